From an optimization exercise on the open Yosys and OpenROAD flow, aimed at small area; shortcuts taken in it are not production practice. At most, simulation tests tie the RTL to the original design; equivalence was not proved. Order is by start time. A run may have started before the one above it ended, and the first run may already hold edits. Some runs may be left out. An edit can pass the tests and still lose a function that they never use. For runs 2 to 4, only the layout was checked, not whether the RTL still works. Power is estimated from default activity; no workload was simulated.

==> flow/design.v <==
module Mux #(parameter N = 4)(
	input [N-1:0] A, B,
	input S,
	output [N-1:0] C
);
assign C = S? A: B;
endmodule 
module Adder #(parameter N = 4)(
    input [N-1:0] A,B,
    output [N-1:0] C
);
assign C = A+B;
endmodule
module Register #(parameter N = 10) (
	input clk, rst,
	input [N-1:0] D,
	input en,
	output logic [N-1:0] Q
);
always_ff @(posedge clk or posedge rst)
	if(rst) Q <= 10'h00;
	else if(en)
		Q <= D;
endmodule 
module Register_File(
    input  logic [3:0] A1, A2, A3,
    input  logic       clk,
    input  logic       rst,
    input  logic       WE3,
    input  logic [31:0] WD3,
    input  logic [31:0] R15,
    output logic [31:0] RD1, RD2
);
    logic [31:0] rf [14:0];   
    always_ff @(posedge clk) begin
        if (rst) begin
            for (int i = 0; i < 15; i++)
                rf[i] <= 32'h00000000;
        end else if (WE3) begin
            rf[A3] <= WD3;
        end
    end
    assign RD1 = (A1 == 4'b1111) ? R15 : rf[A1];
    assign RD2 = (A2 == 4'b1111) ? R15 : rf[A2];
endmodule
module Extender(
    input  logic [23:0] A,
    input  logic [1:0] ImmSrc,
    output logic [31:0] Out
);
 always_comb
    case(ImmSrc)
    2'b00: Out={24'b0,A[7:0]};
    2'b01: Out={20'b0,A[11:0]};
    2'b10: Out={{6{A[23]}},A[23:0],2'b00};
    default: Out=32'bx; 
    endcase
 endmodule
module ALU #(parameter N = 32)(
    input  logic [N-1:0] A,
    input  logic [N-1:0] B,
    input  logic [1:0]   ALUCtrl,
    output logic [N-1:0] Result,
    output logic [3:0]   Flags  
);
    logic [N:0] pre_Result;   
    logic [N:0] pre_Sub;      
    always_comb begin
        Result     = '0;
        pre_Result = '0;
        pre_Sub    = '0;
        Flags      = 4'b0000;
        case (ALUCtrl)
            2'b10: begin   
                Result = A & B;
            end
            2'b11: begin   
                Result = A | B;
            end
            2'b00: begin   
                pre_Result = {1'b0, A} + {1'b0, B};
                Result     = pre_Result[N-1:0];
                Flags[2]   = pre_Result[N];   
                Flags[3]   = (A[N-1] == B[N-1]) && (Result[N-1] != A[N-1]);  
            end
            2'b01: begin   
                pre_Sub    = {1'b0, A} - {1'b0, B};
                Result     = pre_Sub[N-1:0];
                Flags[2]   = pre_Sub[N];   
                Flags[3]   = (A[N-1] != B[N-1]) && (Result[N-1] != A[N-1]);  
            end
        endcase
        Flags[0] = (Result == 0);      
        Flags[1] = Result[N-1];        
    end
endmodule
module Condition_Check(
    input  logic [3:0] Flag,   
    input  logic [3:0] Cond,
    output logic       CondEx
);
logic V, C, N, Z;
assign {V, C, N, Z} = Flag;
always_comb begin
    case (Cond)
        4'b0000: CondEx = Z;                      
        4'b0001: CondEx = ~Z;                     
        4'b0010: CondEx = C;                      
        4'b0011: CondEx = ~C;                     
        4'b0100: CondEx = N;                      
        4'b0101: CondEx = ~N;                     
        4'b0110: CondEx = V;                      
        4'b0111: CondEx = ~V;                     
        4'b1000: CondEx = ~Z & C;                 
        4'b1001: CondEx = Z | ~C;                 
        4'b1010: CondEx = ~(N ^ V);               
        4'b1011: CondEx = N ^ V;                  
        4'b1100: CondEx = ~Z & ~(N ^ V);          
        4'b1101: CondEx = Z | (N ^ V);            
        4'b1110: CondEx = 1'b1;                   
        default: CondEx = 1'b0;                   
    endcase
end
endmodule
module Decoder (
	input logic [1:0] Op,
	input logic[5:0] Funct,
	input logic[3:0] Rd,
	output logic [1:0] FlagW,
	output logic PCS, RegW, MemW, MemtoReg, ALUSrc, 
	output logic [1:0] ImmSrc, RegSrc, ALUControl,
	output logic NoWrite
);
	logic Branch, ALUOP;
	PC_Logic pc_logic_inst(
		.Rd(Rd),
		.Branch(Branch), 
		.RegW(RegW),
		.PCS(PCS)
	);
	Main_Decoder main_decoder_inst(
		.Op(Op),
		.Funct(Funct),
		.Branch(Branch), 
		.RegW(RegW), 
		.MemW(MemW), 
		.MemtoReg(MemtoReg), 
		.ALUSrc(ALUSrc), 
		.ImmSrc(ImmSrc), 
		.RegSrc(RegSrc),
		.ALUOP(ALUOP)
	);
	ALU_Decoder alu_decoder_inst (
		.ALUOP(ALUOP),
		.Funct(Funct[4:0]),
		.ALUControl(ALUControl), 
		.FlagW(FlagW),
		.NoWrite(NoWrite)
	);
endmodule 
module PC_Logic (
	input logic [3:0] Rd,
	input logic Branch, RegW,
	output logic PCS
);
	assign PCS = ((Rd == 4'd15) & RegW) | Branch;
endmodule 
module Main_Decoder (
	input logic [1:0] Op,
	input logic [5:0] Funct,
	output logic Branch, RegW, MemW, MemtoReg, ALUSrc, 
	output logic [1:0] ImmSrc, RegSrc,
	output logic ALUOP
);
    always_comb begin
	     Branch = 0;
        RegW = 0;
        MemW = 0;
        MemtoReg = 0;
        ALUSrc = 0;
        ImmSrc = 2'b00;
        RegSrc = 2'b00;
        ALUOP = 0;
        case (Op)
            2'b00: begin
					 Branch = 0;
					 MemtoReg = 0;
					 MemW = 0;
					 RegW = 1;
					 ALUOP = 1;
                if (Funct[5] == 1'b0) begin
                    ALUSrc = 0;
                    RegSrc = 2'b00;
                end else begin
                    ALUSrc = 1;
                    ImmSrc = 2'b00;
                    RegSrc = 2'b00;  
                end
            end
            2'b01: begin
					 Branch = 0;
					 ALUSrc = 1;
					 ImmSrc = 2'b01;
					 ALUOP = 0;
                if (Funct[0] == 1'b0) begin
                    MemW  = 1;
                    RegW  = 0;
                    RegSrc = 2'b10;
                end else begin
						  MemtoReg = 1;
						  MemW = 0;
						  RegW = 1;
						  RegSrc = 2'b00;
                end
            end
            2'b10: begin
					 Branch = 1;
					 MemtoReg = 0;
					 MemW = 0;
					 ALUSrc = 1;
					 ImmSrc = 2'b10;
					 RegW = 0;
					 RegSrc = 2'b01;
					 ALUOP = 0;
            end
        endcase
    end
endmodule
module ALU_Decoder (
	input logic ALUOP,
	input logic [4:0] Funct,
	output logic [1:0] ALUControl, FlagW,
	output logic NoWrite
);
	always_comb begin
		 case (ALUOP)
			  1'b0: begin
					ALUControl = 2'b00;
					FlagW      = 2'b00;
					NoWrite    = 1'b0;
			  end
			  1'b1: begin
					case (Funct[4:1])
						 4'b0100: begin
							  ALUControl = 2'b00;
							  FlagW      = Funct[0] ? 2'b11 : 2'b00;
							  NoWrite    = 1'b0;
						 end
						 4'b0010: begin
							  ALUControl = 2'b01;
							  FlagW      = Funct[0] ? 2'b11 : 2'b00;
							  NoWrite    = 1'b0;
						 end
						 4'b0000: begin
							  ALUControl = 2'b10;
							  FlagW      = Funct[0] ? 2'b10 : 2'b00;
							  NoWrite    = 1'b0;
						 end
						 4'b1100: begin
							  ALUControl = 2'b11;
							  FlagW      = Funct[0] ? 2'b10 : 2'b00;
							  NoWrite    = 1'b0;
						 end
						 4'b1010: begin 
							  ALUControl = 2'b01;
							  FlagW = 2'b11;
							  NoWrite = 1'b1;
						 end
						 default: begin
							  ALUControl = 2'b00;
							  FlagW      = 2'b00;
							  NoWrite    = 1'b0;
						 end
					endcase
			  end
		 endcase
	end
endmodule 
module Control_Unit(
    input  logic [3:0] Cond,
    input  logic [1:0] Op,
    input  logic [5:0] Funct,
    input  logic [3:0] Rd,
    input  logic [3:0] Flags,
    input  logic       clk,
    input  logic       rst,
    output logic       PCSrc,
    output logic       MemtoReg,
    output logic       MemWrite,
    output logic [1:0] ALUControl,
    output logic       ALUSrc,
    output logic [1:0] ImmSrc,
    output logic       RegWrite,
    output logic [1:0] RegSrc
);
    logic       RegW;
    logic       MemW;
    logic       ALUOP;
    logic       Branch;
    logic       PCS;
    logic       CondEx;
    logic [1:0] FlagW;
    logic [3:0] ALUfLags;
	 logic NoWrite;
	Decoder decoder_inst (
		.Op(Op),
		.Funct(Funct),
		.Rd(Rd),
		.FlagW(FlagW),
		.PCS(PCS), 
		.RegW(RegW), 
		.MemW(MemW), 
		.MemtoReg(MemtoReg), 
		.ALUSrc(ALUSrc), 
		.ImmSrc(ImmSrc), 
		.RegSrc(RegSrc), 
		.ALUControl(ALUControl),
		.NoWrite(NoWrite)
	);
    Register #(2) Register_Flag1(
        .clk(clk), 
        .rst(rst),
        .D(Flags[3:2]),
        .en(FlagW[1] & CondEx),
        .Q(ALUfLags[3:2])
    );
    Register #(2) Register_Flag2(
        .clk(clk), 
        .rst(rst),
        .D(Flags[1:0]),
        .en(FlagW[0] & CondEx),
        .Q(ALUfLags[1:0])
    );
    Condition_Check inst_Condition_Check(
        .Flag(ALUfLags), 
        .Cond(Cond), 
        .CondEx(CondEx)
    );
    assign PCSrc     = PCS & CondEx & ~NoWrite;
    assign RegWrite  = RegW & CondEx;
    assign MemWrite  = MemW & CondEx;
endmodule
module CPU (
	input logic clk, rst,
	input logic [31:0] Instr,
	input logic [31:0] ReadData,
	output logic [31:0] WriteData,
	output logic MemWrite,
	output logic [31:0] PC,
	output logic [31:0] ALUResult,
	output logic [31:0] Result
);
	logic [3:0] RA1, RA2;
	logic [31:0] SrcA, SrcB;
	logic [31:0] next_PC, PCPlus4, PCPlus8;
	logic [31:0] ExtImm;
	logic PCSrc;
	logic MemtoReg;
	logic [1:0] ALUControl;
	logic ALUSrc;
	logic [1:0] ImmSrc;
	logic RegWrite;
	logic [1:0] RegSrc;
	logic [3:0] AluFlags;
	logic started;
	logic load_PC;
	always_ff @(posedge clk or posedge rst) begin
		if (rst)
			started <= 0;
		else
			started <= 1;
	end
	assign load_PC = started;
	Mux #(.N(32)) next_PC_inst (
		.A(Result),
		.B(PCPlus4),
		.S(PCSrc),
		.C(next_PC)
	);
	Register #(.N(32)) PC_Register (
		.clk(clk), 
		.rst(rst),
		.D(next_PC),
		.en(load_PC),
		.Q(PC)
	);
	Mux #(.N(4)) RA1_inst (
		.A(4'd15),
		.B(Instr[19:16]),
		.S(RegSrc[0]),
		.C(RA1)
	);
	Mux #(.N(4)) RA2_inst (
		.A(Instr[15:12]),
		.B(Instr[3:0]),
		.S(RegSrc[1]),
		.C(RA2)
	);
	Adder #(.N(32)) PCPlus4_inst (
		.A(PC),
		.B(32'd4),
		.C(PCPlus4)
	);
	Adder #(.N(32)) PCPlus8_inst (
		.A(32'd8),
		.B(PC),
		.C(PCPlus8)
	);
	Register_File Reg_file_inst (
		.A1(RA1),
		.A2(RA2),
		.A3(Instr[15:12]),
		.clk(clk),
		.rst(rst),
		.WE3(RegWrite),
		.R15(PCPlus8),
		.RD1(SrcA),
		.RD2(WriteData),
		.WD3(Result)
	);
	Extender Extender_ins (
		.A(Instr[23:0]),
		.ImmSrc(ImmSrc),
		.Out(ExtImm)
	);
	Mux #(.N(32)) ALUSrc_inst (
		.A(ExtImm),
		.B(WriteData),
		.S(ALUSrc),
		.C(SrcB)
	);
	ALU #(.N(32)) ALU_inst (
		.A(SrcA),
		.B(SrcB),
		.ALUCtrl(ALUControl),
		.Result(ALUResult),
		.Flags(AluFlags)
	);
	Mux #(.N(32)) MemToReg_inst (
		.A(ReadData),
		.B(ALUResult),
		.S(MemtoReg),
		.C(Result)
	);
	Control_Unit CU_Inst (
		.clk(clk),
		.rst(rst),
		.Cond(Instr[31:28]),
		.Op(Instr[27:26]),
		.Funct(Instr[25:20]),
		.Rd(Instr[15:12]),
		.Flags(AluFlags),
		.PCSrc(PCSrc),
		.MemtoReg(MemtoReg),
		.MemWrite(MemWrite),
		.ALUControl(ALUControl),
		.ALUSrc(ALUSrc),
		.ImmSrc(ImmSrc),
		.RegWrite(RegWrite),
		.RegSrc(RegSrc)
	);
endmodule
==> flow/run.sh <==
#!/bin/bash
# synth_recipe.tcl (not shown) runs the flow's synth.tcl, then flattens the netlist and writes it again
# the make line also repeats each setting of config.mk as NAME=value (left out here)
make -C /OpenROAD-flow-scripts/flow DESIGN_CONFIG=/design/flow/config.mk WORK_HOME=/design/flow/orfs CLKGATE_MAP_FILE= SYNTH_SCRIPT=/design/flow/synth_recipe.tcl finish
==> flow/config.mk <==
export PLATFORM = sky130hd
export DESIGN_NAME = CPU
export DESIGN_NICKNAME = CPU
export VERILOG_FILES = /design/flow/design.v
export SDC_FILE = /design/flow/constraint.sdc
export NUM_CORES = 4
export LEC_CHECK = 0
export CAP_MARGIN = 20
export CORE_MARGIN = 2
export CORE_UTILIZATION = 40
export SLEW_MARGIN = 20
==> flow/constraint.sdc <==
create_clock -name core_clock -period 20.0 [get_ports {clk}]
set_input_delay 4.0000 -clock core_clock [delete_from_list [all_inputs] [get_ports {clk}]]
set_output_delay 4.0000 -clock core_clock [all_outputs]
set_load 0.01 [all_outputs]
==> results of run 1 <==
## worst max-delay path, cell delays in order
cell and delay (ps):
clkdlybuf4s50_1 530, inv_1 100, ha_1 230, nand2b_1 570, mux2_8 850, buf_4 690
mux4_2 590, mux4_2 520, nor2_1 220, nor2_1 60, a31o_2 260, ha_1 670
nand4b_1 280, nor4_1 750, o211ai_1 430, a21oi_2 350, a21oi_1 170, nor2_1 230
mux2i_1 310, a31oi_4 180, mux2i_4 160, buf_4 310, inv_2 60, clkdlybuf4s50_1 510
## flip-flops by register name (all words and copies together) (netlist names)
signal                    cells
Reg_file_inst.rf            482
PC_Register.Q                32
CU_Inst.Register_Flag1.Q      2
CU_Inst.Register_Flag2.Q      2
started                       1
## kinds of logic (layout without fill, tap and decap cells)
kind of cell / count (synthesis) / count (layout) / synth area share
and+or+nand+nor: 1312 / 1312 / 0.161
AOI/OAI and AO/OA: 767 / 767 / 0.147
DFF: 519 / 519 / 0.444
buffers and inverters: 470 / 560 / 0.0544
muxes: 301 / 301 / 0.133
adders and majority gates: 109 / 109 / 0.0398
xor gates and xnor gates: 79 / 79 / 0.0200
other: 1 / 2 / 0.000108
## per-layer routing
layer  vias up  part of all wire  wire (um)
li1      12900                 -          -
met1     14800              0.40      56200
met2      1863              0.45      63200
met3       383              0.10      14900
met4         2             0.052       7320
met5         -          0.000092         13
## cell type report
cell class | count | area (um2) | area share
Multi-Input combinational cell | 2569 | 17600 | 0.447
Sequential cell | 519 | 15400 | 0.391
Timing Repair Buffer | 296 | 2750 | 0.0697
Tap cell | 1144 | 1430 | 0.0363
Clock buffer | 70 | 1410 | 0.0358
Inverter | 172 | 646 | 0.0164
Clock inverter | 22 | 173 | 0.00438
Antenna cell | 1 | 2.50 | 0.0000635
## cells in the final DEF (no fill, tap or decap), drive strengths merged, types with 70 or more instances in the layout
| cell type | instances |
|---|---|
| nor2 | 682 |
| edfxtp | 482 |
| nand2 | 351 |
| o21ai | 202 |
| clkdlybuf4s50 | 191 |
| inv | 173 |
| a21oi | 143 |
| mux2i | 121 |
| mux4 | 117 |
| ha | 107 |
| buf | 105 |
| a31oi | 102 |
| clkbuf | 70 |
## power by group
part | total (W) | switching, W | internal, W
clock | 0.000951 | 0.000432 | 0.000519
combinational | 0.00177 | 0.00113 | 0.000648
sequential | 0.00137 | 0.000115 | 0.00126
## metrics by stage
stage / power [W] / utilization / setup slack [ps]
6_report: 0.00410 / 0.461 / 2900
5_1_grt: 0.00426 / 0.461 / 2450
4_1_cts: 0.00407 / 0.460 / 2940
3_5_place_dp: 0.00312 / 0.442 / 2970
3_3_place_gp: 0.00313 / 0.441 / 2950
2_1_floorplan: 0.00233 / - / 6630
## worst max path at each step
stage / to / slack [ps] / from
finish: Result[31] / 2900 / Instr[27]
global route: Result[31] / 2450 / Instr[27]
CTS: Result[31] / 2940 / Instr[27]
detailed placement: Result[31] / 2970 / Instr[27]
global placement: Result[31] / 2950 / Instr[27]
floorplan: Result[26] / 6630 / Instr[27]
==> reports/qor.yml, run 1 <==
hold_viol: 0
hold_ws_ps: 533
maxSlewViolCount: 0
postSynthCellCount: 3558
grt_most_used_layer: "met2"
met1_usage: 0.417
die_h_um: 298
antenna_found_initial: 1
stdcell_count: 4793
place_area_mm2: 0.0378
clk_pin_slew_ps: 60
finalSetupTns_ps: 0
cp-start-kind: "input port"
mappedNetlistNets: 3733
critical_path_class: "in -> out"
status: "no timing/DRC/antenna violations"
min_period_ps: 17100
cp_max_fo: 75
holdPathEnd: "CU_Inst.Register_Flag2.Q[0]"
fp-row-count: 107
cts_setup_buffers: 0
max-clock-path-buffers: 3
timing.final.crit_share: 0.855
fillerInstances: 7999
maxCapViolations: 0
ys_top_cells_by_area: "edfxtp_1, mux4_2, nor2_1, ha_1, nand2_1"
synth_top_area_frac: 0.417
yosys.area.top_type: "edfxtp_1"
wire_per_inst_um: 29.6
yosys_warnings: 9
vdd_drop_max_mv: 0.0625
finClkSkew_ps: 27.4
numPortBuffers: 194
cp.arrival_ps: 13100
drt_iter0_drc: 3649
ios: 195
grtUsageTotal: 0.310
grt_pass1_vias: 28800
regToRegSetupSlack_ps: 12880
gp_congestion: 0.951
drt_wl_total_um: 142000
cts_tree: "yes"
p_per_area_mw_per_mm2: 104
slew_headroom: 0.348
worstSkewPairLatency_ps: 630
die_width_um: 298
grt_pass1_wl_um: 203000
rsz0062_at_grt: "no"
drc: 0
dpl.hpwl_um: 94400
worstHoldStart: "CU_Inst.Register_Flag2.Q[0]"
synth_cell_types: 101
grtUsageMet3: 0.0623
async_flop_share: 0.0713
ys_seq_elements: 519
nNetsFinal: 3786
cts.sinks: 519
avgSynthCellArea_um2: 9.75
timing.fmax_ghz: 0.0585
syn_area_mm2: 0.0347
initial_utilization: 0.405
synthToLayoutAreaGrowth_pct: 13.6
worst_setup_path_end_kind: "output port"
rr_startpoint: "PC_Register.Q[3]"
hp-class: "reg -> reg"
holdBufCountCts: 0
num_vias: 29900
drive_gt1_frac: 0.128
required_ps: 16000
yosysMostFrequentCell: "nor2_1"
setup_viol: 0
tightestPinTransition_ps: 958
grt_util_met2: 0.482
synth_flop_cell: "edfxtp_1"
dp_cells: 4698
grt_max_degree: 84
numCtsBuffers: 53
cts_root_buffer: "clkbuf_16"
drt-vias-per-instance: 6.24
htree_levels: 2
grt_overflow: 0
cts_resized: 0
design_area_mm2: 0.0394
p_leak_nw: 15.0
dieArea_mm2: 0.0891
dr.pass1.iters: 7
core-area_mm2: 0.0855
synth_edf_count: 482
reg2reg_to: "Reg_file_inst.rf[1][31]"
r2r_cells: 22
synth_common_cells: "nor2_1, edfxtp_1, nand2_1"
hold_path_depth: 1
ant_nets: 0
yosysSeqAreaShare: 0.444
==> run 2, diff against run 1 <==
==> flow/design.v (replaced) <==
module CPU (
	input  logic        clk, rst,
	input  logic [31:0] Instr,
	input  logic [31:0] ReadData,
	output logic [31:0] WriteData,
	output logic        MemWrite,
	output logic [31:0] PC,
	output logic [31:0] ALUResult,
	output logic [31:0] Result
);
	logic        started;
	logic [3:0]  flags;             
	logic [31:0] rf [0:14];         
	logic [3:0] cond, rn, rd, rm;
	logic [1:0] op;
	logic [5:0] funct;
	assign cond  = Instr[31:28];
	assign op    = Instr[27:26];
	assign funct = Instr[25:20];
	assign rn    = Instr[19:16];
	assign rd    = Instr[15:12];
	assign rm    = Instr[3:0];
	logic fV, fC, fN, fZ, condex;
	assign {fV, fC, fN, fZ} = flags;
	always_comb begin
		case (cond)
			4'b0000: condex = fZ;
			4'b0001: condex = ~fZ;
			4'b0010: condex = fC;
			4'b0011: condex = ~fC;
			4'b0100: condex = fN;
			4'b0101: condex = ~fN;
			4'b0110: condex = fV;
			4'b0111: condex = ~fV;
			4'b1000: condex = ~fZ & fC;
			4'b1001: condex = fZ | ~fC;
			4'b1010: condex = ~(fN ^ fV);
			4'b1011: condex = fN ^ fV;
			4'b1100: condex = ~fZ & ~(fN ^ fV);
			4'b1101: condex = fZ | (fN ^ fV);
			4'b1110: condex = 1'b1;
			default: condex = 1'b0;
		endcase
	end
	logic is_dp, is_ls, is_br;
	logic c_add, c_sub, c_and, c_orr, c_cmp;
	logic do_sub, do_log;
	logic regw, memw, memtoreg, alusrc, str;
	logic fw_vc, fw_nz;
	assign is_dp = (op == 2'b00);
	assign is_ls = (op == 2'b01);
	assign is_br = (op == 2'b10);
	assign c_add = (funct[4:1] == 4'b0100);
	assign c_sub = (funct[4:1] == 4'b0010);
	assign c_and = (funct[4:1] == 4'b0000);
	assign c_orr = (funct[4:1] == 4'b1100);
	assign c_cmp = (funct[4:1] == 4'b1010);
	assign do_sub   = is_dp & (c_sub | c_cmp);
	assign do_log   = is_dp & (c_and | c_orr);
	assign str      = is_ls & ~funct[0];
	assign regw     = is_dp | (is_ls & funct[0]);
	assign memw     = str;
	assign memtoreg = is_ls & funct[0];
	assign alusrc   = (is_dp & funct[5]) | is_ls | is_br;
	assign fw_vc    = is_dp & ((funct[0] & (c_add | c_sub | c_and | c_orr)) | c_cmp);
	assign fw_nz    = is_dp & ((funct[0] & (c_add | c_sub)) | c_cmp);
	logic [31:0] pc4, pc8;
	logic [31:3] inc;
	logic [32:3] ic;
	always_comb begin
		ic[3] = 1'b1;
		for (int i = 3; i < 32; i++) begin
			inc[i]  = PC[i] ^ ic[i];
			ic[i+1] = PC[i] & ic[i];
		end
	end
	assign pc8 = {inc, PC[2:0]};
	assign pc4 = {PC[2] ? inc : PC[31:3], ~PC[2], PC[1:0]};
	logic [3:0]  ra1, ra2;
	logic [31:0] rd1, rd2;
	assign ra1 = is_br ? 4'd15 : rn;
	assign ra2 = str ? rd : rm;
	always_comb begin
		rd1 = (ra1 == 4'd15) ? pc8 : 32'd0;
		rd2 = (ra2 == 4'd15) ? pc8 : 32'd0;
		for (int i = 0; i < 15; i++) begin
			rd1 = rd1 | ({32{ra1 == i[3:0]}} & rf[i]);
			rd2 = rd2 | ({32{ra2 == i[3:0]}} & rf[i]);
		end
	end
	assign WriteData = rd2;
	logic [31:0] imm, srcb, bx, sum, alu;
	logic        cout, v_add;
	always_comb begin
		if (is_br)      imm = {{6{Instr[23]}}, Instr[23:0], 2'b00};
		else if (is_ls) imm = {20'd0, Instr[11:0]};
		else            imm = {24'd0, Instr[7:0]};
	end
	assign srcb = alusrc ? imm : rd2;
	assign bx   = srcb ^ {32{do_sub}};
	localparam int K = 12;
	logic [32:0] c;
	logic [31:0] p, g;
	assign p = rd1 ^ bx;
	assign g = rd1 & bx;
	always_comb begin
		c[0] = do_sub;
		for (int i = 0; i < K; i++) begin
			sum[i]  = rd1[i] ^ bx[i] ^ c[i];
			c[i+1]  = (rd1[i] & bx[i]) | (rd1[i] & c[i]) | (bx[i] & c[i]);
		end
		for (int i = K; i < 32; i += 2) begin
			sum[i]   = p[i] ^ c[i];
			sum[i+1] = p[i+1] ^ (g[i] | (p[i] & c[i]));
			c[i+1]   = g[i] | (p[i] & c[i]);
			c[i+2]   = g[i+1] | (p[i+1] & g[i]) | (p[i+1] & p[i] & c[i]);
		end
	end
	assign cout = c[32];
	assign v_add = (rd1[31] == bx[31]) & (sum[31] != rd1[31]);
	always_comb begin
		if (do_log) alu = funct[4] ? (rd1 | srcb) : (rd1 & srcb);
		else        alu = sum;
	end
	assign ALUResult = alu;
	logic nV, nC, nN, nZ;
	assign nZ = (alu == 32'd0);
	assign nN = alu[31];
	assign nC = ~do_log & (cout ^ do_sub);
	assign nV = ~do_log & v_add;
	logic pcsrc, regwrite;
	assign Result   = memtoreg ? ReadData : alu;
	assign MemWrite = memw & condex;
	assign regwrite = regw & condex;
	assign pcsrc    = (((rd == 4'd15) & regw & ~(is_dp & c_cmp)) | is_br) & condex;
	always_ff @(posedge clk) begin
		started <= ~rst;
		PC <= (pcsrc ? Result : pc4) & {32{started & ~rst}};
	end
	always_ff @(posedge clk) begin
		if (rst) flags <= 4'd0;
		else begin
			if (fw_vc & condex) flags[3:2] <= {nV, nC};
			if (fw_nz & condex) flags[1:0] <= {nN, nZ};
		end
	end
	logic [31:0] wd;
	assign wd = Result & {32{~rst}};
	always_ff @(posedge clk) begin
		for (int i = 0; i < 15; i++)
			if (rst | (regwrite & (rd == i[3:0])))
				rf[i] <= wd;
	end
endmodule
==> flow/flow/run.sh (new file) <==
#!/bin/bash
# Own layout flow: the standard ORFS flow, with an area-oriented ABC mapping
# script (no buffering or gate upsizing in ABC) and minimum-size port buffers.
set -euo pipefail
W=$PWD
rm -rf "$W/scripts_own"
cp -r "$FLOW_HOME/scripts" "$W/scripts_own"
cp "$W/flow/abc.script" "$W/scripts_own/abc_speed.script"
bash "$W/standard.sh" \
  SCRIPTS_DIR="$W/scripts_own" \
  BUFFER_PORTS_ARGS="-buffer_cell sky130_fd_sc_hd__buf_1" \
  finish > "$W/orfs_make.log" 2>&1
==> flow/flow/abc.script (new file) <==
&get -n
&st
&dch -f
&nf -p -R 1000 -F 8 -A 8
&put
&get -n
&st
&dch -f
&nf -p -R 1000
&put
topo
==> flow/standard.sh (new file) <==
#!/bin/bash
# synth_recipe.tcl (not shown) runs the flow's synth.tcl, then flattens the netlist and writes it again
# the make line also repeats each setting of config.mk as NAME=value (left out here)
make -C /OpenROAD-flow-scripts/flow DESIGN_CONFIG=/design/flow/config.mk WORK_HOME=/design/flow/orfs CLKGATE_MAP_FILE= SYNTH_SCRIPT=/design/flow/synth_recipe.tcl "${@:-finish}"
removed: flow/run.sh
==> run 2 against run 1 <==
Combinational power is 51% lower. Hold slack improved by 5.1 ps. Sequential power rose by 18%. Routed wire length decreased by 25%. Clock-buffer cell count increased by 12. Maximum frequency is 12% lower. Clock power up 9%. Flip-flop and latch count shrank 2. Critical endpoint is now Result[30].
==> reports/qor.yml, run 2 <==
status: "no timing/DRC/antenna violations"
timing.fmax_ghz: 0.0515
antenna_found_initial: 2
switching_share: 0.329
finalSetupTns_ps: 0
htree_levels: 2
numCtsBuffers: 55
drt_wl_total_um: 107000
cp_max_fo: 5
yosys_warnings: 2
timing.final.crit_share: 0.971
drt-vias-per-instance: 7.06
initial_utilization: 0.403
ios: 195
dpl.hpwl_um: 66100
cts_root_buffer: "clkbuf_16"
worstHoldStart: "PC[31]"
tightestPinTransition_ps: 1010
slew_headroom: 0.325
gp_congestion: 0.981
ant_nets: 0
synth_flop_cell: "edfxtp_1"
fp-row-count: 90
crit_slowest_cell: "fa_2"
dp_cells: 2938
critical_path_class: "in -> out"
power.sequential.fraction: 0.459
worstSkewPairLatency_ps: 620
mappedNetlistNets: 1952
yosysMostFrequentCell: "edfxtp_1"
worst_setup_path_end_kind: "output port"
clkPwrFrac: 0.295
syn_area_mm2: 0.0243
p_int_w: 0.00237
dr.pass1.iters: 10
place_area_mm2: 0.0274
design_area_mm2: 0.0294
grt_overflow: 0
place_ws_ps: -337
setup_viol: 0
drt_iter0_drc: 5119
holdBufCountCts: 0
combPwrFrac: 0.247
clk_pin_slew_ps: 60
final_cell_mix: "edfxtp_1, a222oi_1, buf_1"
finClkSkew_ps: 15.4
stdcell_count: 3045
final_common_cell: "edfxtp_1"
yosysSeqAreaShare: 0.625
holdPathEnd: "PC[31]"
hold_viol: 0
ys_seq_elements: 517
p_per_area_mw_per_mm2: 120
vdd_drop_max_mv: 0.0691
wire_per_inst_um: 35.1
core-area_mm2: 0.0601
synth_top_area_frac: 0.594
required_ps: 16000
max_stage_delay_ps: 570
synth_cell_types: 43
postSynthCellCount: 1818
largest_reg_flops: 480
p_leak_nw: 10.3
cts_tree: "yes"
yosys.area.top_type: "edfxtp_1"
grt_pass1_vias: 20800
maxCapViolations: 0
numPortBuffers: 194
worst_slack_ps: 575
rsz0062_at_grt: "no"
num_vias: 21500
grtUsageTotal: 0.330
hold_ws_ps: 538
avgSynthCellArea_um2: 13.3
synth_common_cells: "edfxtp_1, a222oi_1, nand2_1"
cp.arrival_ps: 15430
nNetsFinal: 2350
synthToLayoutAreaGrowth_pct: 21.0
dieArea_mm2: 0.0626
rr_startpoint: "rf[0][0]"
die_width_um: 250
maxSlewViolCount: 0
synth_edf_count: 480
reg2reg_to: "flags[0]"
regToRegSetupSlack_ps: 8270
fillerInstances: 5310
p_switching_w: 0.00116
min_period_ps: 19430
grt_pass1_wl_um: 148000
async_flop_share: 0
ys_top_cells_by_area: "edfxtp_1, a222oi_1, a22oi_1, dfxtp_1, nand2_1"
registers.top_by_ff_count: "rf"
cp-start-kind: "input port"
drc: 0
die_h_um: 250
cts.sinks: 517
cp_common_cell: "fa_2"
grt_max_degree: 35
reg_top3: "rf: 480 flops, PC: 32 flops, flags: 4 flops"
hold_path_depth: 2
drive_gt1_frac: 0.139
r2r_cells: 48
max-clock-path-buffers: 3
hp-class: "reg -> reg"
-- run 2: cell count changes after synthesis, sizes merged, moves of 59 or more --
cell    delta
a22oi    +110
a222oi   +220
nor2     -555
buf       -76
o21ai    -167
ha        -60
a31oi     -97
mux4     -117
nand2    -166
mux2i    -105
clkinv    +59
a21oi     -61
clkbuf   -221
inv      -172
-- run 2: routing by layer --
| layer | vias to the layer above | GRT usage | part of all wire |
|---|---|---|---|
| met3 | 376 | 0.0955 | 0.15 |
| met2 | 1976 | 0.498 | 0.44 |
| met5 | - | 0 | 0.00012 |
| li1 | 8606 | - | - |
| met4 | 2 | 0.169 | 0.055 |
| met1 | 10500 | 0.435 | 0.36 |
-- run 2: critical path, delay by kind of cell --
kind / cells / cell delay (ps)
compound gates: 14 / 2840
fa+ha+maj: 12 / 5390
buf+inv: 7 / 1110
mux: 2 / 330
simple gates: 15 / 1710
-- run 2: stage by stage --
| stage | util | total power (W) |
|---|---|---|
| floorplan | - | 0.00205 |
| global placement | 0.456 | 0.00246 |
| detailed placement | 0.456 | 0.00248 |
| CTS | 0.487 | 0.00351 |
| global route | 0.488 | 0.00365 |
| finish | 0.488 | 0.00354 |
-- run 2: worst max-delay path by stage --
stage	startpoint	to	slack, ps	cells after the start
floorplan	Instr[26]	Result[31]	3	47
global placement	Instr[26]	Result[31]	-230	51
detailed placement	Instr[26]	Result[31]	-340	51
CTS	Instr[26]	Result[31]	70	52
global route	Instr[26]	Result[31]	0.5	52
finish	Instr[26]	Result[30]	570	50
-- run 2: timing repair --
| item | in CTS | in global routing |
|---|---|---|
| pin swaps | 2 | 6 |
| resized for setup | 9 | 16 |
| endpoints found under the setup margin | 8 | 10 |
| endpoints found under the hold margin | 0 | 0 |
| buffers inserted | 1 | 2 |
-- run 2: power groups by stage --
stage | combinational [W] | sequential (W) | clock [W]
finish | 0.000872 | 0.00162 | 0.00104
global route | 0.000932 | 0.00164 | 0.00108
CTS | 0.000856 | 0.00161 | 0.00105
detailed placement | 0.000850 | 0.00163 | 0
global placement | 0.000838 | 0.00162 | 0
floorplan | 0.000463 | 0.00159 | 0
-- run 2: area by class of cell --
cell class	instances	area, um2	share of cell area
repair buffers	342	1870	0.0635
flip-flops and latches	517	15200	0.516
clock buffers	82	1580	0.0538
well taps	782	978	0.0333
inverters	59	221	0.00754
multi-input cells	1241	9310	0.317
clock inverters	21	245	0.00835
diodes	1	2.50	0.0000852
-- run 2: kinds of logic after synthesis --
family	Yosys count	synth area share
and+or+nand+nor	495	0.0923
muxes	29	0.0126
DFF	517	0.625
AOI/OAI and AO/OA	586	0.196
adders and majority gates	84	0.0482
buffers and inverters	60	0.00944
xor gates and xnor gates	47	0.0170
==> run 3, diff against run 2 <==
--- a/flow/design.v
+++ b/flow/design.v
@@ -99,5 +99,5 @@
 	assign srcb = alusrc ? imm : rd2;
 	assign bx   = srcb ^ {32{do_sub}};
-	localparam int K = 12;
+	localparam int K = 4;
 	logic [32:0] c;
 	logic [31:0] p, g;
@@ -119,8 +119,9 @@
 	assign cout = c[32];
 	assign v_add = (rd1[31] == bx[31]) & (sum[31] != rd1[31]);
-	always_comb begin
-		if (do_log) alu = funct[4] ? (rd1 | srcb) : (rd1 & srcb);
-		else        alu = sum;
-	end
+	logic s_sum, s_and, s_orr;
+	assign s_sum = ~rst & ~do_log;
+	assign s_and = ~rst & do_log & ~funct[4];
+	assign s_orr = ~rst & do_log & funct[4];
+	assign alu = ({32{s_sum}} & sum) | ({32{s_and}} & (rd1 & srcb)) | ({32{s_orr}} & (rd1 | srcb));
 	assign ALUResult = alu;
 	logic nV, nC, nN, nZ;
@@ -130,11 +131,15 @@
 	assign nV = ~do_log & v_add;
 	logic pcsrc, regwrite;
-	assign Result   = memtoreg ? ReadData : alu;
+	assign Result   = (memtoreg & ~rst) ? ReadData : alu;
 	assign MemWrite = memw & condex;
 	assign regwrite = regw & condex;
 	assign pcsrc    = (((rd == 4'd15) & regw & ~(is_dp & c_cmp)) | is_br) & condex;
+	logic go, s_res, s_seq;
+	assign go    = started & ~rst;
+	assign s_res = go & pcsrc;
+	assign s_seq = go & ~pcsrc;
 	always_ff @(posedge clk) begin
 		started <= ~rst;
-		PC <= (pcsrc ? Result : pc4) & {32{started & ~rst}};
+		PC <= ({32{s_res}} & Result) | ({32{s_seq}} & pc4);
 	end
 	always_ff @(posedge clk) begin
@@ -146,5 +151,5 @@
 	end
 	logic [31:0] wd;
-	assign wd = Result & {32{~rst}};
+	assign wd = Result;    
 	always_ff @(posedge clk) begin
 		for (int i = 0; i < 15; i++)
--- a/flow/config.mk
+++ b/flow/config.mk
@@ -6,6 +6,8 @@
 export NUM_CORES = 4
 export LEC_CHECK = 0
-export CAP_MARGIN = 20
+export CAP_MARGIN = 0
 export CORE_MARGIN = 2
-export CORE_UTILIZATION = 40
-export SLEW_MARGIN = 20
+export CORE_UTILIZATION = 35
+export CTS_BUF_LIST = sky130_fd_sc_hd__clkbuf_4 sky130_fd_sc_hd__clkbuf_8
+export PLACE_DENSITY = 0.5
+export SLEW_MARGIN = 0
==> run 3 against run 2 <==
Total power grew 1.3%. Sequential power grew 4%. Die area grew 14%. Final area grew 0.33%. Combinational power shrank about 10%. Routed wire length grew 8.9%. Area after synthesis is essentially flat. Synthesized cell count grew 0.17%. Sequential share of layout area shrank 0.17 points. Critical endpoint is now Result[31]. Largest cell class unchanged.
==> reports/qor.yml, run 3 <==
grt_pass1_wl_um: 160000
drt_iter0_drc: 5000
dieArea_mm2: 0.0715
fp-row-count: 96
p_switching_w: 0.00119
cp_common_cell: "nor2_1"
p_per_area_mw_per_mm2: 122
ios: 195
cts_setup_buffers: 0
synth_top_area_frac: 0.594
drive_gt1_frac: 0.147
place_area_mm2: 0.0273
min_period_ps: 19010
synth_edf_count: 480
numPortBuffers: 194
cts.sinks: 517
p_int_w: 0.00239
cp-start-kind: "input port"
numCtsBuffers: 92
clkPwrFrac: 0.309
timing.fmax_ghz: 0.0526
syn_area_mm2: 0.0243
ys_seq_elements: 517
synth_cell_types: 45
worst_setup_path_end_kind: "output port"
yosysMostFrequentCell: "edfxtp_1"
max-clock-path-buffers: 3
max_stage_delay_ps: 590
finClkSkew_ps: 49.8
cts_root_buffer: "clkbuf_8"
vdd_drop_max_mv: 0.0594
timing.final.crit_share: 0.950
core-area_mm2: 0.0686
wire_per_inst_um: 36.1
htree_levels: 3
synth_flop_cell: "edfxtp_1"
grtUsageTotal: 0.320
setup_viol: 0
crit_slowest_cell: "nor2_4"
avgSynthCellArea_um2: 13.3
dpl.hpwl_um: 77100
mappedNetlistNets: 1959
final_common_cell: "edfxtp_1"
synth_adder_area_share: 0.0424
synthToLayoutAreaGrowth_pct: 21.3
worstSkewPairLatency_ps: 720
grt_pass1_vias: 21000
p_leak_nw: 10.1
holdBufCountCts: 0
tightestPinTransition_ps: 1280
cp_max_fo: 17
antenna_found_initial: 2
postSynthCellCount: 1821
critical_path_class: "in -> out"
die_width_um: 267
drt_wl_total_um: 116000
yosysSeqAreaShare: 0.624
largest_reg_flops: 480
initial_utilization: 0.354
synth_compound_gate_area_share: 0.200
clk_pin_slew_ps: 50
switching_share: 0.332
cts_tree: "yes"
hp-class: "reg -> reg"
registers.top_by_ff_count: "rf"
drc: 0
yosys_warnings: 2
die_h_um: 267
yosys.area.top_type: "edfxtp_1"
grt_max_degree: 44
cp.arrival_ps: 15010
worst_slack_ps: 991
hold_ws_ps: 568
nNetsFinal: 2355
maxSlewViolCount: 0
synth_xor_area_frac: 0.0184
synth_top_family_by_area: "compound AO/OA/AOI/OAI gates"
required_ps: 16000
async_flop_share: 0
dp_cells: 3054
synth.area.mux_share: 0.0177
ys_top_cells_by_area: "edfxtp_1, a222oi_1, a22oi_1, dfxtp_1, ha_1"
combPwrFrac: 0.219
ant_nets: 0
synth-simple-area-share: 0.0839
design_area_mm2: 0.0295
num_vias: 21600
finalSetupTns_ps: 0
gp_congestion: 0.976
grt_overflow: 0
rsz0062_at_grt: "no"
maxCapViolations: 0
drt-vias-per-instance: 6.71
hold_viol: 0
reg_top3: "rf: 480 flops, PC: 32 flops, flags: 4 flops"
status: "no timing/DRC/antenna violations"
slew_headroom: 0.141
final_cell_mix: "edfxtp_1, a222oi_1, buf_1"
synth_common_cells: "edfxtp_1, a222oi_1, nand2_1"
power.sequential.fraction: 0.471
place_ws_ps: 39.4
stdcell_count: 3226
dr.pass1.iters: 14
[run 3: routing by layer]
metal,routed length [um],vias to the layer above,global-route usage,part of all wire
met4,7020,0,0.170,0.060
met2,51000,1903,0.488,0.44
met3,14900,407,0.0810,0.13
met1,43500,10700,0.420,0.37
li1,-,8653,-,-
met5,0,-,0,0
[run 3: critical path: cells and delay by family]
family                   cells  cell delay [ps]
multiplexers                 1              330
XOR/XNOR                     2              430
AND/OR/NAND/NOR             16             3000
buffers and inverters        2              380
AO/OA/AOI/OAI               18             5940
adder cells (fa/ha/maj)      4              900
[run 3: final timing paths]
kind,start,endpoint,slack [ps],depth (start not counted)
worst min register to register,flags[3],flags[3],570,2
worst min-delay path,flags[3],flags[3],570,2
worst max-delay path,Instr[26],Result[31],990,43
worst max register to register,PC[3],flags[0],8810,44
[run 3: power by group through the flow]
stage	logic [W]	clock network [W]	registers [W]
detailed placement	0.000767	0	0.00169
global route	0.000837	0.00116	0.00170
CTS	0.000770	0.00111	0.00168
floorplan	0.000407	0	0.00163
global placement	0.000761	0	0.00170
finish	0.000785	0.00111	0.00169
[run 3: through the flow]
stage	utilization	total power, W
after CTS	0.429	0.00356
after global placement	0.399	0.00246
final	0.430	0.00358
after global routing	0.430	0.00370
after floorplan	-	0.00204
after detailed placement	0.399	0.00246
[run 3: area by class of cell]
type / count / area (um2)
fillers: 6361 / 39100
flip-flops and latches: 517 / 15200
multi-input cells: 1221 / 9210
clock buffers: 139 / 1720
repair buffers: 303 / 1550
well taps: 931 / 1160
clock inverters: 32 / 354
inverters: 82 / 308
diodes: 1 / 2.50
[run 3: timing repair]
| item | in CTS | in global routing |
|---|---|---|
| pin swaps | 0 | 1 |
| setup endpoints to repair | 1 | 9 |
| resized for setup | 1 | 9 |
[run 3: kinds of logic (layout without fill, tap and decap cells)]
group	Yosys count	count (layout)
mux	42	42
xor+xnor	51	51
simple gates	443	443
compound gates	613	613
flops	517	517
buf+inv	83	556
other cells	0	1
fa+ha+maj	72	72
==> run 4, diff against run 3 <==
--- a/flow/flow/run.sh
+++ b/flow/flow/run.sh
@@ -10,3 +10,4 @@
   SCRIPTS_DIR="$W/scripts_own" \
   BUFFER_PORTS_ARGS="-buffer_cell sky130_fd_sc_hd__buf_1" \
+  RECOVER_POWER=100 \
   finish > "$W/orfs_make.log" 2>&1
--- a/flow/config.mk
+++ b/flow/config.mk
@@ -10,4 +10,5 @@
 export CORE_UTILIZATION = 35
 export CTS_BUF_LIST = sky130_fd_sc_hd__clkbuf_4 sky130_fd_sc_hd__clkbuf_8
+export GPL_TIMING_DRIVEN = 0
 export PLACE_DENSITY = 0.5
 export SLEW_MARGIN = 0
==> run 4 against run 3 <==
Now fails the layout checks on capacitance limit, slew limit. Final cell count hardly changed. Final area is 1.7% higher. Via count up 0.18%. Non-clock buffer count rose by 10. Clock power decreased by 8%. Critical endpoint is now Result[28]. Largest cell class unchanged.
==> reports/qor.yml, run 4 <==
status: "failed layout checks"
violations: "capacitance limit, slew limit"
maxCapViolations: 22
ant_nets: 0
avgSynthCellArea_um2: 13.3
critical_path_class: "in -> out"
reg_top3: "rf: 480 flops, PC: 32 flops, flags: 4 flops"
nNetsFinal: 2360
htree_levels: 3
registers.top_by_ff_count: "rf"
hold_viol: 0
dp_cells: 3033
hp-class: "reg -> reg"
rsz0062_at_grt: "no"
worstSkewPairLatency_ps: 730
cts.sinks: 517
cp-start-kind: "input port"
grt_max_degree: 35
synth_top_area_frac: 0.594
dpl.hpwl_um: 74100
worst_setup_path_end_kind: "output port"
timing.fmax_ghz: 0.0514
rr_startpoint: "PC[2]"
tightestPinTransition_ps: 2910
synthToLayoutAreaGrowth_pct: 23.4
ys_seq_elements: 517
crit_slowest_cell: "fa_1"
grt_overflow: 0
slew_headroom: -0.940
drive_gt1_frac: 0.124
async_flop_share: 0
finClkSkew_ps: 59.9
vdd_drop_max_mv: 0.0593
setup_viol: 0
numCtsBuffers: 87
cp_common_cell: "nor2_1"
grt_pass1_wl_um: 157000
holdPathEnd: "PC[0]"
cp_max_fo: 16
antenna_found_initial: 5
cp.arrival_ps: 15460
numPortBuffers: 194
syn_area_mm2: 0.0243
holdBufCountCts: 0
cts_root_buffer: "clkbuf_8"
required_ps: 16000
die_width_um: 267
stdcell_count: 3228
final_common_cell: "edfxtp_1"
num_vias: 21700
reg2reg_to: "PC[31]"
power_w: 0.00345
maxSlewViolCount: 420
r2r_cells: 40
timing.final.crit_share: 0.973
yosys.area.top_type: "edfxtp_1"
yosysMostFrequentCell: "edfxtp_1"
grt_pass1_vias: 21000
final_util: 0.437
drc: 0
synth_flop_cell: "edfxtp_1"
hold_path_depth: 2
clk_pin_slew_ps: 60
gp_congestion: 0.853
core-area_mm2: 0.0686
drt_wl_total_um: 115000
ys_top_cells_by_area: "edfxtp_1, a222oi_1, a22oi_1, dfxtp_1, ha_1"
fillerInstances: 6296
grtUsageTotal: 0.316
dr.pass1.iters: 12
cts_tree: "yes"
postSynthCellCount: 1821
regToRegSetupSlack_ps: 8300
yosysSeqAreaShare: 0.624
wire_per_inst_um: 35.5
drt-vias-per-instance: 6.71
synth_common_cells: "edfxtp_1, a222oi_1, nand2_1"
synth_cell_types: 45
dieArea_mm2: 0.0715
initial_utilization: 0.354
max_stage_delay_ps: 480
ios: 195
die_h_um: 267
drt_iter0_drc: 4539
yosys_warnings: 2
p_per_area_mw_per_mm2: 115
final_cell_mix: "edfxtp_1, a222oi_1, buf_1"
max-clock-path-buffers: 3
fp-row-count: 96
worstHoldStart: "PC[0]"
min_period_ps: 19460
synth_edf_count: 480
largest_reg_flops: 480
mappedNetlistNets: 1959
p_leak_nw: 10.2
finalSetupTns_ps: 0
==> run 4: cell counts after synthesis <==
Identical to the previous run, type by type.
==> run 4: area by class of cell <==
| class | instances | area [um2] | area share |
|---|---|---|---|
| Sequential cell | 517 | 15200 | 0.506 |
| Buffer | 1 | 7.51 | 0.000251 |
| Inverter | 82 | 308 | 0.0103 |
| Clock inverter | 42 | 362 | 0.0121 |
| Antenna cell | 3 | 7.51 | 0.000251 |
| Tap cell | 931 | 1160 | 0.0389 |
| Multi-Input combinational cell | 1221 | 9210 | 0.307 |
| Clock buffer | 119 | 1480 | 0.0492 |
| Timing Repair Buffer | 312 | 2270 | 0.0756 |
==> run 4: through the flow <==
step,hold WS [ps],instance area (um2),worst slack [ps]
2_1_floorplan,488,24300,1700
3_3_place_gp,504,26200,-6650
5_1_grt,556,30000,36.9
3_5_place_dp,515,28200,-2940
6_report,532,30000,539
4_1_cts,527,30300,3.51
==> run 4: repair_timing <==
item                       CTS  global route
setup endpoints to repair   18             7
cloned                       0             0
gates resized for setup     19             5
setup buffers               20            11
pin swaps                   11             5
==> run 4: cells by family (layout without fill, tap and decap cells) <==
group                      Yosys count  count (layout)  synth area share
other                                0               3                 0
xor gates and xnor gates            51              51            0.0184
DFF                                517             517             0.624
buffers and inverters               83             556            0.0130
AOI/OAI and AO/OA                  613             613             0.200
adders and majority gates           72              72            0.0424
muxes                               42              42            0.0177
and+or+nand+nor                    443             443            0.0839
==> run 4: layer usage <==
metal,part of all wire,vias to the layer above,track usage
li1,-,8677,-
met1,0.36,10700,0.401
met2,0.45,1840,0.487
met3,0.13,434,0.0806
met4,0.061,4,0.187
met5,0.00026,-,0
==> run 4: worst max path at each step <==
stage                   start    endpoint  cells after the start
floorplan           Instr[26]  Result[30]                     40
global placement    Instr[27]  Result[31]                     41
detailed placement  Instr[26]  Result[30]                     43
CTS                 Instr[26]  Result[30]                     43
global route        Instr[26]  Result[28]                     45
finish              Instr[26]  Result[28]                     45
==> run 4: power by group <==
part | total (W) | switching (W) | leakage (nW) | internal (W)
logic | 0.000772 | 0.000554 | 3.98 | 0.000218
clock network | 0.00102 | 0.000458 | 0.981 | 0.000559
registers | 0.00166 | 0.000128 | 5.20 | 0.00153
total | 0.00345 | 0.00114 | 10.2 | 0.00231
==> run 4: critical path: cells and delay by family <==
kind | cells | cell delay [ps]
AND/OR/NAND/NOR | 19 | 3280
buffers and inverters | 4 | 1090
adder cells (fa/ha/maj) | 4 | 1160
multiplexers | 1 | 390
AO/OA/AOI/OAI | 17 | 5510
==> run 5, diff against run 4 <==
--- a/flow/design.v
+++ b/flow/design.v
@@ -65,5 +65,5 @@
 	assign fw_vc    = is_dp & ((funct[0] & (c_add | c_sub | c_and | c_orr)) | c_cmp);
 	assign fw_nz    = is_dp & ((funct[0] & (c_add | c_sub)) | c_cmp);
-	logic [31:0] pc4, pc8;
+	logic [31:0] pc8;
 	logic [31:3] inc;
 	logic [32:3] ic;
@@ -76,17 +76,27 @@
 	end
 	assign pc8 = {inc, PC[2:0]};
-	assign pc4 = {PC[2] ? inc : PC[31:3], ~PC[2], PC[1:0]};
 	logic [3:0]  ra1, ra2;
 	logic [31:0] rd1, rd2;
 	assign ra1 = is_br ? 4'd15 : rn;
 	assign ra2 = str ? rd : rm;
+	logic [15:0] sel1, sel2;
 	always_comb begin
-		rd1 = (ra1 == 4'd15) ? pc8 : 32'd0;
-		rd2 = (ra2 == 4'd15) ? pc8 : 32'd0;
-		for (int i = 0; i < 15; i++) begin
-			rd1 = rd1 | ({32{ra1 == i[3:0]}} & rf[i]);
-			rd2 = rd2 | ({32{ra2 == i[3:0]}} & rf[i]);
+		for (int i = 0; i < 16; i++) begin
+			sel1[i] = (ra1 == i[3:0]);
+			sel2[i] = (ra2 == i[3:0]);
 		end
 	end
+	logic [31:0] q1 [0:5];
+	logic [31:0] q2 [0:5];
+	always_comb begin
+		for (int k = 0; k < 5; k++) begin
+			q1[k] = ~(({32{sel1[3*k]}} & rf[3*k]) | ({32{sel1[3*k+1]}} & rf[3*k+1]) | ({32{sel1[3*k+2]}} & rf[3*k+2]));
+			q2[k] = ~(({32{sel2[3*k]}} & rf[3*k]) | ({32{sel2[3*k+1]}} & rf[3*k+1]) | ({32{sel2[3*k+2]}} & rf[3*k+2]));
+		end
+		q1[5] = ~({32{sel1[15]}} & pc8);
+		q2[5] = ~({32{sel2[15]}} & pc8);
+	end
+	assign rd1 = ~(q1[0] & q1[1] & q1[2] & q1[3] & q1[4] & q1[5]);
+	assign rd2 = ~(q2[0] & q2[1] & q2[2] & q2[3] & q2[4] & q2[5]);
 	assign WriteData = rd2;
 	logic [31:0] imm, srcb, bx, sum, alu;
@@ -141,5 +151,6 @@
 	always_ff @(posedge clk) begin
 		started <= ~rst;
-		PC <= ({32{s_res}} & Result) | ({32{s_seq}} & pc4);
+		PC[31:3] <= ({29{s_res}} & Result[31:3]) | ({29{s_seq & PC[2]}} & inc) | ({29{s_seq & ~PC[2]}} & PC[31:3]);
+		PC[2:0]  <= ({3{s_res}} & Result[2:0]) | ({3{s_seq}} & {~PC[2], PC[1:0]});
 	end
 	always_ff @(posedge clk) begin
==> flow/flow/run.sh (replaced) <==
#!/bin/bash
# Own layout flow: the standard ORFS flow (standard.sh) with
#  - an area-oriented ABC mapping script (no buffering or gate upsizing in ABC),
#  - minimum-size port buffers,
#  - a clock tree without dummy loads and with larger sink clusters,
set -euo pipefail
W=$PWD
rm -rf "$W/scripts_own"
cp -r "$FLOW_HOME/scripts" "$W/scripts_own"
cp "$W/flow/abc.script" "$W/scripts_own/abc_speed.script"
bash "$W/standard.sh" \
  SCRIPTS_DIR="$W/scripts_own" \
  BUFFER_PORTS_ARGS="-buffer_cell sky130_fd_sc_hd__buf_1" \
  CTS_ARGS="-sink_clustering_enable -repair_clock_nets -dont_use_dummy_load -buf_list {sky130_fd_sc_hd__clkbuf_4 sky130_fd_sc_hd__clkbuf_8} -sink_clustering_size 14 -sink_clustering_max_diameter 60" \
  finish > "$W/orfs_make.log" 2>&1
--- a/flow/config.mk
+++ b/flow/config.mk
@@ -10,5 +10,4 @@
 export CORE_UTILIZATION = 35
 export CTS_BUF_LIST = sky130_fd_sc_hd__clkbuf_4 sky130_fd_sc_hd__clkbuf_8
-export GPL_TIMING_DRIVEN = 0
 export PLACE_DENSITY = 0.5
 export SLEW_MARGIN = 0
==> run 5 against run 4 <==
The run now finishes clean. Sequential share of layout area up 4.2 points. Hold slack worse by 70 ps. Flip-flop and latch count unchanged. Area after synthesis down 1.5%. Clock-buffer cell count down 70. Via count down 5.6%. Largest power group unchanged. Highest routed layer is now met4.
==> reports/qor.yml, run 5 <==
slew_headroom: 0.115
yosysMostFrequentCell: "edfxtp_1"
drt-vias-per-instance: 6.91
setup_viol: 0
hp-class: "reg -> reg"
die_width_um: 265
yosysSeqAreaShare: 0.634
dpl.hpwl_um: 70700
finalSetupTns_ps: 0
syn_area_mm2: 0.0239
mappedNetlistNets: 1878
clk_pin_slew_ps: 50
final_common_cell: "edfxtp_1"
synthToLayoutAreaGrowth_pct: 15.6
grt_max_degree: 33
postSynthCellCount: 1740
drt_iter0_drc: 5525
synth_flop_cell: "edfxtp_1"
synth_edf_count: 480
grt_util_met2: 0.447
antenna_found_initial: 3
reg_top3: "rf: 480 flops, PC: 32 flops, flags: 4 flops"
worst_setup_path_end_kind: "output port"
p_leak_nw: 9.26
async_flop_share: 0
dieArea_mm2: 0.0704
worstSkewPairLatency_ps: 700
fp-row-count: 95
registers.top_by_ff_count: "rf"
numCtsBuffers: 49
ys_seq_elements: 517
synth_top_area_frac: 0.603
avgSynthCellArea_um2: 13.7
largest_reg_flops: 480
cts.sinks: 517
die_h_um: 265
timing.final.crit_share: 0.946
nNetsFinal: 2226
cts_root_buffer: "clkbuf_8"
tightestPinTransition_ps: 1320
place_area_mm2: 0.0269
grt_most_used_layer: "met2"
min_period_ps: 18920
wire_per_inst_um: 36.2
cp_max_fo: 15
ios: 195
dr.pass1.iters: 15
cp.arrival_ps: 14920
max-clock-path-buffers: 3
numPortBuffers: 194
cp-start-kind: "input port"
crit_slowest_cell: "nor2b_1"
drt_wl_total_um: 107000
finClkSkew_ps: 86.8
yosys_warnings: 4
final_cell_mix: "edfxtp_1, a222oi_1, buf_1"
grt_overflow: 0
initial_utilization: 0.355
cts_tree: "yes"
grt_pass1_wl_um: 148000
grtUsageMet3: 0.0692
grtUsageTotal: 0.296
design_area_mm2: 0.0277
met1_usage: 0.410
vdd_drop_max_mv: 0.0523
synth_cell_types: 45
grt_pass1_vias: 19700
synth_common_cells: "edfxtp_1, a222oi_1, nand2_1"
max_stage_delay_ps: 450
yosys.area.top_type: "edfxtp_1"
hold_viol: 0
final_util: 0.410
hold_ws_ps: 462
maxSlewViolCount: 0
ant_nets: 0
cp_common_cell: "nor2_1"
num_vias: 20500
gp_congestion: 0.942
p_per_area_mw_per_mm2: 111
required_ps: 16000
critical_path_class: "in -> out"
ys_top_cells_by_area: "edfxtp_1, a222oi_1, dfxtp_1, nand2_1, ha_1"
maxCapViolations: 0
htree_levels: 2
drc: 0
timing.fmax_ghz: 0.0529
rsz0062_at_grt: "no"
drive_gt1_frac: 0.104
status: "no timing/DRC/antenna violations"
core-area_mm2: 0.0674
-- run 5: path summary, 6_finish.rpt --
check	end	cells past startpoint	startpoint	slack (ps)
hold / removal	PC[13]	2	PC[13]	460
hold reg to reg	PC[13]	2	PC[13]	460
setup / recovery	Result[31]	48	Instr[26]	1080
setup reg to reg	flags[0]	42	PC[3]	8680
-- run 5: per-stage QoR --
step / total power (W) / instances / setup slack, ps
final: 0.00306 / 2962 / 1080
after CTS: 0.00305 / 2959 / 139
after floorplan: 0.00209 / 1740 / 1540
after global placement: 0.00248 / 2910 / 346
after detailed placement: 0.00249 / 2910 / 194
after global routing: 0.00318 / 2961 / 41.5
-- run 5: layout make-up --
class                      instances  area [um2]
timing repair buffer             298        1510
tap                              873        1090
fill                            6205       39700
multi-input combinational       1163        9000
sequential                       517       15200
antenna                            3        7.51
clock buffer                      49         674
inverter                          59         221
-- run 5: worst max-delay path, delay by kind of cell --
family / cells / cell delay [ps]
simple gates: 19 / 2910
xor+xnor: 2 / 330
fa+ha+maj: 4 / 1100
buf+inv: 6 / 1240
mux: 1 / 400
compound gates: 16 / 4920
-- run 5: logic make-up after synthesis --
kind of cell / synth area share
multiplexers: 0.0105
flip-flops: 0.634
AND/OR/NAND/NOR: 0.0920
XOR/XNOR: 0.0183
AO/OA/AOI/OAI: 0.193
adder cells (fa/ha/maj): 0.0430
buffers and inverters: 0.00957
-- run 5: layer usage --
| metal | routed length [um] | up-vias |
|---|---|---|
| met5 | 0 | - |
| met2 | 46800 | 1682 |
| met3 | 14300 | 251 |
| met1 | 41400 | 10200 |
| met4 | 4780 | 0 |
| li1 | - | 8285 |
-- run 5: what timing repair did --
action / CTS / global route
endpoints found under the setup margin: 0 / 5
gates resized for setup: 0 / 11
setup buffers: 0 / 0
hold buffers: 0 / 0
-- run 5: power breakdown --
group	total [W]	internal, W	switching [W]
registers	0.00169	0.00155	0.000140
clock network	0.000572	0.000217	0.000354
logic	0.000802	0.000226	0.000576
==> run 6, diff against run 5 <==
==> flow/config.mk (replaced) <==
export PLATFORM = sky130hd
export DESIGN_NAME = CPU
export DESIGN_NICKNAME = CPU
export VERILOG_FILES = /design/flow/design.v
export SDC_FILE = /design/flow/constraint.sdc
export NUM_CORES = 4
export LEC_CHECK = 0
export CAP_MARGIN = 10
export CORE_MARGIN = 2
export CORE_UTILIZATION = 58
export PLACE_DENSITY = 0.72
export SLEW_MARGIN = 10
==> run 6 against run 5 <==
Die area decreased by 39%. Final cell count decreased by 12%. Area after synthesis unchanged. Core utilization increased by 25 points. Non-clock buffer count decreased by 16. Global-route usage increased by 13 points. Routed wire length decreased by 14%. Largest cell class unchanged.
==> reports/qor.yml, run 6 <==
maxCapViolations: 0
core-area_mm2: 0.0407
hold_viol: 0
timing.fmax_ghz: 0.0528
holdBufCountCts: 0
final_cell_mix: "edfxtp_1, a222oi_1, buf_1"
drc: 0
grt_pass1_wl_um: 132000
min_period_ps: 18930
max_stage_delay_ps: 710
registers.top_by_ff_count: "rf"
cts.sinks: 517
synth_flop_cell: "edfxtp_1"
critical_path_class: "in -> out"
nNetsFinal: 2208
antenna_found_initial: 4
yosys.area.top_type: "edfxtp_1"
setup_viol: 0
yosysMostFrequentCell: "edfxtp_1"
ys_seq_elements: 517
die_h_um: 207
numCtsBuffers: 47
die_width_um: 207
cts_tree: "yes"
timing.final.crit_share: 0.947
grt_overflow: 0
postSynthCellCount: 1740
initial_utilization: 0.587
yosys_warnings: 4
max-clock-path-buffers: 3
gp_congestion: 1.00
tightestPinTransition_ps: 1280
syn_area_mm2: 0.0239
cp.arrival_ps: 14930
design_area_mm2: 0.0270
drive_gt1_frac: 0.0928
place_area_mm2: 0.0263
final_common_cell: "edfxtp_1"
hp-class: "reg -> reg"
drt_wl_total_um: 92700
grt_max_degree: 35
synth_common_cells: "edfxtp_1, a222oi_1, nand2_1"
p_leak_nw: 9.16
synth_edf_count: 480
yosysSeqAreaShare: 0.634
vdd_drop_max_mv: 0.0717
dieArea_mm2: 0.0429
grt_pass1_vias: 19900
fillerInstances: 3071
status: "no timing/DRC/antenna violations"
required_ps: 16000
slew_headroom: 0.146
rsz0062_at_grt: "no"
finClkSkew_ps: 90.4
largest_reg_flops: 480
clk_pin_slew_ps: 70
maxSlewViolCount: 0
drt-vias-per-instance: 7.94
cp_common_cell: "nor2_1"
synth_top_area_frac: 0.603
mappedNetlistNets: 1878
wire_per_inst_um: 35.6
worstSkewPairLatency_ps: 690
grtUsageTotal: 0.422
async_flop_share: 0
synthToLayoutAreaGrowth_pct: 13.0
cp-start-kind: "input port"
cts_root_buffer: "clkbuf_8"
num_vias: 20600
finalSetupTns_ps: 0
drt_iter0_drc: 5659
crit_slowest_cell: "nor2_2"
cp_num_buf_inv: 3
fp-row-count: 74
numPortBuffers: 194
reg_top3: "rf: 480 flops, PC: 32 flops, flags: 4 flops"
seq_area_mm2: 0.0152
ant_nets: 0
multi_input_area_mm2: 0.00893
dpl.hpwl_um: 60200
ios: 195
ys_top_cells_by_area: "edfxtp_1, a222oi_1, dfxtp_1, nand2_1, ha_1"
worst_setup_path_end_kind: "output port"
dr.pass1.iters: 13
avgSynthCellArea_um2: 13.7
synth_cell_types: 45
crit_family: "compound AO/OA/AOI/OAI gates"
htree_levels: 2
p_per_area_mw_per_mm2: 111
cp_max_fo: 14
## run 6: worst register-to-register path, delay by kind of cell (launching register included)
family	cells	cell delay [ps]
adders and majority gates	4	1030
DFF	1	420
buffers and inverters	1	180
AOI/OAI and AO/OA	19	5980
and+or+nand+nor	18	3550
xor gates and xnor gates	1	70
## run 6: power by group
part | switching [W] | total (W) | internal (W)
Sequential | 0.000141 | 0.00169 | 0.00155
Clock | 0.000342 | 0.000552 | 0.000209
Combinational | 0.000542 | 0.000766 | 0.000224
Total | 0.00102 | 0.00301 | 0.00198
## run 6: repair_timing
item | 4_1_cts | 5_1_grt
resized for setup | 0 | 5
setup buffers | 0 | 0
setup endpoints to repair | 0 | 7
## run 6: final timing paths
path | slack (ps) | startpoint | cells past startpoint | end
setup reg to reg | 8660 | rf[1][0] | 43 | flags[0]
hold / removal | 460 | PC[26] | 2 | PC[26]
setup / recovery | 1070 | Instr[26] | 46 | Result[30]
hold reg to reg | 460 | PC[26] | 2 | PC[26]
## run 6: area by class of cell
class	count	area share
Tap cell	532	0.0246
Antenna cell	2	0.000185
Sequential cell	517	0.561
Multi-Input combinational cell	1163	0.331
Inverter	59	0.00820
Timing Repair Buffer	282	0.0514
Clock buffer	47	0.0239
## run 6: layer usage
layer / routed length [um] / share of wire / global-route usage / vias to the layer above
met5: 22 / 0.00024 / 0 / -
met1: 30600 / 0.33 / 0.560 / 9758
met4: 6990 / 0.075 / 0.275 / 4
met2: 39200 / 0.42 / 0.605 / 2187
li1: - / - / - / 8249
met3: 15800 / 0.17 / 0.128 / 449
## run 6: cells by family (layout without fill, tap and decap cells)
| logic type | Yosys count | in the layout | synth area share |
|---|---|---|---|
| simple gates | 468 | 468 | 0.0920 |
| buf+inv | 60 | 388 | 0.00957 |
| other cells | 0 | 2 | 0 |
| compound gates | 550 | 550 | 0.193 |
| mux | 23 | 23 | 0.0105 |
| xor+xnor | 50 | 50 | 0.0183 |
| flops | 517 | 517 | 0.634 |
| fa+ha+maj | 72 | 72 | 0.0430 |
## run 6: through the flow
stage               total power [W]  worst slack, ps  std cells   util  hold slack [ps]
floorplan                   0.00209             1540       1740      -              478
detailed placement          0.00244              469       2553  0.647              454
global route                0.00311              150       2601  0.663              478
global placement            0.00240              814       2553  0.647              443
CTS                         0.00297              426       2600  0.663              464
finish                      0.00301             1070       2602  0.663              463
==> run 7, diff against run 6 <==
--- a/flow/config.mk
+++ b/flow/config.mk
@@ -8,5 +8,5 @@
 export CAP_MARGIN = 10
 export CORE_MARGIN = 2
-export CORE_UTILIZATION = 58
-export PLACE_DENSITY = 0.72
+export CORE_UTILIZATION = 50
+export PLACE_DENSITY = 0.65
 export SLEW_MARGIN = 10
==> run 7 against run 6 <==
Still clean. Flip-flop and latch count is the same. Hold slack got worse by 9.0 ps. Non-clock buffer count shrank 6. Global-route usage is 4.5 points lower. Setup slack lost 270 ps. Highest routed layer unchanged.
==> reports/qor.yml, run 7 <==
ys_seq_elements: 517
drive_gt1_frac: 0.0926
multi_input_area_mm2: 0.00900
registers.top_by_ff_count: "rf"
cp.arrival_ps: 15200
numPortBuffers: 194
maxCapViolations: 0
cts_tree: "yes"
hold_ws_ps: 454
reg_top3: "rf: 480 flops, PC: 32 flops, flags: 4 flops"
p_int_w: 0.00198
max-clock-path-buffers: 3
synth_top_area_frac: 0.603
synthToLayoutAreaGrowth_pct: 13.5
mappedNetlistNets: 1878
seq_area_mm2: 0.0152
core-area_mm2: 0.0474
switching_share: 0.346
tightestPinTransition_ps: 1260
syn_area_mm2: 0.0239
worstSkewPairLatency_ps: 680
synth_common_cells: "edfxtp_1, a222oi_1, nand2_1"
initial_utilization: 0.504
clk_pin_slew_ps: 50
critical_path_class: "in -> out"
vdd_drop_max_mv: 0.0918
cp_num_buf_inv: 5
reg2reg_to: "flags[0]"
gp_congestion: 1.03
dr.pass1.iters: 15
wire_per_inst_um: 35.7
grtUsageTotal: 0.377
timing.fmax_ghz: 0.0521
r2r_cells: 42
cp_max_fo: 19
regToRegSetupSlack_ps: 8550
power.sequential.fraction: 0.558
p_per_area_mw_per_mm2: 112
die_h_um: 223
p_leak_nw: 9.13
required_ps: 16000
holdPathEnd: "PC[12]"
min_period_ps: 19200
rr_startpoint: "rf[8][0]"
max_stage_delay_ps: 540
final_cell_mix: "edfxtp_1, a222oi_1, buf_1"
worstHoldStart: "PC[12]"
final_common_cell: "edfxtp_1"
ys_top_cells_by_area: "edfxtp_1, a222oi_1, dfxtp_1, nand2_1, ha_1"
cp_common_cell: "nor2_1"
cts.sinks: 517
yosys_warnings: 4
p_switching_w: 0.00105
slew_headroom: 0.151
combPwrFrac: 0.259
timing.final.crit_share: 0.960
grt_pass1_vias: 19800
synth_edf_count: 480
grt_max_degree: 33
hp-class: "reg -> reg"
die_width_um: 223
antenna_found_initial: 8
cts_root_buffer: "clkbuf_8"
ant_nets: 0
htree_levels: 2
drt-vias-per-instance: 7.68
synth_flop_cell: "edfxtp_1"
final_util: 0.572
crit_family: "compound AO/OA/AOI/OAI gates"
hold_viol: 0
grt_pass1_wl_um: 134000
yosysMostFrequentCell: "edfxtp_1"
fillerInstances: 3926
worst_setup_path_end_kind: "output port"
grt_overflow: 0
setup_viol: 0
hold_path_depth: 2
num_vias: 20600
yosysSeqAreaShare: 0.634
maxSlewViolCount: 0
cts_setup_buffers: 0
finalSetupTns_ps: 0
numCtsBuffers: 47
synth_cell_types: 45
largest_reg_flops: 480
async_flop_share: 0
cp-start-kind: "input port"
drt_iter0_drc: 5326
ios: 195
crit_slowest_cell: "or2_0"
dieArea_mm2: 0.0496
clkPwrFrac: 0.183
drt_wl_total_um: 95700
yosys.area.top_type: "edfxtp_1"
fp-row-count: 80
avgSynthCellArea_um2: 13.7
status: "no timing/DRC/antenna violations"
dpl.hpwl_um: 61200
drc: 0
nNetsFinal: 2202
finClkSkew_ps: 62.6
postSynthCellCount: 1740
run 7: per-layer routing:
metal,wire length (um),up-vias,global-route usage,part of all wire
met5,78,-,0,0.00081
met4,6510,12,0.242,0.068
met3,14900,418,0.0952,0.16
met2,42300,2056,0.573,0.44
met1,31900,9854,0.483,0.33
li1,-,8238,-,-
run 7: worst min-delay path, delay by kind of cell (launching register included):
family	cells	cell delay, ps
flip-flops	1	320
AND/OR/NAND/NOR	2	100
run 7: repair_timing:
action / 4_1_cts / 5_1_grt
hold buffers: 0 / 0
setup endpoints to repair: 1 / 7
cloned: 0 / 0
resized for setup: 1 / 6
run 7: power groups by stage:
stage	logic [W]	registers (W)	clock network [W]
after floorplan	0.000426	0.00166	0
after global placement	0.000744	0.00169	0
after detailed placement	0.000761	0.00170	0
after CTS	0.000763	0.00168	0.000555
after global routing	0.000829	0.00171	0.000592
final	0.000784	0.00169	0.000556
run 7: metrics by stage:
step	area, um2	setup WS [ps]	total power, W	instances
2_1_floorplan	23900	1540	0.00209	1740
3_3_place_gp	26500	498	0.00244	2630
3_5_place_dp	26500	-40.1	0.00246	2630
4_1_cts	27100	62.1	0.00300	2677
5_1_grt	27100	-22.3	0.00313	2677
6_report	27100	798	0.00303	2679
run 7: layout make-up:
class,instances,share of cell area
diodes,2,0.000184
multi-input cells,1163,0.332
inverters,59,0.00816
flip-flops and latches,517,0.558
clock buffers,47,0.0238
repair buffers,276,0.0495
well taps,615,0.0284
run 7: worst max-delay path by stage:
stage | from | cells past startpoint | slack [ps] | end
after floorplan | Instr[26] | 43 | 1540 | Result[30]
after global placement | Instr[26] | 49 | 500 | Result[31]
after detailed placement | Instr[26] | 49 | -40 | Result[31]
after CTS | Instr[26] | 49 | 60 | Result[31]
after global routing | Instr[26] | 49 | -20 | Result[31]
final | Instr[26] | 47 | 800 | Result[31]
run 7: cell families (layout without fill, tap and decap cells):
| logic type | count (synthesis) | in the layout | synth area share |
|---|---|---|---|
| mux | 23 | 23 | 0.0105 |
| fa+ha+maj | 72 | 72 | 0.0430 |
| xor+xnor | 50 | 50 | 0.0183 |
| flops | 517 | 517 | 0.634 |
| compound gates | 550 | 550 | 0.193 |
| simple gates | 468 | 468 | 0.0920 |
| other cells | 0 | 2 | 0 |
| buf+inv | 60 | 382 | 0.00957 |
==> run 8, diff against run 7 <==
--- a/flow/flow/run.sh
+++ b/flow/flow/run.sh
@@ -12,4 +12,4 @@
   SCRIPTS_DIR="$W/scripts_own" \
   BUFFER_PORTS_ARGS="-buffer_cell sky130_fd_sc_hd__buf_1" \
-  CTS_ARGS="-sink_clustering_enable -repair_clock_nets -dont_use_dummy_load -buf_list {sky130_fd_sc_hd__clkbuf_4 sky130_fd_sc_hd__clkbuf_8} -sink_clustering_size 14 -sink_clustering_max_diameter 60" \
+  CTS_ARGS="-sink_clustering_enable -repair_clock_nets -dont_use_dummy_load -buf_list {sky130_fd_sc_hd__clkbuf_4 sky130_fd_sc_hd__clkbuf_8} -sink_clustering_size 16 -sink_clustering_max_diameter 65" \
   finish > "$W/orfs_make.log" 2>&1
--- a/flow/config.mk
+++ b/flow/config.mk
@@ -8,5 +8,5 @@
 export CAP_MARGIN = 10
 export CORE_MARGIN = 2
-export CORE_UTILIZATION = 50
-export PLACE_DENSITY = 0.65
+export CORE_UTILIZATION = 58
+export PLACE_DENSITY = 0.72
 export SLEW_MARGIN = 10
==> run 8 against run 7 <==
Highest routed layer unchanged. Area after synthesis is the same. Register-to-register slack gained 40 ps. Sequential power is essentially flat. Die area shrank 14%. Total power shrank 1.6%. Routed wire length shrank 3.2%. Global-route usage grew 4.3 points. First-iteration DRC count grew 15%. Critical path depth shrank 3. Clock power shrank 5.0%. Non-clock buffer count grew 6.
==> reports/qor.yml, run 8 <==
status: "no timing/DRC/antenna violations"
vdd_drop_max_mv: 0.0741
synth_edf_count: 480
worst_setup_path_end_kind: "output port"
drt-vias-per-instance: 7.98
drc: 0
die_width_um: 207
max_stage_delay_ps: 760
holdBufCountCts: 0
grt_pass1_vias: 19800
drt_iter0_drc: 6125
maxSlewViolCount: 0
tightestPinTransition_ps: 1310
yosys.area.top_type: "edfxtp_1"
slew_headroom: 0.125
hp-class: "reg -> reg"
synthToLayoutAreaGrowth_pct: 12.8
ios: 195
drt_wl_total_um: 92700
timing.final.crit_share: 0.950
p_leak_nw: 9.13
ant_nets: 0
p_int_w: 0.00197
antenna_found_initial: 5
synth_common_cells: "edfxtp_1, a222oi_1, nand2_1"
cts_tree: "yes"
critical_path_class: "in -> out"
dieArea_mm2: 0.0429
rsz0062_at_grt: "no"
grtUsageTotal: 0.420
registers.top_by_ff_count: "rf"
timing.fmax_ghz: 0.0526
synth_flop_cell: "edfxtp_1"
grt_pass1_wl_um: 131000
finClkSkew_ps: 72.4
power.sequential.fraction: 0.567
reg_top3: "rf: 480 flops, PC: 32 flops, flags: 4 flops"
final_util: 0.662
clk_pin_slew_ps: 70
drive_gt1_frac: 0.0911
yosysMostFrequentCell: "edfxtp_1"
fp-row-count: 74
syn_area_mm2: 0.0239
mappedNetlistNets: 1878
maxCapViolations: 0
switching_share: 0.341
power_w: 0.00298
final_cell_mix: "edfxtp_1, a222oi_1, buf_1"
cp_max_fo: 19
crit_slowest_cell: "nor2_2"
cp-start-kind: "input port"
numCtsBuffers: 43
avgSynthCellArea_um2: 13.7
max-clock-path-buffers: 3
finalSetupTns_ps: 0
cts_root_buffer: "clkbuf_8"
dpl.hpwl_um: 60200
stdcell_count: 2601
dp_cells: 2553
numPortBuffers: 194
core-area_mm2: 0.0407
synth_cell_types: 45
synth_top_area_frac: 0.603
gp_congestion: 1.00
p_per_area_mw_per_mm2: 111
cp.arrival_ps: 15010
worstSkewPairLatency_ps: 680
hold_ws_ps: 463
combPwrFrac: 0.256
grt_overflow: 0
p_switching_w: 0.00102
dr.pass1.iters: 13
die_h_um: 207
yosysSeqAreaShare: 0.634
hold_viol: 0
required_ps: 16000
postSynthCellCount: 1740
grt_max_degree: 35
yosys_warnings: 4
setup_viol: 0
cp_common_cell: "nor2_1"
cts.sinks: 517
largest_reg_flops: 480
ys_top_cells_by_area: "edfxtp_1, a222oi_1, dfxtp_1, nand2_1, ha_1"
clkPwrFrac: 0.177
ys_seq_elements: 517
min_period_ps: 19010
num_vias: 20700
async_flop_share: 0
wire_per_inst_um: 35.6
nNetsFinal: 2204
initial_utilization: 0.587
final_common_cell: "edfxtp_1"
htree_levels: 2
[run 8: cell types whose count changed in the layout (fill, tap and decap cells not counted), sizes merged]
cell	previous run	this run
buf	276	282
clkbuf	47	43
diode	2	5
[run 8: layout make-up]
type,instances,area [um2]
clock buffer,43,592
antenna,5,12.5
multi-input combinational,1163,8930
tap,532,666
timing repair buffer,282,1390
inverter,59,221
sequential,517,15200
fill,3071,13800
[run 8: logic make-up (layout without fill, tap and decap cells)]
| group | count (synthesis) | after routing | share of synthesized area |
|---|---|---|---|
| compound gates | 550 | 550 | 0.193 |
| flops | 517 | 517 | 0.634 |
| simple gates | 468 | 468 | 0.0920 |
| fa+ha+maj | 72 | 72 | 0.0430 |
| buf+inv | 60 | 384 | 0.00957 |
| xor+xnor | 50 | 50 | 0.0183 |
| mux | 23 | 23 | 0.0105 |
| other cells | 0 | 5 | 0 |
[run 8: layer usage]
layer / share of wire / track usage / up-vias / wire length (um)
met5: 0.00024 / 0 / - / 22
met4: 0.071 / 0.254 / 4 / 6580
met3: 0.17 / 0.128 / 437 / 15900
met2: 0.43 / 0.609 / 2208 / 39600
met1: 0.33 / 0.560 / 9844 / 30600
li1: - / - / 8250 / -
[run 8: power groups by stage]
stage               sequential [W]  combinational, W  clock, W
finish                     0.00169          0.000765  0.000528
global route               0.00171          0.000811  0.000560
detailed placement         0.00170          0.000736         0
global placement           0.00169          0.000715         0
CTS                        0.00168          0.000738  0.000525
floorplan                  0.00166          0.000426         0
[run 8: worst max-delay path, delay by kind of cell]
family	cells	cell delay, ps
muxes	1	350
and+or+nand+nor	17	3130
buffers and inverters	4	1010
AOI/OAI and AO/OA	18	5250
adders and majority gates	3	1000
xor gates and xnor gates	1	260
[run 8: worst paths after layout]
path / start / depth (start not counted) / to / slack, ps
worst max register to register: rf[1][0] / 43 / flags[0] / 8590
worst min register to register: PC[26] / 2 / PC[26] / 460
worst max-delay path: Instr[26] / 44 / Result[30] / 990
worst min-delay path: PC[26] / 2 / PC[26] / 460
[run 8: what timing repair did]
action,in CTS,in global routing
buffers inserted,0,0
gates resized for setup,0,5
hold endpoints to repair,0,0
setup endpoints to repair,0,7
[run 8: through the flow]
| stage | area [um2] | worst slack (ps) |
|---|---|---|
| 2_1_floorplan | 23900 | 1540 |
| 4_1_cts | 26900 | 426 |
| 6_report | 27000 | 994 |
| 3_3_place_gp | 26300 | 814 |
| 5_1_grt | 27000 | 144 |
| 3_5_place_dp | 26300 | 469 |
==> run 9, diff against run 8 <==
--- a/flow/flow/run.sh
+++ b/flow/flow/run.sh
@@ -12,4 +12,4 @@
   SCRIPTS_DIR="$W/scripts_own" \
   BUFFER_PORTS_ARGS="-buffer_cell sky130_fd_sc_hd__buf_1" \
-  CTS_ARGS="-sink_clustering_enable -repair_clock_nets -dont_use_dummy_load -buf_list {sky130_fd_sc_hd__clkbuf_4 sky130_fd_sc_hd__clkbuf_8} -sink_clustering_size 16 -sink_clustering_max_diameter 65" \
+  CTS_ARGS="-sink_clustering_enable -repair_clock_nets -dont_use_dummy_load -buf_list {sky130_fd_sc_hd__clkbuf_4 sky130_fd_sc_hd__clkbuf_8} -sink_clustering_size 17 -sink_clustering_max_diameter 80" \
   finish > "$W/orfs_make.log" 2>&1
==> run 9 against run 8 <==
Non-clock buffer count did not move. Clock power down 5.5%. Clock skew fell by 9.8 ps. Critical path type unchanged. Critical endpoint unchanged. Largest cell class unchanged. Highest routed layer unchanged.
==> reports/qor.yml, run 9 <==
cts_root_buffer: "clkbuf_8"
slew_headroom: 0.134
drt_iter0_drc: 6139
dp_cells: 2553
power_w: 0.00296
finClkSkew_ps: 62.6
dr.pass1.iters: 12
stdcell_count: 2593
async_flop_share: 0
ys_top_cells_by_area: "edfxtp_1, a222oi_1, dfxtp_1, nand2_1, ha_1"
final_common_cell: "edfxtp_1"
vdd_drop_max_mv: 0.0744
max_stage_delay_ps: 480
numPortBuffers: 194
seq_area_mm2: 0.0152
holdBufCountCts: 0
multi_input_area_mm2: 0.00894
cts_setup_buffers: 0
avgSynthCellArea_um2: 13.7
ant_nets: 0
drt-vias-per-instance: 7.96
synth_top_area_frac: 0.603
antenna_found_initial: 5
setup_viol: 0
crit_slowest_cell: "fa_1"
nNetsFinal: 2198
cts.sinks: 517
core-area_mm2: 0.0407
grt_pass1_wl_um: 131000
gp_congestion: 1.00
final_cell_mix: "edfxtp_1, a222oi_1, buf_1"
yosys.area.top_type: "edfxtp_1"
drc: 0
max-clock-path-buffers: 3
timing.final.crit_share: 0.949
hold_viol: 0
tightestPinTransition_ps: 1300
grtUsageTotal: 0.421
synthToLayoutAreaGrowth_pct: 12.4
worst_setup_path_end_kind: "output port"
cp_max_fo: 19
fillerInstances: 3080
drt_wl_total_um: 92700
dieArea_mm2: 0.0429
ys_seq_elements: 517
maxSlewViolCount: 0
maxCapViolations: 0
cp_common_cell: "nor2_1"
grt_max_degree: 35
synth_common_cells: "edfxtp_1, a222oi_1, nand2_1"
required_ps: 16000
yosysMostFrequentCell: "edfxtp_1"
rsz0062_at_grt: "no"
cts_tree: "yes"
die_width_um: 207
yosysSeqAreaShare: 0.634
syn_area_mm2: 0.0239
dpl.hpwl_um: 60200
timing.fmax_ghz: 0.0527
hp-class: "reg -> reg"
initial_utilization: 0.587
wire_per_inst_um: 35.7
critical_path_class: "in -> out"
die_h_um: 207
htree_levels: 2
status: "no timing/DRC/antenna violations"
registers.top_by_ff_count: "rf"
p_leak_nw: 9.09
worstSkewPairLatency_ps: 670
postSynthCellCount: 1740
finalSetupTns_ps: 0
hold_ws_ps: 466
min_period_ps: 18970
num_vias: 20700
numCtsBuffers: 37
clk_pin_slew_ps: 90
p_per_area_mw_per_mm2: 110
yosys_warnings: 4
synth_edf_count: 480
cp.arrival_ps: 14970
synth_flop_cell: "edfxtp_1"
cp-start-kind: "input port"
drive_gt1_frac: 0.0884
grt_pass1_vias: 19800
synth_cell_types: 45
largest_reg_flops: 480
grt_overflow: 0
fp-row-count: 74
reg_top3: "rf: 480 flops, PC: 32 flops, flags: 4 flops"
mappedNetlistNets: 1878
ios: 195
run 9: cell types whose count changed in the layout (fill, tap and decap cells not counted), sizes merged:
cell / change
clkbuf: -6
diode: -2
run 9: stage by stage:
| step | setup slack, ps | utilization | cell area [um2] |
|---|---|---|---|
| floorplan | 1540 | - | 23900 |
| global placement | 814 | 0.647 | 26300 |
| detailed placement | 469 | 0.647 | 26300 |
| CTS | 427 | 0.659 | 26900 |
| global route | 92.2 | 0.660 | 26900 |
| finish | 1030 | 0.660 | 26900 |
run 9: area by class of cell:
type	instances	area share
diodes	3	0.000279
clock buffers	37	0.0189
inverters	59	0.00824
multi-input cells	1163	0.332
flip-flops and latches	517	0.564
well taps	532	0.0248
repair buffers	282	0.0517
run 9: repair_timing:
item	CTS	global route
endpoints found under the hold margin	0	0
resized for setup	0	6
endpoints found under the setup margin	0	7
run 9: cells by family after synthesis:
kind of cell | after synthesis | share of synthesized area
xor+xnor | 50 | 0.0183
mux | 23 | 0.0105
compound gates | 550 | 0.193
flops | 517 | 0.634
simple gates | 468 | 0.0920
fa+ha+maj | 72 | 0.0430
buf+inv | 60 | 0.00957
run 9: worst paths after layout:
path	start	to	slack [ps]	cells after the start
setup / recovery	Instr[26]	Result[30]	1030	46
hold / removal	PC[26]	PC[26]	470	2
setup reg to reg	rf[1][0]	flags[0]	8580	43
hold reg to reg	PC[26]	PC[26]	470	2
run 9: worst max-delay path: cells and delay by family:
| kind | cells | cell delay (ps) |
|---|---|---|
| compound gates | 18 | 5660 |
| xor+xnor | 1 | 190 |
| fa+ha+maj | 4 | 1230 |
| buf+inv | 5 | 910 |
| mux | 1 | 340 |
| simple gates | 17 | 2600 |
run 9: routing by layer:
layer,vias up,track usage,share of wire
met2,2233,0.610,0.42
li1,8232,-,-
met1,9719,0.564,0.33
met4,6,0.247,0.073
met3,460,0.129,0.17
met5,-,0,0.00042
run 9: power breakdown:
part / internal (W) / switching (W)
Combinational: 0.000224 / 0.000543
Sequential: 0.00155 / 0.000141
Clock: 0.000167 / 0.000332
Total: 0.00194 / 0.00102
==> run 10, diff against run 9 <==
==> flow/flow/abc.script (replaced) <==
&get -n
&st
&dch -f
&nf -p -R 1000 -F 8 -A 8 -E 50
&put
&get -n
&st
&dch -f
&nf -p -R 1000 -E 50
&put
topo
==> run 10 against run 9 <==
Maximum frequency grew 0.20%. Clock power shrank 1%. Via count shrank 1.1%. Highest routed layer unchanged. Largest power group unchanged. Register-to-register slack gained 1300 ps. Sequential share of layout area grew 0.47 points. Critical path depth shrank 1.
==> reports/qor.yml, run 10 <==
status: "no timing/DRC/antenna violations"
max_stage_delay_ps: 480
drt_wl_total_um: 91800
critical_path_class: "in -> out"
dieArea_mm2: 0.0428
slew_headroom: 0.0919
diodes: 0
grt_most_used_layer: "met2"
clk_pin_slew_ps: 110
hold_viol: 0
max-clock-path-buffers: 3
drt-vias-per-instance: 8.05
cp.arrival_ps: 14940
grtUsageMet3: 0.140
synth-simple-area-share: 0.0793
required_ps: 16000
cts.sinks: 517
finalSetupTns_ps: 0
synth.area.mux_share: 0.0103
mappedNetlistNets: 1845
synth_xor_area_frac: 0.0176
cp_common_cell: "nor2_1"
async_flop_share: 0
ys_top_cells_by_area: "edfxtp_1, a222oi_1, dfxtp_1, ha_1, nand2_1"
grt_util_met2: 0.632
maxSlewViolCount: 0
num_vias: 20400
postSynthCellCount: 1707
maxCapViolations: 0
grt_pass1_wl_um: 130000
met1_usage: 0.557
dpl.hpwl_um: 57800
core-area_mm2: 0.0407
synthToLayoutAreaGrowth_pct: 11.7
synth_flop_cell: "edfxtp_1"
grtUsageTotal: 0.427
timing.final.crit_share: 0.947
grt_overflow: 0
antenna_found_initial: 3
yosysSeqAreaShare: 0.635
setup_viol: 0
reg_top3: "rf: 480 flops, PC: 32 flops, flags: 4 flops"
worstSkewPairLatency_ps: 670
drt_iter0_drc: 5918
yosys.area.top_type: "edfxtp_1"
final_common_cell: "edfxtp_1"
hp-class: "reg -> reg"
finClkSkew_ps: 47.7
p_per_area_mw_per_mm2: 110
registers.top_by_ff_count: "rf"
timing.fmax_ghz: 0.0528
ios: 195
cts_root_buffer: "clkbuf_8"
ys_seq_elements: 517
regToRegSetupSlack_ps: 9920
crit_slowest_cell: "a311oi_4"
numPortBuffers: 194
gp_congestion: 1.00
synth_cell_types: 49
synth_common_cells: "edfxtp_1, a222oi_1, nand2_1"
tightestPinTransition_ps: 1360
vdd_drop_max_mv: 0.0944
power_w: 0.00294
final_util: 0.655
synth_adder_area_share: 0.0431
synth_edf_count: 480
holdBufCountCts: 0
grt_pass1_vias: 19500
htree_levels: 2
die_width_um: 207
drive_gt1_frac: 0.0818
avgSynthCellArea_um2: 14.0
synth_top_area_frac: 0.604
rsz0062_at_grt: "no"
dp_cells: 2500
yosys_warnings: 4
nNetsFinal: 2145
grt_max_degree: 40
largest_reg_flops: 480
drc: 0
cts_tree: "yes"
syn_area_mm2: 0.0239
min_period_ps: 18940
initial_utilization: 0.586
die_h_um: 207
numCtsBuffers: 36
fp-row-count: 74
synth_compound_gate_area_share: 0.200
wire_per_inst_um: 36.2
final_cell_mix: "edfxtp_1, a222oi_1, buf_1"
ant_nets: 0
worst_setup_path_end_kind: "output port"
dr.pass1.iters: 14
cp-start-kind: "input port"
synth_top_family_by_area: "compound AO/OA/AOI/OAI gates"
stdcell_count: 2537
yosysMostFrequentCell: "edfxtp_1"
cp_max_fo: 15
p_leak_nw: 8.85
-- run 10: cell count changes in the layout (fill, tap and decap cells not counted), sizes merged, moves of 20 or more --
cell,previous run,this run
and3,19,44
nand3,41,61
a22oi,38,18
a222oi,320,346
nand2,196,116
clkinv,59,92
nand4,40,19
-- run 10: critical path: cells and delay by family --
kind                       cells  cell delay [ps]
AOI/OAI and AO/OA             18             5980
and+or+nand+nor               18             2730
adders and majority gates      4             1120
buffers and inverters          3              510
muxes                          1              400
xor gates and xnor gates       1              160
-- run 10: kinds of logic after synthesis --
group	after synthesis
and+or+nand+nor	394
buffers and inverters	93
xor gates and xnor gates	48
adders and majority gates	72
DFF	517
AOI/OAI and AO/OA	560
muxes	23
-- run 10: cell type report --
cell class	instances	area [um2]
Multi-Input combinational cell	1097	8750
Fill cell	3043	14100
Inverter	92	345
Clock buffer	36	495
Sequential cell	517	15200
Timing Repair Buffer	263	1260
Tap cell	532	666
-- run 10: metal layers --
layer	vias to the layer above	wire (um)
met1	9685	30300
met4	2	6370
met2	2203	39400
li1	8129	-
met3	410	15800
met5	-	17
-- run 10: path summary, 6_finish.rpt --
kind                   from    endpoint  cells past startpoint
setup reg to reg   rf[3][0]      PC[31]                     41
hold / removal     flags[3]    flags[3]                      2
hold reg to reg    flags[3]    flags[3]                      2
setup / recovery  Instr[26]  Result[31]                     45
-- run 10: metrics by stage --
step	hold WS, ps	setup WS, ps	cell area, um2
after detailed placement	506	-101	26100
after global placement	499	217	26100
after floorplan	456	1830	23900
after CTS	523	154	26600
final	520	1060	26700
after global routing	546	18.3	26700
-- run 10: power breakdown --
group / switching (W) / internal (W)
Sequential: 0.000145 / 0.00154
Combinational: 0.000538 / 0.000219
Clock: 0.000330 / 0.000163
Total: 0.00101 / 0.00193
-- run 10: repair_timing --
action | in CTS | in global routing
endpoints found under the setup margin | 2 | 11
resized for setup | 1 | 6
hold endpoints to repair | 0 | 0
buffers inserted | 0 | 0
pin swaps | 0 | 0
==> run 11, diff against run 10 <==
==> flow/flow/abc.script (replaced) <==
&get -n
&st
&dch -f
&nf -p -R 1000 -F 8 -A 8
&put
&get -n
&st
&dch -f
&nf -p -R 1000
&put
topo
--- a/flow/config.mk
+++ b/flow/config.mk
@@ -6,7 +6,7 @@
 export NUM_CORES = 4
 export LEC_CHECK = 0
-export CAP_MARGIN = 10
+export CAP_MARGIN = 5
 export CORE_MARGIN = 2
 export CORE_UTILIZATION = 58
 export PLACE_DENSITY = 0.72
-export SLEW_MARGIN = 10
+export SLEW_MARGIN = 5
==> run 11 against run 10 <==
Still clean on timing, DRC and antenna. Area after synthesis is 0.20% higher. Clock skew is 15 ps higher. First-iteration DRC count is 3.7% higher. Register-to-register slack worse by 1300 ps. Via count is 1.1% higher. Final cell count is 2.2% higher. Synthesized cell count is 1.9% higher. Critical path depth is 1 higher. Critical path type unchanged. Largest power group unchanged.
==> reports/qor.yml, run 11 <==
r2r_cells: 43
worstSkewPairLatency_ps: 670
place_ws_ps: 469
max-clock-path-buffers: 3
yosysMostFrequentCell: "edfxtp_1"
rsz0062_at_grt: "no"
synthToLayoutAreaGrowth_pct: 12.4
hold_viol: 0
dr.pass1.iters: 12
fp-row-count: 74
crit_slowest_cell: "fa_1"
finalSetupTns_ps: 0
maxCapViolations: 0
p_per_area_mw_per_mm2: 110
min_period_ps: 18970
drt_iter0_drc: 6139
worst_setup_path_end_kind: "output port"
maxUsedRoutingLayer: "met5"
grt_max_degree: 35
gp_congestion: 1.00
numCtsBuffers: 37
ys_top_cells_by_area: "edfxtp_1, a222oi_1, dfxtp_1, nand2_1, ha_1"
cp_max_fo: 19
final_cell_mix: "edfxtp_1, a222oi_1, buf_1"
die_h_um: 207
cp-start-kind: "input port"
ys_seq_elements: 517
critical_path_class: "in -> out"
slew_headroom: 0.134
cp.arrival_ps: 14970
regToRegSetupSlack_ps: 8580
fillerInstances: 3080
hold_path_depth: 2
synth_common_cells: "edfxtp_1, a222oi_1, nand2_1"
clk_pin_slew_ps: 90
ant_nets: 0
seq_area_mm2: 0.0152
grt_pass1_wl_um: 131000
dr_wl_met2_um: 39400
setup_viol: 0
ios: 195
finClkSkew_ps: 62.6
largest_reg_flops: 480
mappedNetlistNets: 1878
power_w: 0.00296
htree_levels: 2
final_util: 0.660
syn_area_mm2: 0.0239
postSynthCellCount: 1740
holdBufCountCts: 0
synth_flop_cell: "edfxtp_1"
antenna_found_initial: 5
cp_common_cell: "nor2_1"
worst_slack_ps: 1030
drt_wl_total_um: 92700
grtUsageTotal: 0.421
drt-vias-per-instance: 7.96
p_leak_nw: 9.09
met1_length_um: 30700
numPortBuffers: 194
required_ps: 16000
yosys_warnings: 4
hp-class: "reg -> reg"
yosys.area.top_type: "edfxtp_1"
initial_utilization: 0.587
final_common_cell: "edfxtp_1"
grt_pass1_vias: 19800
avgSynthCellArea_um2: 13.7
cts_tree: "yes"
timing.fmax_ghz: 0.0527
core-area_mm2: 0.0407
num_vias: 20700
drive_gt1_frac: 0.0884
dr_wl_met3_um: 15800
tightestPinTransition_ps: 1300
timing.final.crit_share: 0.949
dpl.hpwl_um: 60200
drc: 0
synth_cell_types: 45
synth_top_area_frac: 0.603
maxSlewViolCount: 0
registers.top_by_ff_count: "rf"
cts_root_buffer: "clkbuf_8"
synth_edf_count: 480
reg_top3: "rf: 480 flops, PC: 32 flops, flags: 4 flops"
async_flop_share: 0
grt_overflow: 0
die_width_um: 207
status: "no timing/DRC/antenna violations"
nNetsFinal: 2198
multi_input_area_mm2: 0.00894
max_stage_delay_ps: 480
hold_ws_ps: 466
wire_per_inst_um: 35.7
vdd_drop_max_mv: 0.0744
cts.sinks: 517
dieArea_mm2: 0.0429
yosysSeqAreaShare: 0.634
-- run 11: cell types whose count changed in the layout (fill, tap and decap cells not counted), moves of 14 or more --
cell	previous run	this run
nand4_1	19	40
xor2_1	23	9
nand2_1	106	193
nand3_1	61	40
a222oi_1	346	320
clkinv_1	92	59
a22oi_1	18	38
xnor2_1	25	41
buf_4	68	88
and3_1	44	19
-- run 11: routing by layer --
metal  track usage  vias up
met3         0.129      460
met4         0.247        6
met2         0.610     2233
met1         0.564     9719
met5             0        -
li1              -     8232
-- run 11: path summary, 6_finish.rpt --
kind,end,startpoint
min,PC[26],PC[26]
min reg2reg,PC[26],PC[26]
max reg2reg,flags[0],rf[1][0]
max,Result[30],Instr[26]
-- run 11: cell families (layout without fill, tap and decap cells) --
logic type      after synthesis  in the layout  synth area share
compound gates              550            550             0.193
xor+xnor                     50             50            0.0183
fa+ha+maj                    72             72            0.0430
buf+inv                      60            378           0.00957
flops                       517            517             0.634
mux                          23             23            0.0105
other cells                   0              3                 0
simple gates                468            468            0.0920
-- run 11: through the flow --
stage          std cells  instance area, um2
2_1_floorplan       1740               23900
3_3_place_gp        2553               26300
3_5_place_dp        2553               26300
4_1_cts             2590               26900
5_1_grt             2593               26900
6_report            2593               26900
-- run 11: worst max-delay path, delay by kind of cell --
family          cells  cell delay (ps)
simple gates       17             2600
buf+inv             5              910
xor+xnor            1              190
fa+ha+maj           4             1230
compound gates     18             5660
mux                 1              340
-- run 11: area by class of cell --
cell class / instances / share of cell area
Sequential cell: 517 / 0.564
Multi-Input combinational cell: 1163 / 0.332
Antenna cell: 3 / 0.000279
Inverter: 59 / 0.00824
Tap cell: 532 / 0.0248
Clock buffer: 37 / 0.0189
Timing Repair Buffer: 282 / 0.0517
-- run 11: power breakdown --
group / switching, W / internal [W]
sequential: 0.000141 / 0.00155
combinational: 0.000543 / 0.000224
clock: 0.000332 / 0.000167
total: 0.00102 / 0.00194
-- run 11: timing repair --
action / CTS / global route
endpoints found under the setup margin: 0 / 7
hold endpoints to repair: 0 / 0
gates resized for setup: 0 / 6
setup buffers: 0 / 0
==> run 12, diff against run 11 <==
--- a/flow/flow/run.sh
+++ b/flow/flow/run.sh
@@ -12,4 +12,4 @@
   SCRIPTS_DIR="$W/scripts_own" \
   BUFFER_PORTS_ARGS="-buffer_cell sky130_fd_sc_hd__buf_1" \
-  CTS_ARGS="-sink_clustering_enable -repair_clock_nets -dont_use_dummy_load -buf_list {sky130_fd_sc_hd__clkbuf_4 sky130_fd_sc_hd__clkbuf_8} -sink_clustering_size 17 -sink_clustering_max_diameter 80" \
+  CTS_ARGS="-sink_clustering_enable -repair_clock_nets -dont_use_dummy_load -buf_list {sky130_fd_sc_hd__clkbuf_4 sky130_fd_sc_hd__clkbuf_8} -sink_clustering_size 16 -sink_clustering_max_diameter 65" \
   finish > "$W/orfs_make.log" 2>&1
==> flow/flow/abc.script (replaced) <==
&get -n
&st
&dch -f
&nf -p -R 1000 -F 8 -A 8 -E 50
&put
&get -n
&st
&dch -f
&nf -p -R 1000 -E 50
&put
topo
--- a/flow/config.mk
+++ b/flow/config.mk
@@ -6,7 +6,7 @@
 export NUM_CORES = 4
 export LEC_CHECK = 0
-export CAP_MARGIN = 5
+export CAP_MARGIN = 10
 export CORE_MARGIN = 2
 export CORE_UTILIZATION = 58
 export PLACE_DENSITY = 0.72
-export SLEW_MARGIN = 5
+export SLEW_MARGIN = 10
==> run 12 against run 11 <==
Still clean on timing, DRC and antenna. Non-clock buffer count is 19 lower. Clock skew is 20 ps higher. Global-route usage is 0.68 points higher. Via count is 0.20% lower. Area after synthesis is 0.20% lower. Register-to-register slack better by 1300 ps. Core utilization is 0.37 points lower. Combinational power is 1% lower. Final area is 0.56% lower. Routed wire length is 1.1% lower. Hold slack better by 55 ps. Final cell count is 1.9% lower.
==> reports/qor.yml, run 12 <==
status: "no timing/DRC/antenna violations"
synth_cell_types: 49
holdBufCountCts: 0
synth_common_cells: "edfxtp_1, a222oi_1, nand2_1"
core-area_mm2: 0.0407
yosysSeqAreaShare: 0.635
avgSynthCellArea_um2: 14.0
timing.fmax_ghz: 0.0526
p_switching_w: 0.00102
dpl.hpwl_um: 57800
ys_seq_elements: 517
finClkSkew_ps: 82.2
initial_utilization: 0.586
switching_share: 0.344
die_width_um: 207
numCtsBuffers: 41
htree_levels: 2
final_common_cell: "edfxtp_1"
place_area_mm2: 0.0261
p_leak_nw: 8.88
ios: 195
synth.area.mux_share: 0.0103
seq_area_mm2: 0.0152
drive_gt1_frac: 0.0841
cp.arrival_ps: 14990
worst_setup_path_end_kind: "output port"
yosys.area.top_type: "edfxtp_1"
largest_reg_flops: 480
die_h_um: 207
cp_common_cell: "nor2_1"
clk_pin_slew_ps: 60
grt_pass1_vias: 19600
worstSkewPairLatency_ps: 690
ys_top_cells_by_area: "edfxtp_1, a222oi_1, dfxtp_1, ha_1, nand2_1"
nNetsFinal: 2150
design_area_mm2: 0.0267
fillerInstances: 3030
synth-simple-area-share: 0.0793
async_flop_share: 0
setup_viol: 0
synth_adder_area_share: 0.0431
drt_iter0_drc: 6087
crit_slowest_cell: "a311oi_4"
p_int_w: 0.00195
min_period_ps: 18990
clkPwrFrac: 0.176
timing.final.crit_share: 0.950
maxSlewViolCount: 0
cts.sinks: 517
synth_compound_gate_area_share: 0.200
wire_per_inst_um: 36.0
combPwrFrac: 0.255
max-clock-path-buffers: 3
required_ps: 16000
drc: 0
max_stage_delay_ps: 500
synthToLayoutAreaGrowth_pct: 12.0
antenna_found_initial: 1
multi_input_area_mm2: 0.00875
maxCapViolations: 0
synth_edf_count: 480
dr.pass1.iters: 14
grtUsageTotal: 0.428
cp_max_fo: 15
drt_wl_total_um: 91600
cts_tree: "yes"
num_vias: 20600
numPortBuffers: 194
cts_root_buffer: "clkbuf_8"
drt-vias-per-instance: 8.10
fp-row-count: 74
ant_nets: 0
hold_ws_ps: 520
synth_top_area_frac: 0.604
yosysMostFrequentCell: "edfxtp_1"
synth_xor_area_frac: 0.0176
worst_slack_ps: 1010
tightestPinTransition_ps: 1340
syn_area_mm2: 0.0239
hp-class: "reg -> reg"
grt_overflow: 0
grt_pass1_wl_um: 130000
hold_viol: 0
registers.top_by_ff_count: "rf"
power.sequential.fraction: 0.569
finalSetupTns_ps: 0
power_w: 0.00297
grt_max_degree: 40
slew_headroom: 0.106
vdd_drop_max_mv: 0.0838
reg_top3: "rf: 480 flops, PC: 32 flops, flags: 4 flops"
rsz0062_at_grt: "no"
synth_flop_cell: "edfxtp_1"
p_per_area_mw_per_mm2: 111
yosys_warnings: 4
final_cell_mix: "edfxtp_1, a222oi_1, buf_1"
mappedNetlistNets: 1845
cp-start-kind: "input port"
dieArea_mm2: 0.0428
synth_top_family_by_area: "compound AO/OA/AOI/OAI gates"
critical_path_class: "in -> out"
postSynthCellCount: 1707
gp_congestion: 1.00
place_ws_ps: -101
==> run 12: kinds of logic after synthesis <==
| group | Yosys count |
|---|---|
| flops | 517 |
| buf+inv | 93 |
| simple gates | 394 |
| fa+ha+maj | 72 |
| xor+xnor | 48 |
| mux | 23 |
| compound gates | 560 |
==> run 12: worst paths after layout <==
| kind | from | to | slack, ps | cells after the start |
|---|---|---|---|---|
| worst max-delay path | Instr[26] | Result[31] | 1010 | 45 |
| worst min-delay path | flags[3] | flags[3] | 520 | 2 |
| worst max register to register | rf[3][0] | PC[31] | 9910 | 41 |
| worst min register to register | flags[3] | flags[3] | 520 | 2 |
==> run 12: cell type report <==
cell class                 count  area share
sequential                   517       0.567
multi-input combinational   1097       0.327
clock buffer                  41      0.0211
inverter                      92      0.0129
tap                          532      0.0249
timing repair buffer         263      0.0471
antenna                        1   0.0000936
==> run 12: per-layer routing <==
layer | wire length, um | track usage | up-vias
li1 | - | - | 8136
met1 | 30500 | 0.561 | 9775
met2 | 39800 | 0.637 | 2286
met3 | 15200 | 0.129 | 410
met4 | 6090 | 0.245 | 2
met5 | 41 | 0 | -
==> run 12: critical path: cells and delay by family <==
family	cells	cell delay (ps)
mux	1	400
fa+ha+maj	4	1130
compound gates	18	6000
simple gates	18	2740
xor+xnor	1	160
buf+inv	3	520
==> run 12: metrics by stage <==
step           std cells   util
6_report            2543  0.656
5_1_grt             2542  0.656
4_1_cts             2541  0.655
3_5_place_dp        2500  0.641
3_3_place_gp        2500  0.641
2_1_floorplan       1707      -
==> run 12: repair_timing <==
action | CTS | global route
resized for setup | 1 | 6
setup buffers | 0 | 0
endpoints found under the setup margin | 2 | 11
==> run 12: power groups by stage <==
stage | clock network (W) | registers, W | logic (W)
global route | 0.000551 | 0.00171 | 0.000807
global placement | 0 | 0.00169 | 0.000714
finish | 0.000522 | 0.00169 | 0.000757
floorplan | 0 | 0.00165 | 0.000419
detailed placement | 0 | 0.00170 | 0.000727
CTS | 0.000517 | 0.00168 | 0.000731
==> run 13, diff against run 12 <==
==> flow/flow/abc.script (replaced) <==
&get -n
&st
&dch -f
&nf -p -R 1000 -F 8 -A 8 -E 100
&put
&get -n
&st
&dch -f
&nf -p -R 1000 -E 100
&put
topo
==> run 13 against run 12 <==
Sequential power barely moved. Still clean on timing, DRC and antenna. Critical path depth fell by 4. Hold slack got worse by 5.9 ps. Combinational power rose by 2%. Flip-flop and latch count did not move. Maximum frequency barely moved. Global-route usage rose by 1.5 points. Non-clock buffer count rose by 9. Highest routed layer unchanged. Setup slack got worse by 3.6 ps. Register-to-register slack got worse by 100 ps. Largest cell class unchanged. Clock power rose by 1%.
==> reports/qor.yml, run 13 <==
wire_per_inst_um: 37.5
synth_top_area_frac: 0.604
clk_pin_slew_ps: 110
slew_headroom: 0.108
timing.fmax_ghz: 0.0526
drc: 0
max_stage_delay_ps: 510
min_period_ps: 19000
cp_common_cell: "nor2_1"
largest_reg_flops: 480
cts_setup_buffers: 0
timing.final.crit_share: 0.950
async_flop_share: 0
dr.pass1.iters: 15
p_leak_nw: 8.90
cts_tree: "yes"
numPortBuffers: 194
fp-row-count: 74
p_per_area_mw_per_mm2: 112
maxCapViolations: 0
synthToLayoutAreaGrowth_pct: 12.4
registers.top_by_ff_count: "rf"
syn_area_mm2: 0.0238
cts_root_buffer: "clkbuf_8"
yosysSeqAreaShare: 0.636
tightestPinTransition_ps: 1330
cp_max_fo: 20
dieArea_mm2: 0.0427
synth_cell_types: 45
die_h_um: 207
ant_nets: 0
crit_slowest_cell: "a222oi_1"
initial_utilization: 0.585
hold_ws_ps: 514
ys_seq_elements: 517
drt-vias-per-instance: 8.21
worstSkewPairLatency_ps: 660
cts.sinks: 517
finClkSkew_ps: 54.7
status: "no timing/DRC/antenna violations"
grtUsageTotal: 0.442
numCtsBuffers: 43
grt_pass1_wl_um: 133000
nNetsFinal: 2142
synth_flop_cell: "edfxtp_1"
final_cell_mix: "edfxtp_1, a222oi_1, buf_1"
drive_gt1_frac: 0.0909
power_w: 0.00299
max-clock-path-buffers: 3
yosys.area.top_type: "edfxtp_1"
reg_top3: "rf: 480 flops, PC: 32 flops, flags: 4 flops"
critical_path_class: "in -> out"
ys_top_cells_by_area: "edfxtp_1, a222oi_1, dfxtp_1, ha_1, nand2_1"
drt_iter0_drc: 6741
ios: 195
drt_wl_total_um: 95100
final_common_cell: "edfxtp_1"
avgSynthCellArea_um2: 14.1
setup_viol: 0
vdd_drop_max_mv: 0.0758
cp-start-kind: "input port"
antenna_found_initial: 1
die_width_um: 207
mappedNetlistNets: 1826
required_ps: 16000
fillerInstances: 3011
grt_max_degree: 39
worst_setup_path_end_kind: "output port"
postSynthCellCount: 1688
rsz0062_at_grt: "no"
core-area_mm2: 0.0407
grt_overflow: 0
synth_edf_count: 480
worst_slack_ps: 1000
grt_pass1_vias: 19500
yosys_warnings: 4
place_ws_ps: -55.8
synth_common_cells: "edfxtp_1, a222oi_1, nand2_1"
maxSlewViolCount: 0
yosysMostFrequentCell: "edfxtp_1"
gp_congestion: 0.947
cp.arrival_ps: 15000
dpl.hpwl_um: 58500
diodes: 0
num_vias: 20800
hold_viol: 0
htree_levels: 2
hp-class: "reg -> reg"
## run 13: cell count changes in the layout (fill, tap and decap cells not counted), moves of 4 or more
cell	change
xnor2_1	+7
a211oi_1	-5
o21ai_1	-5
nand3_1	-4
clkinv_1	-7
nand2_1	-5
mux2_1	+4
nor2_1	-14
buf_4	+9
xor2_1	-6
a21oi_1	+6
## run 13: through the flow
step                      std cells  area [um2]  utilization  TNS, ps
after floorplan                1688       23800            -        0
after global placement         2490       26200        0.642        0
after detailed placement       2490       26200        0.642    -55.8
after CTS                      2533       26800        0.657        0
after global routing           2534       26800        0.658        0
final                          2534       26800        0.658        0
## run 13: path summary, 6_finish.rpt
path / from / to / slack, ps / cells after the start
setup / recovery: Instr[26] / Result[30] / 1000 / 41
hold / removal: flags[3] / flags[3] / 510 / 2
setup reg to reg: rf[10][1] / flags[0] / 9810 / 39
hold reg to reg: flags[3] / flags[3] / 510 / 2
## run 13: cells by family after synthesis
logic type / share of synthesized area
xor+xnor: 0.0180
compound gates: 0.199
buf+inv: 0.0137
simple gates: 0.0784
mux: 0.0127
flops: 0.636
fa+ha+maj: 0.0431
## run 13: what timing repair did
action / in CTS / in global routing
setup endpoints to repair: 1 / 11
resized for setup: 1 / 8
hold buffers: 0 / 0
## run 13: final cells by class
class	instances	area, um2	area share
multi-input cells	1085	8740	0.326
clock buffers	43	592	0.0221
repair buffers	272	1330	0.0495
well taps	532	666	0.0248
flip-flops and latches	517	15200	0.566
inverters	85	319	0.0119
## run 13: worst max-delay path: cells and delay by family
| kind | cells | cell delay (ps) |
|---|---|---|
| AO/OA/AOI/OAI | 16 | 5600 |
| XOR/XNOR | 1 | 230 |
| adder cells (fa/ha/maj) | 3 | 930 |
| buffers and inverters | 3 | 680 |
| multiplexers | 2 | 760 |
| AND/OR/NAND/NOR | 16 | 2750 |
## run 13: power by group
group | switching [W] | internal (W)
Combinational | 0.000549 | 0.000222
Sequential | 0.000142 | 0.00155
Clock | 0.000335 | 0.000193
Total | 0.00103 | 0.00196
## run 13: metal layers
layer | track usage | part of all wire | up-vias
li1 | - | - | 8109
met1 | 0.607 | 0.34 | 9814
met2 | 0.599 | 0.40 | 2401
met3 | 0.174 | 0.20 | 474
met4 | 0.249 | 0.069 | 2
met5 | 0 | 0.00014 | -
==> run 14, diff against run 13 <==
--- a/flow/flow/run.sh
+++ b/flow/flow/run.sh
@@ -12,4 +12,4 @@
   SCRIPTS_DIR="$W/scripts_own" \
   BUFFER_PORTS_ARGS="-buffer_cell sky130_fd_sc_hd__buf_1" \
-  CTS_ARGS="-sink_clustering_enable -repair_clock_nets -dont_use_dummy_load -buf_list {sky130_fd_sc_hd__clkbuf_4 sky130_fd_sc_hd__clkbuf_8} -sink_clustering_size 16 -sink_clustering_max_diameter 65" \
+  CTS_ARGS="-sink_clustering_enable -repair_clock_nets -dont_use_dummy_load -buf_list {sky130_fd_sc_hd__clkbuf_4 sky130_fd_sc_hd__clkbuf_8} -sink_clustering_size 17 -sink_clustering_max_diameter 80" \
   finish > "$W/orfs_make.log" 2>&1
==> run 14 against run 13 <==
Still clean. Core utilization shrank 0.18 points. Maximum frequency shrank 0.44%. Sequential power is essentially flat. Critical path depth is the same. Flip-flop and latch count is the same. Total power shrank 0.76%. Clock-buffer cell count shrank 6. Largest cell class unchanged.
==> reports/qor.yml, run 14 <==
largest_reg_flops: 480
synthToLayoutAreaGrowth_pct: 12.1
status: "no timing/DRC/antenna violations"
cts.sinks: 517
cp_common_cell: "nor2_1"
ys_seq_elements: 517
syn_area_mm2: 0.0238
nNetsFinal: 2136
drc: 0
setup_viol: 0
drive_gt1_frac: 0.0887
initial_utilization: 0.585
ys_top_cells_by_area: "edfxtp_1, a222oi_1, dfxtp_1, ha_1, nand2_1"
antenna_found_initial: 2
max_stage_delay_ps: 510
p_per_area_mw_per_mm2: 111
grt_overflow: 0
crit_slowest_cell: "a222oi_1"
drt_iter0_drc: 6678
wire_per_inst_um: 37.8
ant_nets: 0
mappedNetlistNets: 1826
core-area_mm2: 0.0407
htree_levels: 2
cts_setup_buffers: 0
hp-class: "reg -> reg"
startpoint: "Instr[26]"
timing.fmax_ghz: 0.0524
cts_tree: "yes"
yosys_warnings: 4
min_period_ps: 19080
die_width_um: 207
place_area_mm2: 0.0262
synth_common_cells: "edfxtp_1, a222oi_1, nand2_1"
vdd_drop_max_mv: 0.0701
dieArea_mm2: 0.0427
synth_flop_cell: "edfxtp_1"
grt_pass1_vias: 19500
worstSkewPairLatency_ps: 660
dpl.hpwl_um: 58500
fp-row-count: 74
synth_edf_count: 480
synth_cell_types: 45
yosys.area.top_type: "edfxtp_1"
critical_path_class: "in -> out"
worstHoldStart: "flags[3]"
grtUsageTotal: 0.444
rsz0062_at_grt: "no"
final_cell_mix: "edfxtp_1, a222oi_1, buf_1"
worst_slack_ps: 918
drt-vias-per-instance: 8.22
yosysMostFrequentCell: "edfxtp_1"
tightestPinTransition_ps: 1280
rr_startpoint: "rf[10][1]"
holdBufCountCts: 0
registers.top_by_ff_count: "rf"
die_h_um: 207
grt_pass1_wl_um: 133000
cp_max_fo: 20
p_leak_nw: 8.85
grt_max_degree: 39
timing.final.crit_share: 0.954
max-clock-path-buffers: 3
hold_viol: 0
postSynthCellCount: 1688
synth_top_area_frac: 0.604
worst_setup_path_end_kind: "output port"
slew_headroom: 0.143
maxCapViolations: 0
avgSynthCellArea_um2: 14.1
gp_congestion: 0.947
maxSlewViolCount: 0
place_ws_ps: -55.8
required_ps: 16000
yosysSeqAreaShare: 0.636
async_flop_share: 0
cp-start-kind: "input port"
cts_root_buffer: "clkbuf_8"
num_vias: 20800
ios: 195
finClkSkew_ps: 50.2
final_common_cell: "edfxtp_1"
design_area_mm2: 0.0267
clk_pin_slew_ps: 90
drt_wl_total_um: 95600
cp.arrival_ps: 15080
numPortBuffers: 194
fillerInstances: 3032
numCtsBuffers: 37
dr.pass1.iters: 12
reg_top3: "rf: 480 flops, PC: 32 flops, flags: 4 flops"
-- run 14: cell counts after synthesis --
Identical to the previous run, type by type.
-- run 14: where the power goes --
group | leakage (nW) | internal (W) | switching (W)
Clock | 0.266 | 0.000167 | 0.000335
Combinational | 3.39 | 0.000222 | 0.000551
Sequential | 5.20 | 0.00155 | 0.000142
Total | 8.85 | 0.00194 | 0.00103
-- run 14: final cells by class --
cell class	count	area [um2]	share of cell area
Clock buffer	37	509	0.0191
Inverter	85	319	0.0119
Tap cell	532	666	0.0249
Multi-Input combinational cell	1085	8740	0.327
Antenna cell	2	5.00	0.000187
Timing Repair Buffer	272	1330	0.0496
Sequential cell	517	15200	0.567
-- run 14: cell families after synthesis --
logic type | share of synthesized area
buffers and inverters | 0.0137
adders and majority gates | 0.0431
muxes | 0.0127
AOI/OAI and AO/OA | 0.199
and+or+nand+nor | 0.0784
DFF | 0.636
xor gates and xnor gates | 0.0180
-- run 14: timing repair --
action                                  4_1_cts  5_1_grt
endpoints found under the setup margin        1       11
gates resized for setup                       1        9
pin swaps                                     0        0
-- run 14: routing by layer --
metal  share of wire  track usage  up-vias
li1                -            -     8104
met1            0.33        0.611     9795
met2            0.40        0.605     2443
met3            0.20        0.172      460
met4           0.067        0.245        2
met5         0.00014      0.00691        -
-- run 14: worst max-delay path, delay by kind of cell --
family                     cells  cell delay (ps)
AOI/OAI and AO/OA             16             5630
xor gates and xnor gates       1              230
adders and majority gates      3              930
buffers and inverters          3              680
muxes                          2              760
and+or+nand+nor               16             2770
-- run 14: worst paths after layout --
kind	end	slack (ps)	cells after the start
worst max-delay path	Result[30]	920	41
worst min-delay path	flags[3]	520	2
worst max register to register	flags[0]	9750	39
worst min register to register	flags[3]	520	2
-- run 14: per-stage QoR --
stage / total power, W / hold WS (ps) / util / TNS [ps] / std cells
final: 0.00297 / 517 / 0.656 / 0 / 2530
after global routing: 0.00306 / 527 / 0.656 / 0 / 2528
after CTS: 0.00291 / 505 / 0.655 / 0 / 2527
after detailed placement: 0.00243 / 492 / 0.642 / -55.8 / 2490
after global placement: 0.00241 / 483 / 0.642 / 0 / 2490
after floorplan: 0.00208 / 456 / - / 0 / 1688

[port drivers added, routing unchanged]
Ports are ideal in the flow. The routed layouts listed here were re-timed in OpenROAD.
Step 1, drivers: a clkbuf_16 drives clk and a buf_2 each remaining input, both assumed.
Step 2, shift: input delay + t, output delay - t, t = (earliest + latest rising clock arrival at the registers) / 2. This alone moves slack from input paths to output paths.
Three values: ideal ports, drivers, drivers and shift; two values: the first two.
run | t (ns) | setup WS [ns] | hold slack, ns
run 1 | 0.679 | 2.897 / 2.871 / 2.871 | 0.533 / 0.533 / 0.533
run 2 | 0.669 | 0.575 / 0.550 / 0.550 | 0.538 / 0.538 / 0.538
run 3 | 0.748 | 0.991 / 0.961 / 0.961 | 0.568 / 0.568 / 0.568
run 4 | 0.758 | 0.539 / 0.511 / 0.511 | 0.532 / 0.532 / 0.532
run 5 | 0.715 | 1.085 / 1.057 / 1.057 | 0.462 / 0.462 / 0.462
run 6 | 0.701 | 1.067 / 0.978 / 0.978 | 0.463 / 0.463 / 0.463
run 7 | 0.703 | 0.798 / 0.776 / 0.776 | 0.454 / 0.454 / 0.454
run 8 | 0.698 | 0.994 / 0.906 / 0.906 | 0.463 / 0.463 / 0.463
run 9 | 0.690 | 1.026 / 0.945 / 0.945 | 0.466 / 0.466 / 0.466
run 10 | 0.704 | 1.064 / 1.037 / 1.037 | 0.520 / 0.520 / 0.520
run 11 | 0.690 | 1.026 / 0.945 / 0.945 | 0.466 / 0.466 / 0.466
run 12 | 0.699 | 1.006 / 0.980 / 0.980 | 0.520 / 0.520 / 0.520
run 13 | 0.689 | 1.002 / 0.971 / 0.971 | 0.514 / 0.514 / 0.514
run 14 | 0.692 | 0.918 / 0.887 / 0.887 | 0.517 / 0.517 / 0.517
For run 6, which loses most, drivers alone change the setup slack by -0.089 ns; drivers and shift together by -0.089 ns.
